What follows belongs to an exercise in optimizing a design on an open flow for small area, a short achievable clock period and few clock cycles; a production flow would make more cautious choices.
Where RTL was checked, it was by simulation tests only, not by an equivalence proof against the original.
Runs are listed by start time; runs that overlapped did not see each other's results, and the first one shown may already differ from the original design.
Not every run is shown, and edits may drop behaviour that the tests do not exercise.
Function not checked in run 2: the RTL went through the layout flow alone.
Power figures rest on the tool's default switching activity, not on a simulated workload.

<file path="config.mk">
export PLATFORM = sky130hd
export DESIGN_NAME = RISCV
export DESIGN_NICKNAME = RISCV
export VERILOG_FILES = /design/flow/design.v
export SDC_FILE = /design/flow/constraint.sdc
export NUM_CORES = 8
export LEC_CHECK = 0
export CAP_MARGIN = 20
export CORE_MARGIN = 2
export CORE_UTILIZATION = 40
export SLEW_MARGIN = 20
</file>
<file path="constraint.sdc">
create_clock -name core_clock -period 8.5 [get_ports {clk}]
set_input_delay 1.7000 -clock core_clock [delete_from_list [all_inputs] [get_ports {clk}]]
set_output_delay 1.7000 -clock core_clock [all_outputs]
set_load 0.01 [all_outputs]
</file>
<file path="design.v">
module RISCV(clk,
            rst,
            mem_wen_D_o,
            mem_addr_D_o,
            mem_wdata_D_o,
            mem_rdata_D,
            mem_addr_I_o,
            mem_rdata_I);
    input               clk, rst;
    input       [31:0]  mem_rdata_I;
    input       [63:0]  mem_rdata_D;
    output              mem_wen_D_o;
    output reg  [31:2]  mem_addr_I_o;
    output      [31:2]  mem_addr_D_o;
    output      [63:0]  mem_wdata_D_o;
    wire    [31:0]  instruction_1;
    reg     [31:0]  instruction_2;
    wire    [31:0]  immediate_2;
    wire            Jal_2;
    wire            Jalr_2;
    wire            MemWrite_2;
    wire            MemtoReg_2;
    wire            RegWrite_2;
    wire            ALUSrc_2;
    wire            ALUOP_2;
    wire    [63:0]  r_data1_2, r_data2_2;
    wire            pre_WB_data1, pre_WB_data2;
    wire            MEM_forwd_in1_2, MEM_forwd_in2_2;
    wire            WB_forwd_in1_2, WB_forwd_in2_2;
    wire            no_forwd_in1_2;
    wire            no_forwd_in2_2;
    reg     [31:0]  instruction_3;
    reg     [31:0]  immediate_3;
    reg             Jal_3;
    reg             Jalr_3;
    reg             MemWrite_3;
    reg             MemtoReg_3;
    reg             RegWrite_3;
    reg             ALUSrc_3;
    reg             ALUOP_3;
    reg     [63:0]  r_data1_3, r_data2_3;
    reg             MEM_forwd_in1_3, MEM_forwd_in2_3;
    reg             WB_forwd_in1_3, WB_forwd_in2_3;
    reg             no_forwd_in1_3;
    reg             no_forwd_in2_3;
    wire            load_use_hazd_in1, load_use_hazd_in2;
    wire    [63:0]  f_data1_3, f_data2_3;
    wire    [63:0]  PC_4_out_3, PC_imm_out, Jalr_adder_out;
    wire            Branch;
    wire    [63:0]  ALU_in2, ALU_result_3;
    wire    [63:0]  nxt_mem_addr_I;
    wire            flush;
    wire            stall;
    reg     [31:0]  instruction_4;
    reg     [63:0]  PC_4_out_4;
    reg     [63:0]  ALU_result_4;
    reg     [63:0]  f_data2_4;
    reg             Jal_4;
    reg             Jalr_4;
    reg             MemtoReg_4;
    reg             MemWrite_4;
    reg             RegWrite_4;
    wire    [63:0]  mem_data_4;
    wire    [63:0]  forwd_data_4;
    reg     [31:0]  instruction_5;
    reg     [63:0]  mem_data_5;
    reg     [63:0]  PC_4_out_5;
    reg     [63:0]  ALU_result_5;
    reg             Jal_5;
    reg             Jalr_5;
    reg             MemtoReg_5;
    reg             RegWrite_5;
    wire    [63:0]  Reg_write_data;
    wire    [63:0]  forwd_data_5;
    assign instruction_1 = {mem_rdata_I[7:0], mem_rdata_I[15:8],
                            mem_rdata_I[23:16], mem_rdata_I[31:24]};
    always @(posedge clk or posedge rst) begin
        if (rst) instruction_2 <= 0;
        else begin
            if (flush) instruction_2 <= 0; 
            else instruction_2 <= instruction_1;
        end
    end
    CONTROL control(
        .clk(clk), .rst(rst), .opcode(instruction_2[6:2]),
        .Jal(Jal_2), .Jalr(Jalr_2), .MemWrite(MemWrite_2),
        .MemtoReg(MemtoReg_2), .RegWrite(RegWrite_2),
        .ALUSrc(ALUSrc_2), .ALUOP(ALUOP_2)
    );
    Imm_Gen imm_gen(
        .immediate(immediate_2), .instruction(instruction_2)
    );
    REGISTERS registers(
        .clk(clk), .rst(rst), .instruction({instruction_2[31:12],instruction_5[11:7],instruction_2[6:0]}),
        .Regwrite(RegWrite_5), .Writedata(Reg_write_data),
        .reg_data1(r_data1_2), .reg_data2(r_data2_2)
    );
    assign  pre_WB_data1 = RegWrite_5&(instruction_5[11:7]==instruction_2[19:15])&(instruction_5[11:7]!=5'b0);
    assign  pre_WB_data2 = RegWrite_5&(instruction_5[11:7]==instruction_2[24:20])&(instruction_5[11:7]!=5'b0);
    assign  MEM_forwd_in1_2   = (instruction_3[11:7]==instruction_2[19:15])&RegWrite_3&(instruction_3[11:7]!=5'b0);
    assign  MEM_forwd_in2_2   = (instruction_3[11:7]==instruction_2[24:20])&RegWrite_3&(instruction_3[11:7]!=5'b0);
    assign  WB_forwd_in1_2    = (instruction_4[11:7]==instruction_2[19:15])&RegWrite_4&(instruction_4[11:7]!=5'b0);
    assign  WB_forwd_in2_2    = (instruction_4[11:7]==instruction_2[24:20])&RegWrite_4&(instruction_4[11:7]!=5'b0);
    always @(posedge clk or posedge rst) begin
        if (rst) begin
            Jal_3           <= 0;
            Jalr_3          <= 0;
            MemWrite_3      <= 0;
            MemtoReg_3      <= 0;
            RegWrite_3      <= 0;
            ALUSrc_3        <= 0;
            ALUOP_3         <= 0;
            instruction_3   <= 0;
            immediate_3     <= 0;
            r_data1_3       <= 0;
            r_data2_3       <= 0;
            MEM_forwd_in1_3 <= 0;
            MEM_forwd_in2_3 <= 0;
            WB_forwd_in1_3  <= 0;
            WB_forwd_in2_3  <= 0;
        end
        else begin
            if (flush|stall) begin
                Jal_3           <= 0;
                Jalr_3          <= 0;
                MemWrite_3      <= 0;
                MemtoReg_3      <= 0;
                RegWrite_3      <= 0;
                ALUSrc_3        <= 0;
                ALUOP_3         <= 0;
                instruction_3   <= 0;
                immediate_3     <= 0;
                r_data1_3       <= 0;
                r_data2_3       <= 0;
                MEM_forwd_in1_3 <= 0;
                MEM_forwd_in2_3 <= 0;
                WB_forwd_in1_3  <= 0;
                WB_forwd_in2_3  <= 0;
            end
            else begin
            Jal_3           <= Jal_2;
            Jalr_3          <= Jalr_2;
            MemWrite_3      <= MemWrite_2;
            MemtoReg_3      <= MemtoReg_2;
            RegWrite_3      <= RegWrite_2;
            ALUSrc_3        <= ALUSrc_2;
            ALUOP_3         <= ALUOP_2;
            instruction_3   <= instruction_2;
            immediate_3     <= immediate_2;
            MEM_forwd_in1_3 <= MEM_forwd_in1_2;
            MEM_forwd_in2_3 <= MEM_forwd_in2_2;
            WB_forwd_in1_3  <= WB_forwd_in1_2;
            WB_forwd_in2_3  <= WB_forwd_in2_2;
            if (pre_WB_data1)   r_data1_3 <= Reg_write_data;
            else                r_data1_3 <= r_data1_2;
            if (pre_WB_data2)   r_data2_3 <= Reg_write_data;
            else                r_data2_3 <= r_data2_2;
            end
        end
    end
    assign  load_use_hazd_in1   = (instruction_5[6:0]==7'b11)&(instruction_5[14:12]==3'b11)&(instruction_5[11:7]==instruction_3[19:15])&(instruction_5[11:7]!=5'b0);
    assign  load_use_hazd_in2   = (instruction_5[6:0]==7'b11)&(instruction_5[14:12]==3'b11)&(instruction_5[11:7]==instruction_3[24:20])&(instruction_5[11:7]!=5'b0);
    assign  flush               = Branch|Jal_3|Jalr_3;
    assign  stall               = ((instruction_3[6:0]==7'b11)&(instruction_3[14:12]==3'b11)
            &((instruction_3[11:7]==instruction_2[19:15])|(instruction_3[11:7]==instruction_2[24:20])));
    assign  f_data1_3   = (MEM_forwd_in1_3)? forwd_data_4 : (WB_forwd_in1_3)?forwd_data_5 : r_data1_3;
    assign  f_data2_3   = (MEM_forwd_in2_3)? forwd_data_4 : (WB_forwd_in2_3)?forwd_data_5 : r_data2_3;
    assign  ALU_in2 = (ALUSrc_3)? {{32{immediate_3[31]}},immediate_3} : f_data2_3;
    assign  PC_4_out_3 = {32'b0,mem_addr_I_o, 2'b0} + 4;
    assign  PC_imm_out = {32'b0,mem_addr_I_o, 2'b0} + {{32{immediate_3[31]}},immediate_3};
    assign  Jalr_adder_out = f_data1_3 + {{32{immediate_3[31]}},immediate_3};
    assign  nxt_mem_addr_I = (Branch || Jal_3)? (PC_imm_out-8) : (Jalr_3) ? Jalr_adder_out : PC_4_out_3;
    Branch_Unit BRANCH(
        .Branch(Branch), .opcode(instruction_3[6:0]), .funct3(instruction_3[14:12]),
        .r_data_1(f_data1_3), .r_data_2(f_data2_3)
    );
    ALU alu(
        .Z(ALU_result_3), .A(f_data1_3), .B(ALU_in2),
        .inst({instruction_3[5],instruction_3[30],instruction_3[14:12]}), .ALUOP(ALUOP_3)
    );
    always @(posedge clk or posedge rst) begin
        if (rst) begin
            mem_addr_I_o      <= 0;
            instruction_4   <= 0;
            PC_4_out_4      <= 0;
            ALU_result_4    <= 0;
            f_data2_4       <= 0;
            Jal_4           <= 0;
            Jalr_4          <= 0;
            MemtoReg_4      <= 0;
            MemWrite_4      <= 0;
            RegWrite_4      <= 0;
        end
        else begin
            if ((instruction_2[6:0]==7'b11)&(instruction_2[14:12]==3'b11)
                &((instruction_2[11:7]==instruction_1[19:15])|(instruction_2[11:7]==instruction_1[24:20]))
                &!flush&!stall)
                mem_addr_I_o <= nxt_mem_addr_I[31:2]-1;
            else mem_addr_I_o <= nxt_mem_addr_I[31:2];
            instruction_4   <= instruction_3;
            PC_4_out_4      <= PC_4_out_3;
            ALU_result_4    <= ALU_result_3;
            f_data2_4       <= f_data2_3;
            Jal_4           <= Jal_3;
            Jalr_4          <= Jalr_3;
            MemtoReg_4      <= MemtoReg_3;
            MemWrite_4      <= MemWrite_3;
            RegWrite_4      <= RegWrite_3;
        end
    end
    assign mem_addr_D_o = ALU_result_4[31:2];
    assign mem_wen_D_o = MemWrite_4;
    assign mem_data_4 = {mem_rdata_D[7:0],mem_rdata_D[15:8],mem_rdata_D[23:16],mem_rdata_D[31:24],
                            mem_rdata_D[39:32],mem_rdata_D[47:40],mem_rdata_D[55:48],mem_rdata_D[63:56]};
    assign mem_wdata_D_o = {f_data2_4[7:0],f_data2_4[15:8],f_data2_4[23:16],f_data2_4[31:24],
                            f_data2_4[39:32],f_data2_4[47:40],f_data2_4[55:48],f_data2_4[63:56]};
    assign forwd_data_4 = ALU_result_4;
    always @(posedge clk or posedge rst)begin
        if (rst) begin
            instruction_5 <= 0;
            mem_data_5  <= 0;
            Jal_5       <= 0;
            Jalr_5      <= 0;
            MemtoReg_5  <= 0;
            RegWrite_5  <= 0;
            PC_4_out_5  <= 0;
            ALU_result_5 <= 0;
        end
        else begin
            instruction_5 <= instruction_4;
            mem_data_5  <= mem_data_4;
            Jal_5       <= Jal_4;
            Jalr_5      <= Jalr_4;
            MemtoReg_5  <= MemtoReg_4;
            RegWrite_5  <= RegWrite_4;
            PC_4_out_5  <= PC_4_out_4;
            ALU_result_5 <= ALU_result_4;
        end
    end
    assign Reg_write_data = (Jalr_5 || Jal_5)? (PC_4_out_5-8) : (MemtoReg_5)? mem_data_5 : ALU_result_5;
    assign forwd_data_5 = (MemtoReg_5)? mem_data_5 : ALU_result_5;
endmodule
module ALU(Z,A,B,inst,ALUOP);
    input  [63:0]   A,B;
    input  [4:0]    inst;
    input           ALUOP;
    output [63:0]   Z;
    reg    [63:0]   Z;
    wire   [3:0]    ctrl;
    assign ctrl = (ALUOP) ? inst[3:0] : 4'b0000;
    always @(*) begin
        case (ctrl)
            4'b0000 : Z = A + B;         
            4'b0001 : Z = A << B[5:0];   
            4'b1001 : Z = A << B[5:0];   
            4'b0010 : Z = ($signed(A)<$signed(B))?1:0;     
            4'b1010 : Z = ($signed(A)<$signed(B))?1:0;     
            4'b0100 : Z = A^B;           
            4'b1100 : Z = A^B;           
            4'b0101 : Z = A >> B[5:0];   
            4'b0110 : Z = A | B;         
            4'b1110 : Z = A | B;         
            4'b0111 : Z = A & B;         
            4'b1111 : Z = A & B;         
            4'b1000 : Z = (inst[4])? (A - B) : (A+B);         
            4'b1101 : Z = $signed(A) >>> B[5:0];   
            default : Z = A;
        endcase
    end
endmodule
module CONTROL(clk,
            rst,
            opcode,
            Jal,
            Jalr,
            MemWrite,
            MemtoReg,
            RegWrite,
            ALUSrc,
            ALUOP
			);
    input           clk, rst;
    input   [6:2]   opcode;
	output          Jal, Jalr, MemWrite, MemtoReg, RegWrite, ALUSrc, ALUOP;
    localparam JAL      = 5'b11011;
    localparam JALR     = 5'b11001;
    localparam LD       = 5'b00000;
    localparam SD       = 5'b01000;
    localparam R_TYPE   = 5'b01100;
    localparam SB       = 5'b11000;
	assign Jal       = (opcode == JAL)? 1 : 0;
    assign Jalr      = (opcode == JALR)? 1 : 0;
    assign MemWrite  = (opcode == SD)? 1 : 0;
    assign MemtoReg  = (opcode == LD)? 1 : 0;
    assign RegWrite  = (opcode == SD || opcode == SB)? 0 : 1; 
    assign ALUSrc    = (opcode == R_TYPE || opcode == JAL || opcode == SB)? 0 : 1;
    assign ALUOP     = (opcode == SD || opcode == LD)? 0 : 1;
endmodule
module Branch_Unit(
                Branch,
                opcode,
                funct3,
                r_data_1,
                r_data_2
);
    input   [6:0]   opcode;
    input   [14:12] funct3;
    input   [63:0]  r_data_1, r_data_2;
    output          Branch;
    localparam SB = 7'b1100011;
    localparam BEQ = 3'b0;
    localparam BNE = 3'b1;
    wire equal, beq, bne;
    assign equal = ~|(r_data_1 ^ r_data_2);
    assign beq = (opcode == SB && funct3 == BEQ)? 1 : 0;
    assign bne = (opcode == SB && funct3 == BNE)? 1 : 0;
    assign Branch = ((beq && equal) || (bne && !equal))? 1 : 0;
endmodule
module Imm_Gen (
            immediate,
            instruction
);
    input      [31:0] instruction;
    output reg [31:0] immediate;
    wire [6:0] opcode;
    assign opcode = instruction[6:0];
    always @(*) begin
        immediate[11:0]  = instruction[31:20];
        immediate[31:12] = { 20{instruction[31]} };
        case (opcode)
            7'b0100011: begin  
                immediate[11:5]  = instruction[31:25];
                immediate[4:0]   = instruction[11:7];
                immediate[31:12] = { 20{instruction[31]} };
            end
            7'b1100011: begin  
                immediate[12]    = instruction[31];
                immediate[10:5]  = instruction[30:25];
                immediate[4:1]   = instruction[11:8];
                immediate[11]    = instruction[7];
                immediate[31:13] = { 19{instruction[31]} };
                immediate[0]     = 0;
            end
            7'b1101111: begin  
                immediate[20]    = instruction[31];
                immediate[10:1]  = instruction[30:21];
                immediate[11]    = instruction[20];
                immediate[19:12] = instruction[19:12];
                immediate[31:21] = { 11{instruction[31]} };
                immediate[0]     = 0;
            end
        endcase
    end
endmodule
module REGISTERS(clk,
                rst,
                instruction,
                Regwrite,
                Writedata,
                reg_data1,
                reg_data2);
    input   [31:0]  instruction;
    input           Regwrite,rst,clk;
    input   [63:0]  Writedata;
    output  [63:0]  reg_data1, reg_data2;
    reg     [63:0]  x[0:31];
    reg     [63:0]  nxt_x[0:31];
    wire    [4:0]   read_1, read_2, write_1;
    assign read_1 = instruction[19:15];
    assign read_2 = instruction[24:20];
    assign write_1 = instruction[11:7];
    assign reg_data1 = x[read_1];
    assign reg_data2 = x[read_2];
    integer i;
    always @(*) begin
        nxt_x[0] = x[0];
        for (i=1; i<32; i=i+1)
            nxt_x[i] = (Regwrite && (write_1 == i)) ? Writedata : x[i];
    end
    always @(posedge clk or posedge rst) begin
        if (rst) begin
            for (i=0; i<32; i=i+1)
                x[i] <= 0;
        end
        else begin
            for (i=0; i<32; i=i+1)
                x[i] <= nxt_x[i];
        end
    end
endmodule
</file>
<file path="run.sh">
#!/bin/bash
# synth_recipe.tcl (not shown) runs the flow's synth.tcl, then flattens the netlist and writes it again
# the make line also repeats each setting of config.mk as NAME=value (left out here)
make -C /OpenROAD-flow-scripts/flow DESIGN_CONFIG=/design/flow/config.mk WORK_HOME=/design/flow/orfs CLKGATE_MAP_FILE= SYNTH_SCRIPT=/design/flow/synth_recipe.tcl finish
</file>
==> results of run 1 <==
## metrics by stage
stage,power [mW],setup WS (ns)
5_1_grt,62.1,0.821
3_3_place_gp,44.4,1.46
4_1_cts,58.5,1.36
2_1_floorplan,34.1,-28.77
3_5_place_dp,44.6,1.36
6_report,60.0,0.842
## power breakdown
group	internal [mW]	total [mW]	switching (mW)
Sequential	17.4	23.1	5.72
Combinational	7.13	22.8	15.7
Clock	8.22	14.1	5.84
Total	32.8	60.0	27.2
## critical path, stage by stage, from the launching register on
cell and delay [ns]:
dfrtp_4 0.70, nor2_4 0.78, buf_4 0.32, a222oi_1 0.09, buf_4 0.22, xnor2_1 0.93, nand4_1 0.20, nor4_1 0.34
a31oi_1 0.21, nor4_2 0.59, mux2i_1 0.87, nand2_2 0.18, mux2i_1 0.30, ha_1 0.18, and2_1 0.18, nand3_1 0.13
nor4_1 0.71, nand2_1 0.14, nor4_1 0.28, xnor2_1 0.16
## placed cells by master, fill, tap and decap left out, types with 195 or more instances in the layout
cell / count
mux2i_1: 330
a22oi_1: 942
a22o_1: 496
o21ai_0: 2433
clkdlybuf4s50_1: 222
nand4_1: 239
a21oi_1: 517
dfrtp_1: 2550
clkbuf_16: 304
nor3_1: 195
nand2_1: 2435
nand3_1: 340
inv_1: 341
ha_1: 295
buf_4: 435
nor2_1: 693
a221oi_1: 503
## cells by family (layout without fill, tap and decap cells)
| logic type | after synthesis | in the layout | share of synthesized area |
|---|---|---|---|
| compound gates | 6047 | 6047 | 0.284 |
| simple gates | 4439 | 4439 | 0.136 |
| flops | 2558 | 2558 | 0.455 |
| buf+inv | 1842 | 1610 | 0.0515 |
| mux | 407 | 407 | 0.0301 |
| fa+ha+maj | 296 | 296 | 0.0264 |
| xor+xnor | 261 | 261 | 0.0163 |
| other cells | 0 | 59 | 0 |
## metal layers
metal / share of wire / GRT usage / vias to the layer above
li1: - / - / 57300
met1: 0.36 / 0.547 / 70100
met2: 0.41 / 0.625 / 12700
met3: 0.14 / 0.177 / 3816
met4: 0.091 / 0.331 / 30
met5: 0.00025 / 0.00297 / -
## path summary, 6_finish.rpt
kind | cells after the start | end | start | slack [ns]
max | 19 | mem_addr_I_o[22] | MEM_forwd_in1_3 | 0.84
min | 0 | Jal_5 | Jal_4 | 0.34
max reg2reg | 19 | mem_addr_I_o[22] | MEM_forwd_in1_3 | 0.84
min reg2reg | 0 | Jal_5 | Jal_4 | 0.34
max in group asynchronous | 4 | registers.x[16][42] | rst | 5.25
min in group asynchronous | 2 | registers.x[27][61] | rst | 1.27
## layout make-up
cell class | instances | area (µm²) | share of cell area
sequential | 2558 | 64000 | 0.402
inverter | 352 | 1330 | 0.00835
multi-input combinational | 11500 | 70600 | 0.444
antenna | 59 | 148 | 0.000927
tap | 4599 | 5750 | 0.0361
clock inverter | 115 | 1800 | 0.0113
timing repair buffer | 727 | 6890 | 0.0433
clock buffer | 416 | 8610 | 0.0541
==> run_results.csv, run 1 <==
group,metric,value,unit
pwr,max-vdd-ir-drop,0.000203,V
synth,synth_commonest_cells,"dfrtp_1, nand2_1, o21ai_0, clkbuf_1, a22oi_1",
die,pin_count,223,
clock_tree,cts-root-to-sink-buffers,4,
synth,synth-edff-count,0,
hold_path,hp-class,"flip-flop to flip-flop",
synth,synth_most_common_cell,"dfrtp_1",
timing,timing_worst_slew_pin_value,1.28,ns
pwr,power_density,377,nW/µm²
synth,synth_area,141000,µm²
grt,groute.usage.overall,0.445,
timing,fin_setup_tns,0,ns
synth,yosysTopAreaCell,"dfrtp_1",
synth,synth_flop_cell,"dfrtp_1",
routing,dr_total_vias,144000,
final_layout,fin_nets,15800,
die,dieWidth,597,µm
routing,vias_per_cell,7.10,
synth,synthCells,15900,
placement,gpl.final_weighted_congestion,1.04,
status,outcome,"complete, no violations",
critical_path,endpoint_kind,"flip-flop",
die,placeable_core_area,350000,µm²
routing,first_pass_drt_iterations,13,
placement,place_area,149000,µm²
timing,setup_viol,0,
final_layout,layout-area-overhead-vs-synth,13.3,%
timing,maxSlewViolCount,0,
grt,grt.overflow.total,0,
timing,setup_repair_after_global_routing_missed_its_margin,"no",
placement,number_of_cells_in_the_design_after_placement,19700,
clock_tree,clk-insertion-delay-late,0.99,ns
timing,final.min_clock_period,7.66,ns
synth,syn_avg_cell_area,8.87,µm²
synth,share_of_flip_flops_with_an_asynchronous_set_or_reset_after_synthesis,1.00,
run,cap_violations,0,
final_layout,final_area,159000,µm²
synth,synth_top_area_share,0.455,
clock_tree,post_cts_buffers,0,
grt,grt_antenna_before_repair,72,
final_layout,finalCoreUtilization,0.455,
timing,fin_hold_ws,0.342,ns
grt,grt_pass1_vias,134000,
synth,number_of_library_cell_types_mapped_by_synthesis,104,
critical_path,cp_data_required_time,9.38,ns
pwr,power_leakage,68.5,nW
synth,mappedNetlistNets,16200,
clock_tree,path_clk_slew,0.07,ns
timing,final-hold-violation-count,0,
critical_path,crit_path_start_kind,"flip-flop",
final_layout,largest_register_ff_count,1984,
timing,timing.slew.headroom,0.145,
final_layout,nFillCells,34000,
critical_path,cp.arrival,8.54,ns
synth,yosysWarningCount,6,
synth,yosys-top-cells-area,"dfrtp_1, o21ai_0, nand2_1",
routing,routedWlPerCell,40.3,µm
timing,fmaxAchievable,0.131,GHz
grt,grt_start_max_net_pins,167,
clock_tree,number_of_buffers_created_by_cts,297,
clock_tree,cts_root_buf,"clkbuf_16",
placement,numPortBuffers,222,
final_layout,post_route_insts_no_fill,20300,
die,row_count,217,
clock_tree,post_cts_resize_count,0,
die,fp.dieH,597,µm
final_layout,post_route_cells_drive_above_1_share,0.0855,
die,initial_core_utilization,0.402,
routing,drcViolationCount,0,
placement,dp_hpwl,513,mm
clock_tree,clock_tree_from_tritoncts,"built",
critical_path,category_of_the_most_critical_setup_path,"flip-flop to flip-flop",
die,floorplan_die_area,356000,µm²
grt,global_route_wire_length_before_repair,1110,mm
final_layout,top_reg_by_flops,"registers.x",
clock_tree,total_of_hold_buffers_inserted_after_clock_tree_synthesis,0,
synth,seq_area_frac_synth,0.455,
clock_tree,h-tree-depth,5,
routing,drt-total-wl,817,mm
synth,postSynthRegisterBits,2558,
clock_tree,cts.sinks,2558,
routing,dr.first_iter.drc_count,26800,
critical_path,critical_path.max_fanout,38,
timing,largest_clock_skew_in_the_final_design,0.0602,ns
timing,timing.final.crit_share,0.901,
routing,drt.antenna.violating_nets,0,
Testbench counts, summed over its fixed seeds: cycles 143,235.
==> run 2: changes to the inputs <==
==> design.v (replaced) <==
module RISCV(clk,
            rst,
            mem_wen_D_o,
            mem_addr_D_o,
            mem_wdata_D_o,
            mem_rdata_D,
            mem_addr_I_o,
            mem_rdata_I);
    input               clk, rst;
    input       [31:0]  mem_rdata_I;
    input       [63:0]  mem_rdata_D;
    output              mem_wen_D_o;
    output reg  [31:2]  mem_addr_I_o;
    output      [31:2]  mem_addr_D_o;
    output      [63:0]  mem_wdata_D_o;
    integer i;
    wire [31:0] inst = {mem_rdata_I[7:0], mem_rdata_I[15:8],
                        mem_rdata_I[23:16], mem_rdata_I[31:24]};
    wire [29:0] pc = mem_addr_I_o;
    wire [4:0] f_rd  = inst[11:7];
    wire [4:0] f_rs1 = inst[19:15];
    wire [4:0] f_rs2 = inst[24:20];
    wire [2:0] f_f3  = inst[14:12];
    wire f_ctl    =  inst[6];                        
    wire f_br     =  inst[6] & ~inst[2];
    wire f_jalr   =  inst[6] &  inst[2] & ~inst[3];
    wire f_jal    =  inst[6] &  inst[3];
    wire f_load   = ~inst[6] & ~inst[5] & ~inst[4];
    wire f_opimm  = ~inst[6] & ~inst[5] &  inst[4];
    wire f_store  = ~inst[6] &  inst[5] & ~inst[4];
    wire f_op     = ~inst[6] &  inst[5] &  inst[4];
    wire f_alu    = ~inst[6] &  inst[4];             
    wire f_wr     = (f_load | f_alu | f_jal | f_jalr) & (f_rd != 5'd0);
    wire [63:0] f_immi = {{52{inst[31]}}, inst[31:20]};
    wire [11:0] f_imm12 = f_store ? {inst[31:25], inst[11:7]} : inst[31:20];
    wire [29:0] f_offb = {{20{inst[31]}}, inst[7], inst[30:25], inst[11:9]};
    wire [29:0] f_offj = {{12{inst[31]}}, inst[19:12], inst[20], inst[30:22]};
    wire        f_pred   = f_jal | (f_br & inst[31]);
    wire [29:0] f_target = pc + (f_jal ? f_offj : f_offb);
    wire [29:0] f_pc1    = pc + 30'd1;
    reg         x_v;
    reg  [63:0] x_a, x_b;
    reg  [11:0] x_imm;
    reg  [29:0] x_alt;         
    reg  [4:0]  x_rd;
    reg         x_wr, x_load, x_store, x_br, x_bne, x_jalr, x_link, x_pred;
    reg         x_sub, x_cmp;   
    reg         x_s_add, x_s_sh, x_s_slt, x_s_xor, x_s_or, x_s_and;
    reg         x_sh_left, x_sh_arith;
    wire [63:0] x_wb;           
    wire        x_we = x_v & x_wr;
    reg  [31:1] rf_valid;
    reg  [63:0] rf [1:31];
    wire [31:0] dec1 = 32'd1 << f_rs1;
    wire [31:0] dec2 = 32'd1 << f_rs2;
    wire [31:0] sel1 = dec1 & {rf_valid, 1'b0};
    wire [31:0] sel2 = dec2 & {rf_valid, 1'b0};
    reg  [63:0] rd1, rd2;
    always @(*) begin
        rd1 = 64'd0;
        rd2 = 64'd0;
        for (i = 1; i < 32; i = i + 1) begin
            rd1 = rd1 | ({64{sel1[i]}} & rf[i]);
            rd2 = rd2 | ({64{sel2[i]}} & rf[i]);
        end
    end
    wire [31:0] wdec = (32'd1 << x_rd) & {32{x_we}};
    genvar g;
    generate
        for (g = 1; g < 32; g = g + 1) begin : gen_rf
            always @(posedge clk)
                if (wdec[g]) rf[g] <= x_wb;
        end
    endgenerate
    always @(posedge clk or posedge rst) begin
        if (rst) rf_valid <= 31'd0;
        else     rf_valid <= rf_valid | wdec[31:1];
    end
    wire fwd1 = x_we & (x_rd == f_rs1);
    wire fwd2 = x_we & (x_rd == f_rs2);
    wire [63:0] f_a = fwd1 ? x_wb : rd1;
    wire [63:0] f_r2 = fwd2 ? x_wb : rd2;
    wire [63:0] f_b = f_opimm ? f_immi : f_r2;
    wire        x_eq      = (x_a == x_b);
    wire        x_taken   = x_eq ^ x_bne;
    wire [31:0] x_sum     = x_a[31:0] + {{20{x_imm[11]}}, x_imm};
    wire        x_redirect = x_v & (x_jalr | (x_br & (x_taken ^ x_pred)));
    wire [29:0] x_target  = x_jalr ? x_sum[31:2] : x_alt;
    wire [63:0] x_bi   = x_b ^ {64{x_sub}};
    wire [63:0] x_add  = x_a + x_bi + {63'd0, x_sub};
    wire        x_lt   = (x_a[63] ^ x_b[63]) ? x_a[63] : x_add[63];
    reg  [63:0] x_shin, x_shout;
    always @(*) begin
        for (i = 0; i < 64; i = i + 1) x_shin[i] = x_sh_left ? x_a[63-i] : x_a[i];
    end
    wire [63:0] x_shr = $signed({x_sh_arith & x_a[63], x_shin}) >>> x_b[5:0];
    always @(*) begin
        for (i = 0; i < 64; i = i + 1) x_shout[i] = x_sh_left ? x_shr[63-i] : x_shr[i];
    end
    wire [63:0] x_mem  = {mem_rdata_D[7:0],mem_rdata_D[15:8],mem_rdata_D[23:16],mem_rdata_D[31:24],
                          mem_rdata_D[39:32],mem_rdata_D[47:40],mem_rdata_D[55:48],mem_rdata_D[63:56]};
    wire [63:0] x_lnk  = {32'd0, x_alt, 2'b00};
    assign x_wb = ({64{x_s_add}} & x_add)
                | ({64{x_s_sh}}  & x_shout)
                | ({64{x_s_slt}} & {63'd0, x_lt})
                | ({64{x_s_xor}} & (x_a ^ x_b))
                | ({64{x_s_or}}  & (x_a | x_b))
                | ({64{x_s_and}} & (x_a & x_b))
                | ({64{x_load}}  & x_mem)
                | ({64{x_link}}  & x_lnk);
    assign mem_wen_D_o   = x_v & x_store;
    assign mem_addr_D_o  = x_sum[31:2];
    assign mem_wdata_D_o = {x_b[7:0],x_b[15:8],x_b[23:16],x_b[31:24],
                            x_b[39:32],x_b[47:40],x_b[55:48],x_b[63:56]};
    always @(posedge clk or posedge rst) begin
        if (rst) begin
            mem_addr_I_o <= 30'd0;
            x_v          <= 1'b0;
        end else begin
            if (x_redirect)  mem_addr_I_o <= x_target;
            else if (f_pred) mem_addr_I_o <= f_target;
            else             mem_addr_I_o <= f_pc1;
            x_v <= ~x_redirect;
        end
    end
    always @(posedge clk) begin
        x_a      <= f_a;
        x_b      <= f_b;
        x_imm    <= f_imm12;
        x_alt    <= (f_pred | f_jalr) ? f_pc1 : f_target;
        x_rd     <= f_rd;
        x_wr     <= f_wr;
        x_load   <= f_load;
        x_store  <= f_store;
        x_br     <= f_br;
        x_bne    <= f_f3[0];
        x_jalr   <= f_jalr;
        x_link   <= f_jal | f_jalr;
        x_pred   <= inst[31];
        x_sub    <= f_alu & ((f_f3 == 3'd2) | (f_op & inst[30] & (f_f3 == 3'd0)));
        x_s_add  <= f_alu & (f_f3 == 3'd0);
        x_s_sh   <= f_alu & (f_f3[1:0] == 2'd1);
        x_s_slt  <= f_alu & (f_f3 == 3'd2);
        x_s_xor  <= f_alu & (f_f3 == 3'd4);
        x_s_or   <= f_alu & (f_f3 == 3'd6);
        x_s_and  <= f_alu & (f_f3 == 3'd7);
        x_sh_left  <= ~f_f3[2];
        x_sh_arith <= inst[30];
    end
endmodule
==> run 2 against run 1 <==
  * Non-clock buffer count shrank 194
  * Total power down 48%
  * Sequential cell count decreased by 322
  * Global-route usage is 3.5 points lower
  * Synthesized cell count decreased by 49%
  * Hold slack better by 0.16 ns
  * Cell area shrank 23%
  * Via count shrank 33%
  * Synthesized area is 24% lower
  * Fmax up 5.6%
  * Critical path type is now flip-flop to output port
  * Critical endpoint is now mem_addr_D_o[26]
  * Largest cell class is now registers
  * Largest power group unchanged
  * Highest routed layer unchanged
==> run_results.csv, run 2 <==
group,metric,value,unit
synth,synth_most_common_cell,"edfxtp_1",
placement,numPortBuffers,220,
critical_path,cp.arrival,5.55,ns
synth,syn_avg_cell_area,13.2,µm²
final_layout,layout.cells.most_common,"edfxtp_1",
clock_tree,number_of_buffers_created_by_cts,224,
die,pin_count,223,
timing,fin_setup_tns,0,ns
run,cap_violations,0,
clock_tree,cts.sinks,2236,
timing,timing.final.crit_share,0.853,
hold_path,hold_path_startpoint,"rf_valid[18]",
die,initial_core_utilization,0.401,
pwr,share_of_power_burned_in_the_clock_network,0.320,
die,floorplan_die_area,272000,µm²
final_layout,reg.largest.list,"rf x1984, x_a x64, x_b x64",
routing,drt.antenna.violating_nets,0,
routing,first_pass_drt_iterations,17,
final_layout,layout-area-overhead-vs-synth,14.3,%
final_layout,fin_nets,8568,
timing,timing.slew.headroom,0.0970,
routing,dr_total_vias,95800,
synth,yosys-top-cells-area,"edfxtp_1, a221oi_1, a22o_1",
hold_path,whs_endpoint,"rf_valid[18]",
timing,final-hold-violation-count,0,
clock_tree,h-tree-depth,4,
synth,yosysTopAreaCell,"edfxtp_1",
routing,drt-total-wl,582,mm
critical_path,crit-reg2reg-capture,"rf[9][19]",
clock_tree,cts-root-to-sink-buffers,4,
clock_tree,post_cts_buffers,0,
synth,seq_area_frac_synth,0.605,
die,row_count,190,
critical_path,cp_data_required_time,6.80,ns
hold_path,hp-class,"flip-flop to flip-flop",
synth,synth_top_area_share,0.555,
clock_tree,clock_tree_from_tritoncts,"built",
grt,groute.usage.overall,0.410,
routing,dr.first_iter.drc_count,23200,
clock_tree,path_clk_slew,0.07,ns
timing,final.min_clock_period,7.25,ns
routing,routedWlPerCell,48.6,µm
critical_path,worst_r2r_path_depth,10,
grt,grt.overflow.total,0,
synth,mappedNetlistNets,8471,
critical_path,endpoint_kind,"output port",
timing,fmaxAchievable,0.138,GHz
pwr,power.internal,21.0,mW
timing,largest_clock_skew_in_the_final_design,0.0876,ns
clock_tree,post_cts_resize_count,0,
final_layout,leading_cell_types_in_the_layout_fill_and_taps_excluded,"edfxtp_1, a221oi_1, a22o_1, a22oi_1, a21oi_1",
critical_path,worst_r2r_setup_slack,1.87,ns
status,outcome,"complete, no violations",
grt,grt_start_max_net_pins,66,
timing,timing_worst_slew_pin_value,1.34,ns
pwr,portion_of_total_power_attributed_to_combinational_logic,0.241,
critical_path,critical_path.max_fanout,8,
grt,grt_antenna_before_repair,39,
pwr,report.power.total,31.5,mW
die,placeable_core_area,267000,µm²
final_layout,top_reg_by_flops,"rf",
synth,yosysWarningCount,2,
critical_path,crit_path_start_kind,"flip-flop",
placement,dp_hpwl,331,mm
synth,synthCells,8121,
pwr,max-vdd-ir-drop,0.000186,V
hold_path,holdPathStages,1,
critical_path,category_of_the_most_critical_setup_path,"flip-flop to output port",
timing,maxSlewViolCount,0,
synth,number_of_library_cell_types_mapped_by_synthesis,85,
grt,global_route_wire_length_before_repair,764,mm
synth,share_of_flip_flops_with_an_asynchronous_set_or_reset_after_synthesis,0.0277,
clock_tree,total_of_hold_buffers_inserted_after_clock_tree_synthesis,0,
placement,gpl.final_weighted_congestion,1.05,
clock_tree,clk-insertion-delay-late,0.94,ns
final_layout,post_route_cells_drive_above_1_share,0.120,
synth,synth_commonest_cells,"edfxtp_1, a221oi_1, a22o_1, clkbuf_1, a22oi_1",
pwr,seq_power_share,0.439,
pwr,power_density,257,nW/µm²
timing,setup_viol,0,
synth,synth_flop_cell,"edfxtp_1",
synth,postSynthRegisterBits,2236,
final_layout,largest_register_ff_count,1984,
pwr,p_sw_frac,0.332,
routing,drcViolationCount,0,
pwr,p_sw,10.4,mW
synth,synth_area,107000,µm²
timing,setup_repair_after_global_routing_missed_its_margin,"no",
critical_path,r2r-start,"x_b[0]",
die,dieWidth,522,µm
routing,vias_per_cell,8.00,
synth,synth-edff-count,1984,
clock_tree,cts_root_buf,"clkbuf_16",
die,fp.dieH,522,µm
grt,grt_pass1_vias,87600,
pwr,power_leakage,41.9,nW
run 2: changes by cell type in the layout (fill, tap and decap cells not counted), sizes merged, moves of 230 or more:
cell / before / now
dfrtp: 2558 / 62
o21ai: 2457 / 155
nand2: 2460 / 258
edfxtp: 0 / 1984
a22oi: 942 / 382
nor2: 791 / 271
a221oi: 505 / 747
a22o: 496 / 726
run 2: how the worst max path moves through the flow:
| stage | startpoint | to | slack, ns | depth (start not counted) |
|---|---|---|---|---|
| after CTS | x_a[6] | mem_addr_D_o[26] | 1.32 | 11 |
| after global placement | mem_rdata_I[27] | mem_addr_I_o[31] | 1.83 | 15 |
| after floorplan | x_b[3] | rf[10][39] | 3.11 | 14 |
| after global routing | x_a[6] | mem_addr_D_o[26] | 1.15 | 11 |
| after detailed placement | mem_rdata_I[27] | mem_addr_I_o[31] | 2.03 | 15 |
| final | x_a[6] | mem_addr_D_o[26] | 1.25 | 11 |
run 2: layout make-up:
class,instances,area (µm²)
Timing Repair Buffer,533,5210
Clock buffer,276,6020
Antenna cell,33,82.6
Inverter,215,807
Tap cell,3552,4440
Sequential cell,2236,64900
Multi-Input combinational cell,5008,39900
Clock inverter,128,1220
Fill cell,23600,145000
run 2: layer usage:
layer / part of all wire / GRT usage / vias to the layer above
met1: 0.32 / 0.483 / 46400
met3: 0.19 / 0.207 / 3447
met5: 0.0011 / 0.00702 / -
met2: 0.39 / 0.569 / 11600
li1: - / - / 34300
met4: 0.097 / 0.301 / 58
run 2: critical path: stages (launching register included):
cell	delay, ns
dfxtp_1	0.70
ha_1	0.38
and4_1	0.22
a211o_1	0.29
o21ai_0	0.29
o21ai_0	0.33
or4b_2	0.74
a41oi_1	0.34
o21ai_0	0.20
a21o_1	0.22
xor2_1	0.29
clkdlybuf4s50_1	0.61
run 2: cell families after synthesis:
family | synth area share
AOI/OAI and AO/OA | 0.217
xor gates and xnor gates | 0.0170
adders and majority gates | 0.0295
buffers and inverters | 0.0311
DFF | 0.605
muxes | 0.0376
and+or+nand+nor | 0.0624
run 2: metrics by stage:
| step | setup WS, ns | std cells | utilization | hold slack, ns | area [µm²] |
|---|---|---|---|---|---|
| 2_1_floorplan | 3.11 | 8121 | - | 0.446 | 107000 |
| 3_3_place_gp | 1.83 | 11500 | 0.431 | 0.483 | 115000 |
| 3_5_place_dp | 2.03 | 11500 | 0.431 | 0.486 | 115000 |
| 4_1_cts | 1.32 | 11900 | 0.458 | 0.501 | 122000 |
| 5_1_grt | 1.15 | 12000 | 0.458 | 0.518 | 123000 |
| 6_report | 1.25 | 12000 | 0.458 | 0.500 | 123000 |
run 2: power by group through the flow:
stage                     Combinational [mW]  Clock (mW)  Sequential, mW
after floorplan                         4.09           0            13.5
after global placement                  7.16           0            14.0
after detailed placement                7.20           0            14.0
after CTS                               7.23        9.98            13.7
after global routing                    7.85        10.4            13.8
final                                   7.60        10.1            13.8
==> run 3: changes to the inputs <==
==> design.v (replaced) <==
module RISCV(clk,
            rst,
            mem_wen_D_o,
            mem_addr_D_o,
            mem_wdata_D_o,
            mem_rdata_D,
            mem_addr_I_o,
            mem_rdata_I);
    input               clk, rst;
    input       [31:0]  mem_rdata_I;
    input       [63:0]  mem_rdata_D;
    output              mem_wen_D_o;
    output reg  [31:2]  mem_addr_I_o;
    output reg  [31:2]  mem_addr_D_o;
    output      [63:0]  mem_wdata_D_o;
    integer i;
    wire [31:0] inst = {mem_rdata_I[7:0], mem_rdata_I[15:8],
                        mem_rdata_I[23:16], mem_rdata_I[31:24]};
    wire [29:0] pc = mem_addr_I_o;
    wire [4:0] f_rd  = inst[11:7];
    wire [4:0] f_rs1 = inst[19:15];
    wire [4:0] f_rs2 = inst[24:20];
    wire [2:0] f_f3  = inst[14:12];
    wire f_br     =  inst[6] & ~inst[2];
    wire f_jalr   =  inst[6] &  inst[2] & ~inst[3];
    wire f_jal    =  inst[6] &  inst[3];
    wire f_load   = ~inst[6] & ~inst[5] & ~inst[4];
    wire f_opimm  = ~inst[6] & ~inst[5] &  inst[4];
    wire f_store  = ~inst[6] &  inst[5] & ~inst[4];
    wire f_op     = ~inst[6] &  inst[5] &  inst[4];
    wire f_alu    = ~inst[6] &  inst[4];             
    wire f_wr     = (f_load | f_alu | f_jal | f_jalr) & (f_rd != 5'd0);
    wire [63:0] f_immi  = {{52{inst[31]}}, inst[31:20]};
    wire [11:0] f_imm12 = f_store ? {inst[31:25], inst[11:7]} :
                          f_br    ? {inst[31], inst[31], inst[7], inst[30:25], inst[11:9]} :
                                    inst[31:20];
    wire [29:0] f_offb  = {{20{inst[31]}}, inst[7], inst[30:25], inst[11:9]};
    wire [29:0] f_offj  = {{12{inst[31]}}, inst[19:12], inst[20], inst[30:22]};
    wire        f_same   = (f_rs1 == f_rs2);
    wire        f_bpred  = f_same ? ~f_f3[0] : inst[31];
    wire        f_pred   = f_jal | (f_br & f_bpred);
    wire [10:0] f_fb     = {1'b0, pc[9:0]} + {1'b0, f_offb[9:0]};
    wire [10:0] f_fj     = {1'b0, pc[9:0]} + {1'b0, f_offj[9:0]};
    wire        f_fb_ok  = (f_fb[10] == inst[31]);
    wire        f_fj_ok  = (f_fj[10] == inst[31]) & (f_offj[17:10] == {8{inst[31]}});
    wire [29:0] f_ftb    = {pc[29:10], f_fb[9:0]};
    wire [29:0] f_ftj    = {pc[29:10], f_fj[9:0]};
    reg         fx_pend;       
    reg  [18:0] fx_off;
    wire [29:0] fx_tgt   = pc + {{11{fx_off[18]}}, fx_off};
    wire        f_slow   = ~fx_pend & ((f_jal & ~f_fj_ok) | (f_br & f_bpred & ~f_fb_ok));
    wire [29:0] f_pc1    = pc + 30'd1;
    reg  [4:0]  lk_reg, kc_reg;
    reg  [9:0]  lk_val, kc_val;
    wire        f_lk_hit = f_jalr & (f_rs1 == lk_reg);
    wire        f_kc_hit = f_jalr & (f_rs1 == kc_reg);
    wire [9:0]  f_jbase  = f_lk_hit ? lk_val : kc_val;
    wire [10:0] f_jl     = {1'b0, lk_val} + {1'b0, inst[31:22]};
    wire [10:0] f_jk     = {1'b0, kc_val} + {1'b0, inst[31:22]};
    wire [29:0] f_jtgt   = {20'd0, ({10{f_lk_hit}} & f_jl[9:0]) | ({10{~f_lk_hit}} & f_jk[9:0])};
    wire        f_jpred  = f_lk_hit | f_kc_hit;
    wire        f_jok    = f_lk_hit ? (f_jl[10] == inst[31]) : (f_kc_hit & (f_jk[10] == inst[31]));
    wire        f_li     = f_opimm & (f_f3 == 3'd0) & (f_rs1 == 5'd0);
    always @(posedge clk or posedge rst) begin
        if (rst) begin
            lk_reg <= 5'd0; lk_val <= 10'd0;
            kc_reg <= 5'd0; kc_val <= 10'd0;
        end else begin
            if ((f_jal | f_jalr) & (f_rd != 5'd0)) begin
                lk_reg <= f_rd; lk_val <= f_pc1[9:0];
            end
            if (f_li & (f_rd != 5'd0)) begin
                kc_reg <= f_rd; kc_val <= inst[31:22];
            end
        end
    end
    reg         x_v;
    reg  [63:0] x_a, x_b;
    reg  [11:0] x_imm;
    reg  [29:0] x_alt;         
    reg  [4:0]  x_rd;
    reg         x_wr, x_load, x_store, x_br, x_bne, x_jalr, x_link, x_pred;
    reg         x_sub;
    reg         x_s_add, x_s_sll, x_s_sr, x_s_slt, x_s_xor, x_s_or, x_s_and;
    reg         x_sh_arith;
    reg  [63:0] x_bn;          
    reg  [9:0]  x_jb;          
    reg         x_jp;          
    reg         m_v;
    reg  [63:0] m_res;         
    reg  [4:0]  m_rd;
    reg         m_wr, m_load, m_store;
    wire        x_we = x_v & x_wr;
    wire        m_we = m_v & m_wr;
    wire [63:0] m_mem = {mem_rdata_D[7:0],mem_rdata_D[15:8],mem_rdata_D[23:16],mem_rdata_D[31:24],
                         mem_rdata_D[39:32],mem_rdata_D[47:40],mem_rdata_D[55:48],mem_rdata_D[63:56]};
    wire [63:0] m_wb  = m_load ? m_mem : m_res;
    wire [63:0] x_res;
    reg  [31:1] rf_valid;
    reg  [63:0] rf [1:31];
    wire [31:0] dec1 = 32'd1 << f_rs1;
    wire [31:0] dec2 = 32'd1 << f_rs2;
    wire [31:0] sel1 = dec1 & {rf_valid, 1'b0};
    wire [31:0] sel2 = dec2 & {rf_valid, 1'b0};
    reg  [63:0] rd1, rd2;
    always @(*) begin
        rd1 = 64'd0;
        rd2 = 64'd0;
        for (i = 1; i < 32; i = i + 1) begin
            rd1 = rd1 | ({64{sel1[i]}} & rf[i]);
            rd2 = rd2 | ({64{sel2[i]}} & rf[i]);
        end
    end
    wire [31:0] wdec = (32'd1 << m_rd) & {32{m_we}};
    genvar g;
    generate
        for (g = 1; g < 32; g = g + 1) begin : gen_rf
            always @(posedge clk)
                if (wdec[g]) rf[g] <= m_wb;
        end
    endgenerate
    always @(posedge clk or posedge rst) begin
        if (rst) rf_valid <= 31'd0;
        else     rf_valid <= rf_valid | wdec[31:1];
    end
    wire fx1 = x_we & ~x_load & (x_rd == f_rs1);
    wire fx2 = x_we & ~x_load & (x_rd == f_rs2);
    wire fm1 = m_we & (m_rd == f_rs1);
    wire fm2 = m_we & (m_rd == f_rs2);
    wire [63:0] f_a  = fx1 ? x_res : fm1 ? m_wb : rd1;
    wire [63:0] f_r2 = fx2 ? x_res : fm2 ? m_wb : rd2;
    wire [63:0] f_b  = f_opimm ? f_immi : f_r2;
    wire f_sub = f_alu & ((f_f3 == 3'd2) | (f_op & inst[30] & (f_f3 == 3'd0)));
    wire f_use2 = (~inst[6] & inst[5]) | f_br;      
    wire f_ldwait = x_we & x_load & (((x_rd == f_rs1) & ~f_jal) | ((x_rd == f_rs2) & f_use2));
    wire f_stall = f_ldwait | f_slow;
    wire [63:0] a = x_a;
    wire [63:0] b = x_b;
    wire        x_eq      = (a == b);
    wire        x_jok     = x_jp & (a[31:0] == {20'd0, x_jb, 2'b00});
    wire [31:0] x_sum     = a[31:0] + {{20{x_imm[11]}}, x_imm};
    wire        x_redirect = x_v & ((x_jalr & ~x_jok) | (x_br & (x_eq ^ x_bne ^ x_pred)));
    wire [29:0] x_pc1     = x_alt + 30'd1;
    wire [29:0] x_btgt    = x_alt + {{19{x_imm[10]}}, x_imm[10:0]};
    wire [29:0] x_target  = x_jalr ? x_sum[31:2] : (x_eq ^ x_bne) ? x_btgt : x_pc1;
    wire [64:0] x_add1 = {a, 1'b1} + {x_bn, x_sub};
    wire [63:0] x_add  = x_add1[64:1];
    wire        x_lt   = (a[63] ^ b[63]) ? a[63] : x_add[63];
    wire [63:0] x_sll  = a << b[5:0];
    wire [63:0] x_sr   = $signed({x_sh_arith & a[63], a}) >>> b[5:0];
    wire [63:0] x_lnk  = {32'd0, x_pc1, 2'b00};
    assign x_res = ({64{x_s_add}} & x_add)
                 | ({64{x_s_sll}} & x_sll)
                 | ({64{x_s_sr}}  & x_sr)
                 | ({64{x_s_slt}} & {63'd0, x_lt})
                 | ({64{x_s_xor}} & (a ^ b))
                 | ({64{x_s_or}}  & (a | b))
                 | ({64{x_s_and}} & (a & b))
                 | ({64{x_link}}  & x_lnk)
                 | ({64{x_store}} & b);
    assign mem_wen_D_o   = m_v & m_store;
    assign mem_wdata_D_o = {m_res[7:0],m_res[15:8],m_res[23:16],m_res[31:24],
                            m_res[39:32],m_res[47:40],m_res[55:48],m_res[63:56]};
    wire s_hold = f_stall;
    wire s_fx   = ~f_stall & fx_pend;
    wire s_j    = ~f_stall & ~fx_pend & f_jal;
    wire s_b    = ~f_stall & ~fx_pend & f_br & f_bpred;
    wire s_jr   = ~f_stall & f_jpred;
    wire s_n    = ~f_stall & ~f_jal & ~(f_br & f_bpred) & ~f_jpred;
    wire [29:0] f_next = ({30{s_hold}} & pc)
                       | ({30{s_fx}}   & fx_tgt)
                       | ({30{s_j}}    & f_ftj)
                       | ({30{s_b}}    & f_ftb)
                       | ({30{s_jr}}   & f_jtgt)
                       | ({30{s_n}}    & f_pc1);
    always @(posedge clk or posedge rst) begin
        if (rst) begin
            mem_addr_I_o <= 30'd0;
            fx_pend      <= 1'b0;
            x_v          <= 1'b0;
            m_v          <= 1'b0;
        end else begin
            mem_addr_I_o <= x_redirect ? x_target : f_next;
            fx_pend      <= ~x_redirect & (fx_pend ? f_ldwait : f_slow);
            x_v <= ~x_redirect & ~f_stall;
            m_v <= x_v;
        end
    end
    always @(posedge clk) begin
        x_a      <= f_a;
        x_b      <= f_b;
        x_bn     <= f_b ^ {64{f_sub}};
        x_jb     <= f_jbase;
        x_jp     <= f_jok;
        x_imm    <= f_imm12;
        x_alt    <= pc;
        fx_off   <= f_jal ? f_offj[18:0] : f_offb[18:0];
        x_rd     <= f_rd;
        x_wr     <= f_wr;
        x_load   <= f_load;
        x_store  <= f_store;
        x_br     <= f_br;
        x_bne    <= f_f3[0];
        x_jalr   <= f_jalr;
        x_link   <= f_jal | f_jalr;
        x_pred   <= f_bpred;
        x_sub    <= f_sub;
        x_s_add  <= f_alu & (f_f3 == 3'd0);
        x_s_sll  <= f_alu & (f_f3 == 3'd1);
        x_s_sr   <= f_alu & (f_f3 == 3'd5);
        x_s_slt  <= f_alu & (f_f3 == 3'd2);
        x_s_xor  <= f_alu & (f_f3 == 3'd4);
        x_s_or   <= f_alu & (f_f3 == 3'd6);
        x_s_and  <= f_alu & (f_f3 == 3'd7);
        x_sh_arith <= inst[30];
        m_res        <= x_res;
        mem_addr_D_o <= x_sum[31:2];
        m_rd         <= x_rd;
        m_wr         <= x_wr;
        m_load       <= x_load;
        m_store      <= x_store;
    end
endmodule
==> flow/run.sh (new file) <==
#!/bin/bash
set -euo pipefail
bash standard.sh \
  'BUFFER_PORTS_ARGS=-buffer_cell sky130_fd_sc_hd__buf_4' \
  'CTS_ARGS=-sink_clustering_enable -repair_clock_nets -dont_use_dummy_load -buf_list sky130_fd_sc_hd__clkbuf_8' \
  finish > make.log 2>&1
==> standard.sh (new file) <==
#!/bin/bash
# synth_recipe.tcl (not shown) runs the flow's synth.tcl, then flattens the netlist and writes it again
# the make line also repeats each setting of config.mk as NAME=value (left out here)
make -C /OpenROAD-flow-scripts/flow DESIGN_CONFIG=/design/flow/config.mk WORK_HOME=/design/flow/orfs CLKGATE_MAP_FILE= SYNTH_SCRIPT=/design/flow/synth_recipe.tcl "${@:-finish}"
--- a/config.mk
+++ b/config.mk
@@ -7,5 +7,8 @@
 export LEC_CHECK = 0
 export CAP_MARGIN = 20
+export CELL_PAD_IN_SITES_DETAIL_PLACEMENT = 1
 export CORE_MARGIN = 2
-export CORE_UTILIZATION = 40
+export CORE_UTILIZATION = 42
+export PLACE_DENSITY = 0.5
+export SETUP_SLACK_MARGIN = 5
 export SLEW_MARGIN = 20
removed: run.sh
==> run 3 against run 2 <==
  * Global-route usage rose by 11 points
  * Synthesized cell count rose by 23%
  * Worst setup slack improved by 3.0 ns
  * Sequential power rose by 12%
  * Clock power fell by 9.5%
  * Non-clock buffer count rose by 1061
  * Total power rose by 30%
  * Largest power group is now combinational cells
  * Still clean
  * Critical path type is now flip-flop to flip-flop
  * Sequential cell count rose by 228
  * Fmax rose by 71%
==> run_results.csv, run 3 <==
group,metric,value,unit
status,outcome,"complete, no violations",
critical_path,critical_path.max_fanout,6,
critical_path,worst_path_max_delay_cell,"nand4_1",
placement,pre_cts_slack,2.34,ns
synth,yosysWarningCount,2,
die,row_count,197,
final_layout,largest_register_ff_count,1984,
routing,first_pass_drt_iterations,15,
routing,drt.antenna.violating_nets,0,
clock_tree,cts.sinks,2464,
timing,final-hold-violation-count,0,
routing,drcViolationCount,0,
synth,synth-edff-count,1984,
timing,maxSlewViolCount,0,
clock_tree,path_clk_slew,0.06,ns
grt,grt_pass1_vias,112000,
timing,fmaxAchievable,0.236,GHz
die,floorplan_die_area,294000,µm²
timing,final.min_clock_period,4.23,ns
pwr,power_leakage,56.5,nW
routing,drt-total-wl,815,mm
final_layout,post_route_insts_no_fill,15100,
synth,synth_area,122000,µm²
timing,setup_repair_after_global_routing_missed_its_margin,"yes",
hold_path,hp-class,"flip-flop to flip-flop",
synth,synth_flop_cell,"edfxtp_1",
routing,vias_per_cell,8.14,
clock_tree,clk-insertion-delay-late,1.18,ns
final_layout,layout.cells.most_common,"edfxtp_1",
final_layout,top_reg_by_flops,"rf",
clock_tree,total_of_hold_buffers_inserted_after_clock_tree_synthesis,0,
clock_tree,cts-root-to-sink-buffers,4,
timing,timing.final.crit_share,0.498,
critical_path,critPathMaxStageDelay,0.62,ns
clock_tree,cts_root_buf,"clkbuf_8",
timing,timing.slew.headroom,0.106,
final_layout,finalCoreUtilization,0.545,
pwr,max-vdd-ir-drop,0.000171,V
grt,global_route_wire_length_before_repair,1030,mm
pwr,power_density,261,nW/µm²
critical_path,critical_path.top_delay_family,"simple AND/OR/NAND/NOR gates",
synth,number_of_library_cell_types_mapped_by_synthesis,89,
synth,mappedNetlistNets,10400,
routing,dr_total_vias,123000,
timing,fin_setup_tns,0,ns
synth,yosys-top-cells-area,"edfxtp_1, dfxtp_1, a22oi_1",
placement,numPortBuffers,220,
grt,grt.overflow.total,0,
final_layout,fin_nets,11700,
clock_tree,clock_tree_from_tritoncts,"built",
critical_path,worstPathBufferInverterCount,3,
die,initial_core_utilization,0.422,
run,cap_violations,0,
synth,synth_most_common_cell,"edfxtp_1",
timing,largest_clock_skew_in_the_final_design,0.161,ns
grt,groute.usage.overall,0.517,
synth,share_of_flip_flops_with_an_asynchronous_set_or_reset_after_synthesis,0.0381,
final_layout,leading_cell_types_in_the_layout_fill_and_taps_excluded,"edfxtp_1, buf_4, a22oi_1, a22o_1, nand2_1",
die,fp.dieH,542,µm
pwr,report.power.total,41.1,mW
placement,dp_hpwl,431,mm
synth,synth_top_area_share,0.490,
synth,seq_area_frac_synth,0.572,
grt,grt_antenna_before_repair,98,
critical_path,cp.arrival,5.22,ns
routing,routedWlPerCell,53.9,µm
routing,dr.first_iter.drc_count,27400,
final_layout,layout-area-overhead-vs-synth,29.1,%
timing,setup_ws,4.27,ns
critical_path,crit_path_start_kind,"flip-flop",
synth,yosysTopAreaCell,"edfxtp_1",
placement,gpl.final_weighted_congestion,1.05,
placement,number_of_cells_in_the_design_after_placement,13600,
final_layout,post_route_cells_drive_above_1_share,0.333,
die,placeable_core_area,288000,µm²
synth,synth_commonest_cells,"edfxtp_1, a22oi_1, a221oi_1, a22o_1, nor2_1",
critical_path,endpoint_kind,"flip-flop",
critical_path,category_of_the_most_critical_setup_path,"flip-flop to flip-flop",
die,pin_count,223,
clock_tree,h-tree-depth,5,
critical_path,critical_path.cell_chain,"inv_1 > ha_4 > nor4_4 > nand4_1 > nor4_2 > buf_4 > xor2_4 > xor2_1 > a22o_1 > and2_4 > buf_12 > a221oi_4 > o21ai_1 > o32a_1",
clock_tree,number_of_buffers_created_by_cts,420,
synth,postSynthRegisterBits,2464,
die,dieWidth,542,µm
synth,synthCells,9977,
critical_path,cp_data_required_time,9.49,ns
synth,syn_avg_cell_area,12.2,µm²
grt,grt_start_max_net_pins,67,
timing,timing_worst_slew_pin_value,1.34,ns
timing,setup_viol,0,
==> run 3: cell count changes after synthesis, moves of 59 or more <==
cell      delta
nand4_1     -59
o21ai_0    +251
clkbuf_1    +62
a22o_1     -191
nand2_1    +252
nand3_1    +162
a22oi_1    +407
nor2_1     +243
ha_1        +66
a221oi_1   -144
nor3_1      +85
dfxtp_1    +196
==> run 3: final cells by class <==
| cell class | count | area (µm²) |
|---|---|---|
| inverter | 240 | 936 |
| timing repair buffer | 1594 | 18400 |
| multi-input combinational | 6527 | 57200 |
| tap | 3781 | 4730 |
| clock buffer | 420 | 5780 |
| fill | 28300 | 131000 |
| antenna | 97 | 243 |
| sequential | 2464 | 69800 |
==> run 3: layer usage <==
layer | track usage | wire [µm]
met5 | 0.0390 | 2320
met4 | 0.417 | 89100
met3 | 0.232 | 136000
met2 | 0.716 | 320000
met1 | 0.613 | 267000
==> run 3: repair_timing <==
| action | 4_1_cts | 5_1_grt |
|---|---|---|
| pin swaps | 296 | 378 |
| gates resized for setup | 1226 | 751 |
| endpoints found under the setup margin | 643 | 410 |
| cloned | 74 | 49 |
| setup buffers | 591 | 309 |
==> run 3: worst paths after layout <==
kind	from	to	slack, ns	depth (start not counted)
min in group asynchronous	rst	mem_addr_I_o[26]	0.79	3
setup / recovery	x_a[41]	mem_addr_I_o[11]	4.27	14
hold reg to reg	x_wr	m_wr	0.40	0
setup reg to reg	x_a[41]	mem_addr_I_o[11]	4.27	14
max in group asynchronous	rst	mem_addr_I_o[2]	6.25	4
hold / removal	x_wr	m_wr	0.40	0
==> run 3: logic make-up after synthesis <==
kind of cell             share of synthesized area
AO/OA/AOI/OAI                                0.213
AND/OR/NAND/NOR                             0.0813
adder cells (fa/ha/maj)                     0.0336
flip-flops                                   0.572
multiplexers                                0.0474
buffers and inverters                       0.0320
XOR/XNOR                                    0.0207
==> run 3: stage by stage <==
step | cell area (µm²) | hold WS [ns]
6_report | 157000 | 0.399
3_5_place_dp | 132000 | 0.383
3_3_place_gp | 132000 | 0.379
2_1_floorplan | 127000 | 0.329
4_1_cts | 150000 | 0.398
5_1_grt | 157000 | 0.402
==> run 3: report_power, final <==
| group | internal (mW) | switching, mW |
|---|---|---|
| Combinational | 5.87 | 10.5 |
| Clock | 4.32 | 4.82 |
| Sequential | 14.4 | 1.12 |
| Total | 24.6 | 16.5 |
==> run 3: worst register-to-register path, stage by stage (launching register included) <==
cell and delay, ns:
dfxtp_4 0.38, inv_1 0.08, ha_4 0.25, nor4_4 0.61, nand4_1 0.62, nor4_2 0.44
buf_4 0.24, xor2_4 0.20, xor2_1 0.09, a22o_1 0.21, and2_4 0.21, buf_12 0.15
a221oi_4 0.18, o21ai_1 0.11, o32a_1 0.35
Testbench counts for the RTL of run 3, summed over its fixed seeds: cycles 120,139.
==> run 4: changes to the inputs <==
--- a/design.v
+++ b/design.v
@@ -32,7 +32,5 @@
     wire f_wr     = (f_load | f_alu | f_jal | f_jalr) & (f_rd != 5'd0);
     wire [63:0] f_immi  = {{52{inst[31]}}, inst[31:20]};
-    wire [11:0] f_imm12 = f_store ? {inst[31:25], inst[11:7]} :
-                          f_br    ? {inst[31], inst[31], inst[7], inst[30:25], inst[11:9]} :
-                                    inst[31:20];
+    wire [11:0] f_imm12 = f_store ? {inst[31:25], inst[11:7]} : inst[31:20];
     wire [29:0] f_offb  = {{20{inst[31]}}, inst[7], inst[30:25], inst[11:9]};
     wire [29:0] f_offj  = {{12{inst[31]}}, inst[19:12], inst[20], inst[30:22]};
@@ -46,8 +44,5 @@
     wire [29:0] f_ftb    = {pc[29:10], f_fb[9:0]};
     wire [29:0] f_ftj    = {pc[29:10], f_fj[9:0]};
-    reg         fx_pend;       
-    reg  [18:0] fx_off;
-    wire [29:0] fx_tgt   = pc + {{11{fx_off[18]}}, fx_off};
-    wire        f_slow   = ~fx_pend & ((f_jal & ~f_fj_ok) | (f_br & f_bpred & ~f_fb_ok));
+    wire        f_fix    = (f_jal & ~f_fj_ok) | (f_br & f_bpred & ~f_fb_ok);
     wire [29:0] f_pc1    = pc + 30'd1;
     reg  [4:0]  lk_reg, kc_reg;
@@ -76,9 +71,11 @@
     end
     reg         x_v;
-    reg  [63:0] x_a, x_b;
+    reg  [63:0] x_a;
     reg  [11:0] x_imm;
     reg  [29:0] x_alt;         
     reg  [4:0]  x_rd;
-    reg         x_wr, x_load, x_store, x_br, x_bne, x_jalr, x_link, x_pred;
+    reg         x_wr, x_load, x_store, x_br, x_bne, x_jal, x_jalr, x_link, x_pred;
+    reg  [18:0] x_off;         
+    reg         x_fix;         
     reg         x_sub;
     reg         x_s_add, x_s_sll, x_s_sr, x_s_slt, x_s_xor, x_s_or, x_s_and;
@@ -133,18 +130,19 @@
     wire f_sub = f_alu & ((f_f3 == 3'd2) | (f_op & inst[30] & (f_f3 == 3'd0)));
     wire f_use2 = (~inst[6] & inst[5]) | f_br;      
-    wire f_ldwait = x_we & x_load & (((x_rd == f_rs1) & ~f_jal) | ((x_rd == f_rs2) & f_use2));
-    wire f_stall = f_ldwait | f_slow;
+    wire f_stall = x_we & x_load & (((x_rd == f_rs1) & ~f_jal) | ((x_rd == f_rs2) & f_use2));
     wire [63:0] a = x_a;
-    wire [63:0] b = x_b;
+    wire [63:0] b = x_bn;
     wire        x_eq      = (a == b);
     wire        x_jok     = x_jp & (a[31:0] == {20'd0, x_jb, 2'b00});
     wire [31:0] x_sum     = a[31:0] + {{20{x_imm[11]}}, x_imm};
-    wire        x_redirect = x_v & ((x_jalr & ~x_jok) | (x_br & (x_eq ^ x_bne ^ x_pred)));
+    wire        x_taken   = x_eq ^ x_bne;
+    wire        x_redirect = x_v & ((x_jalr & ~x_jok) | (x_jal & x_fix) |
+                                    (x_br & ((x_taken ^ x_pred) | (x_taken & x_fix))));
     wire [29:0] x_pc1     = x_alt + 30'd1;
-    wire [29:0] x_btgt    = x_alt + {{19{x_imm[10]}}, x_imm[10:0]};
-    wire [29:0] x_target  = x_jalr ? x_sum[31:2] : (x_eq ^ x_bne) ? x_btgt : x_pc1;
+    wire [29:0] x_btgt    = x_alt + {{11{x_off[18]}}, x_off};
+    wire [29:0] x_target  = x_jalr ? x_sum[31:2] : (x_jal | x_taken) ? x_btgt : x_pc1;
     wire [64:0] x_add1 = {a, 1'b1} + {x_bn, x_sub};
     wire [63:0] x_add  = x_add1[64:1];
-    wire        x_lt   = (a[63] ^ b[63]) ? a[63] : x_add[63];
+    wire        x_lt   = (a[63] ^ ~x_bn[63]) ? a[63] : x_add[63];
     wire [63:0] x_sll  = a << b[5:0];
     wire [63:0] x_sr   = $signed({x_sh_arith & a[63], a}) >>> b[5:0];
@@ -162,13 +160,9 @@
     assign mem_wdata_D_o = {m_res[7:0],m_res[15:8],m_res[23:16],m_res[31:24],
                             m_res[39:32],m_res[47:40],m_res[55:48],m_res[63:56]};
-    wire s_hold = f_stall;
-    wire s_fx   = ~f_stall & fx_pend;
-    wire s_j    = ~f_stall & ~fx_pend & f_jal;
-    wire s_b    = ~f_stall & ~fx_pend & f_br & f_bpred;
-    wire s_jr   = ~f_stall & f_jpred;
-    wire s_n    = ~f_stall & ~f_jal & ~(f_br & f_bpred) & ~f_jpred;
-    wire [29:0] f_next = ({30{s_hold}} & pc)
-                       | ({30{s_fx}}   & fx_tgt)
-                       | ({30{s_j}}    & f_ftj)
+    wire s_j    = f_jal;
+    wire s_b    = f_br & f_bpred;
+    wire s_jr   = f_jpred;
+    wire s_n    = ~f_jal & ~(f_br & f_bpred) & ~f_jpred;
+    wire [29:0] f_next = ({30{s_j}}    & f_ftj)
                        | ({30{s_b}}    & f_ftb)
                        | ({30{s_jr}}   & f_jtgt)
@@ -177,10 +171,8 @@
         if (rst) begin
             mem_addr_I_o <= 30'd0;
-            fx_pend      <= 1'b0;
             x_v          <= 1'b0;
             m_v          <= 1'b0;
         end else begin
-            mem_addr_I_o <= x_redirect ? x_target : f_next;
-            fx_pend      <= ~x_redirect & (fx_pend ? f_ldwait : f_slow);
+            if (!f_stall) mem_addr_I_o <= x_redirect ? x_target : f_next;
             x_v <= ~x_redirect & ~f_stall;
             m_v <= x_v;
@@ -189,5 +181,4 @@
     always @(posedge clk) begin
         x_a      <= f_a;
-        x_b      <= f_b;
         x_bn     <= f_b ^ {64{f_sub}};
         x_jb     <= f_jbase;
@@ -195,5 +186,7 @@
         x_imm    <= f_imm12;
         x_alt    <= pc;
-        fx_off   <= f_jal ? f_offj[18:0] : f_offb[18:0];
+        x_off    <= f_jal ? f_offj[18:0] : f_offb[18:0];
+        x_fix    <= f_fix;
+        x_jal    <= f_jal;
         x_rd     <= f_rd;
         x_wr     <= f_wr;
==> flow/run.sh (replaced) <==
#!/bin/bash
set -euo pipefail
here=$(pwd)
bash standard.sh \
  'ADDER_MAP_FILE=' \
  'BUFFER_PORTS_ARGS=-buffer_cell sky130_fd_sc_hd__buf_4' \
  'CTS_ARGS=-sink_clustering_enable -repair_clock_nets -dont_use_dummy_load -buf_list sky130_fd_sc_hd__clkbuf_8' \
  "POST_GLOBAL_ROUTE_TCL=$here/flow/post_grt.tcl" \
  finish > make.log 2>&1
==> flow/post_grt.tcl (new file) <==
# After global routing: repair antennas again with a 30% ratio margin, so
# that detailed routing rarely leaves antenna violations to repair (each
# repair after detailed routing reroutes the design).
repair_antennas -ratio_margin 30 -iterations 3
check_placement -verbose
==> run 4 against run 3 <==
  * Now fails the layout checks on max-slew violations
  * Critical path depth fell by 1
  * Register-to-register slack got worse by 0.24 ns
  * Largest cell class unchanged
  * Global-route usage fell by 0.37 points
  * Synthesized cell count shrank 1.0%
  * Total power is 7.0% lower
  * Clock skew rose by 0.0052 ns
  * Critical endpoint is now mem_addr_I_o[18]
==> run_results.csv, run 4 <==
group,metric,value,unit
status,outcome,"complete, but fails checks",
status,failed_checks,"max-slew violations",
grt,grt_start_max_net_pins,77,
hold_path,hp-class,"flip-flop to flip-flop",
critical_path,critPathMostFrequentCell,"nand4_1",
clock_tree,cts-root-to-sink-buffers,4,
placement,number_of_cells_in_the_design_after_placement,13200,
timing,final.min_clock_period,4.47,ns
synth,seq_area_frac_synth,0.584,
grt,use_met1,0.615,
pwr,power.internal,23.1,mW
clock_tree,total_of_hold_buffers_inserted_after_clock_tree_synthesis,0,
grt,gr-max-usage-layer,"met2",
synth,yosysWarningCount,2,
synth,yosys-top-cells-area,"edfxtp_1, dfxtp_1, a22oi_1",
synth,synthCells,9874,
grt,grt_pass1_vias,108000,
critical_path,endpoint_kind,"flip-flop",
synth,synth_area,117000,µm²
clock_tree,post_cts_buffers,471,
synth,synth-edff-count,1984,
placement,gpl.final_weighted_congestion,1.04,
routing,drt-total-wl,774,mm
pwr,p_sw_frac,0.395,
synth,synth_top_area_share,0.510,
die,pin_count,223,
routing,drcViolationCount,0,
critical_path,cp_num_cells,13,
critical_path,critical_path.cell_chain,"buf_4 > xnor2_4 > nand4_1 > nor4_4 > nand4_1 > xor2_2 > xnor2_1 > a222oi_1 > nor2b_4 > or3_4 > or4_4 > o21ai_2 > a221o_1",
routing,drt.antenna.violating_nets,0,
pwr,report.power.total,38.2,mW
timing,setup_viol,0,
grt,grt_antenna_before_repair,91,
pwr,power_density,256,nW/µm²
synth,mappedNetlistNets,9972,
final_layout,largest_register_ff_count,1984,
synth,yosysTopAreaCell,"edfxtp_1",
timing,fmaxAchievable,0.224,GHz
timing,fin_setup_tns,0,ns
pwr,p_sw,15.1,mW
clock_tree,post_cts_resize_count,1316,
run,cap_violations,0,
timing,timing_worst_slew_pin_value,1.61,ns
final_layout,nFillCells,27400,
critical_path,worstPathBufferInverterCount,1,
synth,synth_most_common_cell,"edfxtp_1",
final_layout,top_reg_by_flops,"rf",
die,row_count,193,
final_layout,layout-area-overhead-vs-synth,27.7,%
critical_path,critical_path.max_fanout,15,
synth,syn_avg_cell_area,11.8,µm²
synth,postSynthRegisterBits,2395,
placement,dp_hpwl,409,mm
timing,fin_hold_ws,0.384,ns
critical_path,critPathMaxStageDelay,0.53,ns
clock_tree,number_of_buffers_created_by_cts,407,
die,dieWidth,532,µm
critical_path,worst_r2r_path_depth,13,
synth,number_of_library_cell_types_mapped_by_synthesis,88,
timing,maxSlewViolCount,25,
pwr,portion_of_total_power_attributed_to_combinational_logic,0.365,
grt,groute.usage.overall,0.513,
grt,global_route_wire_length_before_repair,988,mm
clock_tree,clock_tree_from_tritoncts,"built",
final_layout,leading_cell_types_in_the_layout_fill_and_taps_excluded,"edfxtp_1, buf_4, a22oi_1, a22o_1, nand2_1",
critical_path,category_of_the_most_critical_setup_path,"flip-flop to flip-flop",
final_layout,fin_nets,10900,
die,floorplan_die_area,283000,µm²
clock_tree,path_clk_slew,0.06,ns
clock_tree,cts_root_buf,"clkbuf_8",
die,placeable_core_area,277000,µm²
grt,grtUsageMet3,0.224,
final_layout,finalCoreUtilization,0.539,
final_layout,layout.cells.most_common,"edfxtp_1",
critical_path,cp_data_required_time,9.48,ns
critical_path,crit_path_start_kind,"flip-flop",
grt,gr-usage-met2,0.715,
routing,dr.first_iter.drc_count,27500,
grt,grt.overflow.total,0,
timing,timing.slew.headroom,-0.0754,
placement,numPortBuffers,220,
clock_tree,h-tree-depth,5,
pwr,max-vdd-ir-drop,0.000141,V
synth,synth_commonest_cells,"edfxtp_1, a22oi_1, clkbuf_1, a221oi_1, a22o_1",
synth,share_of_flip_flops_with_an_asynchronous_set_or_reset_after_synthesis,0.0388,
timing,largest_clock_skew_in_the_final_design,0.166,ns
die,fp.dieH,532,µm
clock_tree,clk-insertion-delay-late,1.20,ns
timing,timing.final.crit_share,0.526,
clock_tree,cts.sinks,2395,
final_layout,post_route_cells_drive_above_1_share,0.313,
pwr,seq_power_share,0.404,
routing,routedWlPerCell,52.8,µm
pwr,share_of_power_burned_in_the_clock_network,0.231,
critical_path,critical_path.top_delay_family,"simple AND/OR/NAND/NOR gates",
routing,vias_per_cell,8.04,
routing,first_pass_drt_iterations,21,
die,initial_core_utilization,0.422,
final_layout,post_route_insts_no_fill,14700,
critical_path,cp.arrival,5.46,ns
hold_path,holdPathStages,0,
synth,synth_flop_cell,"edfxtp_1",
routing,dr_total_vias,118000,
critical_path,worst_path_max_delay_cell,"nand4_1",
timing,final-hold-violation-count,0,
pwr,power_leakage,51.6,nW
[run 4: through the flow]
step           area (µm²)  setup slack, ns
6_report           149000             4.03
3_5_place_dp       125000             2.56
3_3_place_gp       125000             2.51
2_1_floorplan      120000             3.62
4_1_cts            142000             4.16
[run 4: worst paths after layout]
kind / from / end / slack [ns]
worst max-delay path: x_a[49] / mem_addr_I_o[18] / 4.03
worst min-delay path: x_wr / m_wr / 0.38
worst max register to register: x_a[49] / mem_addr_I_o[18] / 4.03
worst min register to register: x_wr / m_wr / 0.38
max in group asynchronous: rst / mem_addr_I_o[10] / 6.66
min in group asynchronous: rst / lk_reg[4] / 0.60
[run 4: worst register-to-register path: cells and delay by family (launching register included)]
kind | cells | cell delay [ns]
xor gates and xnor gates | 3 | 0.82
and+or+nand+nor | 6 | 2.36
AOI/OAI and AO/OA | 3 | 0.72
buffers and inverters | 1 | 0.21
DFF | 1 | 0.29
[run 4: cells by family after synthesis]
family                   count (synthesis)  share of synthesized area
AND/OR/NAND/NOR                       2095                     0.0867
AO/OA/AOI/OAI                         3418                      0.215
adder cells (fa/ha/maj)                 82                    0.00717
XOR/XNOR                               437                     0.0327
multiplexers                           446                     0.0414
flip-flops                            2395                      0.584
buffers and inverters                 1001                     0.0327
[run 4: area by class of cell]
type | count | area, µm² | area share
inverter | 79 | 314 | 0.00210
sequential | 2395 | 68500 | 0.459
clock buffer | 407 | 5600 | 0.0375
antenna | 107 | 268 | 0.00179
multi-input combinational | 6518 | 53400 | 0.358
timing repair buffer | 1442 | 16500 | 0.111
tap | 3705 | 4640 | 0.0311
[run 4: layer usage]
| metal | vias to the layer above | part of all wire |
|---|---|---|
| met4 | 125 | 0.11 |
| met3 | 4115 | 0.17 |
| met1 | 58500 | 0.33 |
| met2 | 13400 | 0.39 |
| li1 | 41700 | - |
| met5 | - | 0.0044 |
[run 4: power groups by stage]
stage | clock [mW] | combinational [mW] | sequential [mW]
after detailed placement | 0 | 9.97 | 15.4
final | 8.82 | 13.9 | 15.4
after CTS | 8.70 | 12.0 | 15.3
after floorplan | 0 | 5.68 | 14.7
after global placement | 0 | 9.87 | 15.3
Testbench counts for the RTL of run 4, summed over its fixed seeds: cycles 120,139.
==> run 5: changes to the inputs <==
==> flow/run.sh (replaced) <==
#!/bin/bash
set -euo pipefail
here=$(pwd)
bash standard.sh \
  'ADDER_MAP_FILE=' \
  'BUFFER_PORTS_ARGS=-buffer_cell sky130_fd_sc_hd__buf_4' \
  'CTS_ARGS=-sink_clustering_enable -repair_clock_nets -dont_use_dummy_load -buf_list sky130_fd_sc_hd__clkbuf_16 -sink_clustering_size 20 -sink_clustering_max_diameter 80' \
  "POST_GLOBAL_ROUTE_TCL=$here/flow/post_grt.tcl" \
  finish > make.log 2>&1
==> run 5 against run 4 <==
  * Still fails the layout checks on max-slew violations
  * Sequential power barely moved
  * First-iteration DRC count decreased by 0.60%
  * Cell area increased by 2.0%
  * Worst setup slack better by 0.078 ns
  * Utilization is 1.1 points higher
  * Sequential cell count stayed put
  * Synthesized cell count unchanged
  * Sequential share of layout area fell by 0.90 points
  * Critical path type unchanged
  * Critical endpoint unchanged
  * Largest power group unchanged
  * Highest routed layer unchanged
==> run_results.csv, run 5 <==
group,metric,value,unit
critical_path,r2r-start,"x_a[15]",
routing,first_pass_drt_iterations,28,
clock_tree,clk-insertion-delay-late,0.98,ns
die,dieWidth,532,µm
timing,timing.slew.headroom,-0.0373,
clock_tree,clock_tree_from_tritoncts,"built",
synth,synthCells,9874,
grt,grt_pass1_vias,107000,
synth,number_of_library_cell_types_mapped_by_synthesis,88,
final_layout,top_reg_by_flops,"rf",
synth,mappedNetlistNets,9972,
grt,grt_antenna_before_repair,91,
timing,setup_viol,0,
pwr,power_leakage,52.7,nW
critical_path,crit-reg2reg-capture,"mem_addr_I_o[18]",
pwr,report.power.total,37.1,mW
die,placeable_core_area,277000,µm²
run,cap_violations,0,
routing,dr_total_vias,118000,
grt,groute.usage.overall,0.518,
synth,yosysWarningCount,2,
hold_path,holdPathStages,0,
pwr,max-vdd-ir-drop,0.000192,V
grt,use_met1,0.616,
clock_tree,h-tree-depth,4,
status,outcome,"complete, but fails checks",
critical_path,worst_setup_path_startpoint,"x_a[15]",
synth,synth_top_area_share,0.510,
placement,pre_cts_slack,2.56,ns
timing,timing_worst_slew_pin_value,1.56,ns
critical_path,category_of_the_most_critical_setup_path,"flip-flop to flip-flop",
clock_tree,number_of_buffers_created_by_cts,156,
synth,postSynthRegisterBits,2395,
timing,fmaxAchievable,0.228,GHz
placement,place_area,125000,µm²
critical_path,cp_data_required_time,9.31,ns
final_layout,post_route_cells_drive_above_1_share,0.328,
hold_path,hold_path_startpoint,"x_wr",
timing,maxSlewViolCount,19,
timing,timing.final.crit_share,0.517,
synth,yosys-top-cells-area,"edfxtp_1, dfxtp_1, a22oi_1",
routing,vias_per_cell,8.06,
final_layout,post_route_insts_no_fill,14600,
final_layout,layout.cells.most_common,"edfxtp_1",
hold_path,whs_endpoint,"m_wr",
critical_path,critical_path.max_fanout,17,
grt,gr-max-usage-layer,"met2",
clock_tree,post_cts_buffers,585,
critical_path,worst_r2r_path_depth,13,
timing,final.min_clock_period,4.39,ns
synth,seq_area_frac_synth,0.584,
die,pin_count,223,
die,row_count,193,
final_layout,largest_register_ff_count,1984,
clock_tree,total_of_hold_buffers_inserted_after_clock_tree_synthesis,0,
routing,drt.antenna.violating_nets,0,
synth,synth_most_common_cell,"edfxtp_1",
placement,gpl.final_weighted_congestion,1.04,
synth,synth_commonest_cells,"edfxtp_1, a22oi_1, clkbuf_1, a221oi_1, a22o_1",
die,initial_core_utilization,0.422,
critical_path,worst_r2r_setup_slack,4.11,ns
timing,final-hold-violation-count,0,
grt,grt.overflow.total,0,
timing,fin_setup_tns,0,ns
routing,dr.first_iter.drc_count,27400,
critical_path,crit_path_start_kind,"flip-flop",
placement,numPortBuffers,220,
final_layout,layout-area-overhead-vs-synth,30.2,%
final_layout,final_area,152000,µm²
synth,synth_flop_cell,"edfxtp_1",
die,floorplan_die_area,283000,µm²
grt,gr-usage-met2,0.719,
placement,dp_hpwl,409,mm
pwr,power_density,244,nW/µm²
final_layout,leading_cell_types_in_the_layout_fill_and_taps_excluded,"edfxtp_1, buf_4, a22oi_1, a22o_1, nand2_1",
hold_path,hp-class,"flip-flop to flip-flop",
die,fp.dieH,532,µm
synth,synth-edff-count,1984,
routing,drcViolationCount,0,
synth,syn_avg_cell_area,11.8,µm²
clock_tree,post_cts_resize_count,1652,
synth,synth_area,117000,µm²
critical_path,cp.arrival,5.20,ns
timing,largest_clock_skew_in_the_final_design,0.127,ns
synth,share_of_flip_flops_with_an_asynchronous_set_or_reset_after_synthesis,0.0388,
clock_tree,path_clk_slew,0.08,ns
critical_path,endpoint_kind,"flip-flop",
status,failed_checks,"max-slew violations",
synth,yosysTopAreaCell,"edfxtp_1",
grt,grt_start_max_net_pins,104,
clock_tree,cts_root_buf,"clkbuf_16",
grt,grtUsageMet3,0.235,
clock_tree,cts.sinks,2395,
placement,number_of_cells_in_the_design_after_placement,13200,
final_layout,fin_nets,10900,
routing,routedWlPerCell,53.6,µm
routing,drt-total-wl,785,mm
grt,global_route_wire_length_before_repair,995,mm
clock_tree,cts-root-to-sink-buffers,4,
timing,setup_ws,4.11,ns
==> run 5: layer usage <==
layer,share of wire,up-vias
li1,-,41800
met5,0.0040,-
met4,0.11,92
met1,0.33,58700
met3,0.17,4343
met2,0.39,13100
==> run 5: kinds of logic (layout without fill, tap and decap cells) <==
family                     Yosys count  after routing  share of synthesized area
other                                0            104                          0
DFF                               2395           2395                      0.584
xor gates and xnor gates           437            437                     0.0327
and+or+nand+nor                   2095           2133                     0.0867
muxes                              446            446                     0.0414
adders and majority gates           82             82                    0.00717
buffers and inverters             1001           1926                     0.0327
AOI/OAI and AO/OA                 3418           3418                      0.215
==> run 5: worst max path at each step <==
stage | end | slack [ns] | cells past startpoint
6_report | mem_addr_I_o[18] | 4.11 | 13
4_1_cts | mem_addr_I_o[18] | 4.14 | 13
3_5_place_dp | x_bn[46] | 2.56 | 14
3_3_place_gp | x_bn[57] | 2.51 | 14
2_1_floorplan | mem_addr_I_o[11] | 3.62 | 14
==> run 5: power by group <==
group          internal [mW]  total [mW]  leakage [nW]  switching, mW
clock network           3.26        7.49          1.92           4.23
logic                   4.98        14.1          28.8           9.15
registers               14.1        15.4          22.0           1.39
total                   22.3        37.1          52.7           14.8
==> run 5: worst max-delay path: stages, from the launching register on <==
cell and delay [ns]:
dfxtp_1 0.31, buf_6 0.17, xnor2_1 0.53, nand3_1 0.30, nor4_4 0.31, nand4_1 0.49
xor2_2 0.32, xnor2_1 0.15, a222oi_1 0.40, nor2b_4 0.13, or3_4 0.37, or4_4 0.48
o21ai_2 0.15, a221o_1 0.14
==> run 5: layout make-up <==
| class | instances | area (µm²) |
|---|---|---|
| diodes | 104 | 260 |
| clock buffers | 156 | 3900 |
| fillers | 27100 | 125000 |
| inverters | 79 | 314 |
| multi-input cells | 6516 | 54700 |
| flip-flops and latches | 2395 | 68500 |
| well taps | 3705 | 4640 |
| repair buffers | 1691 | 19900 |
==> run 5: metrics by stage <==
| stage | utilization | hold WS [ns] |
|---|---|---|
| finish | 0.550 | 0.389 |
| CTS | 0.517 | 0.381 |
| global placement | 0.451 | 0.375 |
| detailed placement | 0.451 | 0.366 |
| floorplan | - | 0.343 |
==> run 6: changes to the inputs <==
--- a/config.mk
+++ b/config.mk
@@ -6,5 +6,5 @@
 export NUM_CORES = 8
 export LEC_CHECK = 0
-export CAP_MARGIN = 20
+export CAP_MARGIN = 30
 export CELL_PAD_IN_SITES_DETAIL_PLACEMENT = 1
 export CORE_MARGIN = 2
@@ -12,3 +12,4 @@
 export PLACE_DENSITY = 0.5
 export SETUP_SLACK_MARGIN = 5
-export SLEW_MARGIN = 20
+export SLEW_MARGIN = 40
+export TNS_END_PERCENT = 10
==> run 6 against run 5 <==
  * Now clean on timing, DRC and antenna
  * Hold slack worse by 0.0082 ns
  * Sequential power about the same
  * Total power decreased by 3.8%
  * Clock skew is 0.014 ns lower
  * First-iteration DRC count grew 0.44%
  * Cell area decreased by 7.2%
  * Synthesized cell count did not move
  * Fmax shrank 1.7%
  * Global-route usage shrank 1.2 points
  * Largest cell class unchanged
  * Highest routed layer unchanged
==> run_results.csv, run 6 <==
group,metric,value,unit
status,outcome,"complete, no violations",
grt,global_route_wire_length_before_repair,973,mm
critical_path,endpoint_kind,"flip-flop",
synth,syn_avg_cell_area,11.8,µm²
timing,setup_ws,4.03,ns
final_layout,post_route_insts_no_fill,14200,
critical_path,cp.arrival,5.19,ns
run,cap_violations,0,
routing,first_pass_drt_iterations,14,
placement,number_of_cells_in_the_design_after_placement,13300,
clock_tree,clock_tree_from_tritoncts,"built",
clock_tree,cts-root-to-sink-buffers,4,
timing,maxSlewViolCount,0,
critical_path,critical_path.max_fanout,11,
final_layout,leading_cell_types_in_the_layout_fill_and_taps_excluded,"edfxtp_1, buf_4, a22oi_1, a22o_1, a221oi_1",
final_layout,layout.cells.most_common,"edfxtp_1",
routing,vias_per_cell,8.09,
clock_tree,h-tree-depth,4,
critical_path,critPathMaxStageDelay,0.42,ns
placement,numPortBuffers,220,
synth,synth_flop_cell,"edfxtp_1",
synth,synth-edff-count,1984,
synth,seq_area_frac_synth,0.584,
clock_tree,path_clk_slew,0.08,ns
synth,share_of_flip_flops_with_an_asynchronous_set_or_reset_after_synthesis,0.0388,
timing,setup_viol,0,
placement,gpl.final_weighted_congestion,1.05,
grt,grt_pass1_vias,104000,
clock_tree,number_of_buffers_created_by_cts,158,
die,pin_count,223,
timing,fin_hold_ws,0.381,ns
routing,routedWlPerCell,53.4,µm
timing,largest_clock_skew_in_the_final_design,0.112,ns
grt,grt_start_max_net_pins,76,
critical_path,worstPathBufferInverterCount,3,
critical_path,worst_path_max_delay_cell,"nand2_1",
synth,synth_top_area_share,0.510,
critical_path,r2r-start,"x_bn[51]",
critical_path,crit_path_start_kind,"input pin",
routing,dr_total_vias,115000,
die,fp.dieH,532,µm
routing,drcViolationCount,0,
critical_path,worst_setup_path_startpoint,"mem_rdata_I[0]",
routing,dr.first_iter.drc_count,27500,
critical_path,category_of_the_most_critical_setup_path,"input pin to flip-flop",
die,floorplan_die_area,283000,µm²
pwr,p_sw_frac,0.396,
critical_path,cp_data_required_time,9.22,ns
clock_tree,total_of_hold_buffers_inserted_after_clock_tree_synthesis,0,
pwr,power_leakage,48.2,nW
critical_path,worst_r2r_path_depth,12,
final_layout,final_area,141000,µm²
final_layout,finalCoreUtilization,0.510,
final_layout,nFillCells,27800,
timing,timing.final.crit_share,0.526,
placement,place_area,125000,µm²
grt,grt_antenna_before_repair,117,
final_layout,layout-area-overhead-vs-synth,20.9,%
clock_tree,clk-insertion-delay-late,0.95,ns
timing,final-hold-violation-count,0,
routing,drt.antenna.violating_nets,0,
synth,synth_area,117000,µm²
die,initial_core_utilization,0.422,
die,dieWidth,532,µm
pwr,p_sw,14.1,mW
final_layout,largest_register_ff_count,1984,
final_layout,post_route_cells_drive_above_1_share,0.233,
synth,synth_most_common_cell,"edfxtp_1",
clock_tree,cts_root_buf,"clkbuf_16",
timing,fmaxAchievable,0.224,GHz
grt,grt.overflow.total,0,
timing,final.min_clock_period,4.47,ns
synth,mappedNetlistNets,9972,
synth,number_of_library_cell_types_mapped_by_synthesis,88,
pwr,report.power.total,35.7,mW
die,placeable_core_area,277000,µm²
synth,yosys-top-cells-area,"edfxtp_1, dfxtp_1, a22oi_1",
critical_path,critPathMostFrequentCell,"buf_4",
pwr,power_density,252,nW/µm²
synth,synth_commonest_cells,"edfxtp_1, a22oi_1, clkbuf_1, a221oi_1, a22o_1",
pwr,seq_power_share,0.430,
timing,timing_worst_slew_pin_value,1.29,ns
die,row_count,193,
critical_path,critical_path.top_delay_family,"simple AND/OR/NAND/NOR gates",
critical_path,worst_r2r_setup_slack,4.12,ns
timing,timing.slew.headroom,0.143,
pwr,max-vdd-ir-drop,0.000201,V
final_layout,area_of_combinational_cells_with_multiple_inputs,49900,µm²
placement,pre_cts_slack,2.40,ns
final_layout,layout.area.seq,68400,µm²
clock_tree,post_cts_buffers,334,
pwr,portion_of_total_power_attributed_to_combinational_logic,0.360,
placement,dp_hpwl,425,mm
timing,fin_setup_tns,0,ns
synth,synthCells,9874,
pwr,power.internal,21.5,mW
final_layout,top_reg_by_flops,"rf",
synth,yosysWarningCount,2,
clock_tree,cts.sinks,2395,
critical_path,critical_path.cell_chain,"bufbuf_16 > nor3_4 > buf_4 > and3_4 > buf_4 > a22oi_1 > nand4_1 > nor3_1 > nand2_1 > o21ai_2 > nand2_2 > o21ai_0 > a21oi_1 > xor2_1",
synth,yosysTopAreaCell,"edfxtp_1",
grt,groute.usage.overall,0.507,
synth,postSynthRegisterBits,2395,
critical_path,timing.critical_path.to,"x_bn[61]",
clock_tree,post_cts_resize_count,828,
final_layout,fin_nets,10500,
pwr,share_of_power_burned_in_the_clock_network,0.210,
routing,drt-total-wl,758,mm
critical_path,crit-reg2reg-capture,"mem_addr_I_o[14]",
hold_path,hp-class,"flip-flop to flip-flop",
critical_path,cp_num_cells,14,
run 6: cell counts after synthesis:
No cell type changed its count.
run 6: worst min-delay path by stage:
stage | start | end | slack, ns | cells after the start
floorplan | x_wr | m_wr | 0.34 | 0
global placement | x_wr | m_wr | 0.37 | 0
detailed placement | x_wr | m_wr | 0.36 | 0
CTS | x_wr | m_wr | 0.38 | 0
finish | x_wr | m_wr | 0.38 | 0
run 6: cell families after synthesis:
group | Yosys count | synth area share
muxes | 446 | 0.0414
AOI/OAI and AO/OA | 3418 | 0.215
and+or+nand+nor | 2095 | 0.0867
buffers and inverters | 1001 | 0.0327
adders and majority gates | 82 | 0.00717
xor gates and xnor gates | 437 | 0.0327
DFF | 2395 | 0.584
run 6: area by class of cell:
class                      count  share of cell area
clock buffer                 158              0.0280
antenna                      133             0.00236
sequential                  2395               0.484
tap                         3705              0.0328
inverter                      79             0.00218
timing repair buffer        1223              0.0967
multi-input combinational   6510               0.354
run 6: metal layers:
layer  vias up  global-route usage  wire length, µm
met1     57300               0.617           253000
met3      3774               0.203           124000
met2     13000               0.709           304000
met5         -              0.0108             1010
li1      40800                   -                -
met4        62               0.399            75800
run 6: power groups by stage:
| stage | clock [mW] | sequential, mW | combinational (mW) |
|---|---|---|---|
| floorplan | 0 | 14.7 | 5.58 |
| CTS | 7.40 | 15.2 | 11.5 |
| global placement | 0 | 15.4 | 10.0 |
| detailed placement | 0 | 15.4 | 10.2 |
| finish | 7.48 | 15.3 | 12.8 |
==> run 7: changes to the inputs <==
--- a/design.v
+++ b/design.v
@@ -78,4 +78,6 @@
     reg  [18:0] x_off;         
     reg         x_fix;         
+    reg         x_r_eq, x_r_ne;    
+    reg         x_t_eq, x_t_ne;    
     reg         x_sub;
     reg         x_s_add, x_s_sll, x_s_sr, x_s_slt, x_s_xor, x_s_or, x_s_and;
@@ -136,10 +138,8 @@
     wire        x_jok     = x_jp & (a[31:0] == {20'd0, x_jb, 2'b00});
     wire [31:0] x_sum     = a[31:0] + {{20{x_imm[11]}}, x_imm};
-    wire        x_taken   = x_eq ^ x_bne;
-    wire        x_redirect = x_v & ((x_jalr & ~x_jok) | (x_jal & x_fix) |
-                                    (x_br & ((x_taken ^ x_pred) | (x_taken & x_fix))));
+    wire        x_redirect = (x_eq ? x_r_eq : x_r_ne) | (x_v & x_jalr & ~x_jok);
     wire [29:0] x_pc1     = x_alt + 30'd1;
     wire [29:0] x_btgt    = x_alt + {{11{x_off[18]}}, x_off};
-    wire [29:0] x_target  = x_jalr ? x_sum[31:2] : (x_jal | x_taken) ? x_btgt : x_pc1;
+    wire [29:0] x_target  = x_jalr ? x_sum[31:2] : (x_eq ? x_t_eq : x_t_ne) ? x_btgt : x_pc1;
     wire [64:0] x_add1 = {a, 1'b1} + {x_bn, x_sub};
     wire [63:0] x_add  = x_add1[64:1];
@@ -172,8 +172,14 @@
             mem_addr_I_o <= 30'd0;
             x_v          <= 1'b0;
+            x_r_eq       <= 1'b0;
+            x_r_ne       <= 1'b0;
             m_v          <= 1'b0;
         end else begin
             if (!f_stall) mem_addr_I_o <= x_redirect ? x_target : f_next;
             x_v <= ~x_redirect & ~f_stall;
+            x_r_eq <= ~x_redirect & ~f_stall &
+                      ((f_br & (f_f3[0] ? f_bpred : (~f_bpred | f_fix))) | (f_jal & f_fix));
+            x_r_ne <= ~x_redirect & ~f_stall &
+                      ((f_br & (f_f3[0] ? (~f_bpred | f_fix) : f_bpred)) | (f_jal & f_fix));
             m_v <= x_v;
         end
@@ -188,4 +194,6 @@
         x_off    <= f_jal ? f_offj[18:0] : f_offb[18:0];
         x_fix    <= f_fix;
+        x_t_eq   <= f_jal | (f_br & ~f_f3[0]);
+        x_t_ne   <= f_jal | (f_br &  f_f3[0]);
         x_jal    <= f_jal;
         x_rd     <= f_rd;
--- a/config.mk
+++ b/config.mk
@@ -13,3 +13,3 @@
 export SETUP_SLACK_MARGIN = 5
 export SLEW_MARGIN = 40
-export TNS_END_PERCENT = 10
+export TNS_END_PERCENT = 3
==> run 7 against run 6 <==
  * Sequential cell count is 1 lower
  * Die area is 0.70% higher
  * Sequential share of layout area is 1.6 points higher
  * Cell area is 3.2% lower
  * First-iteration DRC count is 1.7% lower
  * Cell count is 1.9% lower
  * Critical path depth is 1 lower
  * Worst setup slack worse by 0.080 ns
  * Sequential power hardly changed
  * Still clean on timing, DRC and antenna
  * Utilization is 2.1 points lower
  * Register-to-register slack worse by 0.02 ns
==> run_results.csv, run 7 <==
group,metric,value,unit
status,outcome,"complete, no violations",
pwr,power_density,254,nW/µm²
clock_tree,total_of_hold_buffers_inserted_after_clock_tree_synthesis,0,
synth,synth-edff-count,1984,
critical_path,crit_path_start_kind,"input pin",
critical_path,worst_r2r_setup_slack,4.10,ns
timing,fmaxAchievable,0.220,GHz
routing,drt-total-wl,739,mm
clock_tree,path_clk_slew,0.07,ns
die,floorplan_die_area,284000,µm²
timing,setup_viol,0,
grt,global_route_wire_length_before_repair,956,mm
placement,pre_cts_slack,2.66,ns
critical_path,cp.arrival,5.24,ns
die,fp.dieH,533,µm
final_layout,post_route_insts_no_fill,13900,
final_layout,fin_nets,10100,
synth,synth_most_common_cell,"edfxtp_1",
final_layout,largest_register_ff_count,1984,
critical_path,worst_path_max_delay_cell,"and3_4",
critical_path,crit-reg2reg-capture,"x_bn[58]",
die,placeable_core_area,279000,µm²
critical_path,critical_path.max_fanout,13,
critical_path,category_of_the_most_critical_setup_path,"input pin to flip-flop",
timing,timing_worst_slew_pin_value,1.39,ns
clock_tree,post_cts_buffers,180,
final_layout,top_reg_by_flops,"rf",
synth,yosysTopAreaCell,"edfxtp_1",
die,pin_count,223,
die,row_count,194,
timing,maxSlewViolCount,0,
final_layout,layout-area-overhead-vs-synth,16.1,%
routing,dr_total_vias,112000,
clock_tree,number_of_buffers_created_by_cts,160,
clock_tree,cts-root-to-sink-buffers,4,
synth,synthCells,9869,
clock_tree,h-tree-depth,4,
synth,number_of_library_cell_types_mapped_by_synthesis,100,
pwr,power_leakage,46.2,nW
pwr,max-vdd-ir-drop,0.000191,V
critical_path,critPathMostFrequentCell,"buf_4",
clock_tree,clock_tree_from_tritoncts,"built",
routing,routedWlPerCell,53.0,µm
synth,share_of_flip_flops_with_an_asynchronous_set_or_reset_after_synthesis,0.0397,
critical_path,cp_data_required_time,9.19,ns
timing,timing.final.crit_share,0.535,
final_layout,leading_cell_types_in_the_layout_fill_and_taps_excluded,"edfxtp_1, buf_4, a22oi_1, nor2_1, a22o_1",
placement,place_area,126000,µm²
critical_path,critPathMaxStageDelay,0.61,ns
grt,groute.usage.overall,0.494,
critical_path,worst_r2r_path_depth,13,
critical_path,r2r-start,"x_bn[3]",
clock_tree,post_cts_resize_count,304,
timing,fin_setup_tns,0,ns
critical_path,critical_path.cell_chain,"buf_4 > nor3b_4 > buf_4 > and3_4 > buf_4 > a22oi_2 > nand4_1 > nor3_4 > a21oi_4 > nor2_1 > a21oi_1 > o21ai_1 > xnor2_1",
synth,yosysWarningCount,2,
pwr,report.power.total,34.7,mW
routing,vias_per_cell,8.06,
synth,synth_top_area_share,0.506,
final_layout,final_area,137000,µm²
timing,final-hold-violation-count,0,
routing,drt.antenna.violating_nets,0,
grt,grt.overflow.total,0,
synth,mappedNetlistNets,9967,
placement,number_of_cells_in_the_design_after_placement,13300,
hold_path,hp-class,"flip-flop to flip-flop",
routing,first_pass_drt_iterations,12,
final_layout,finalCoreUtilization,0.490,
final_layout,post_route_cells_drive_above_1_share,0.205,
timing,timing.slew.headroom,0.0729,
clock_tree,cts.sinks,2394,
grt,grt_pass1_vias,103000,
die,dieWidth,533,µm
synth,synth_flop_cell,"edfxtp_1",
timing,final.min_clock_period,4.55,ns
timing,largest_clock_skew_in_the_final_design,0.137,ns
synth,synth_commonest_cells,"edfxtp_1, a22oi_1, clkbuf_1, nor2_1, a221oi_1",
grt,grt_antenna_before_repair,106,
synth,yosys-top-cells-area,"edfxtp_1, dfxtp_1, a22oi_1",
synth,syn_avg_cell_area,11.9,µm²
placement,numPortBuffers,220,
final_layout,layout.cells.most_common,"edfxtp_1",
routing,drcViolationCount,0,
synth,seq_area_frac_synth,0.580,
hold_path,holdPathStages,0,
die,initial_core_utilization,0.422,
timing,setup_ws,3.95,ns
hold_path,hold_path_startpoint,"x_wr",
critical_path,endpoint_kind,"flip-flop",
timing,fin_hold_ws,0.382,ns
synth,postSynthRegisterBits,2394,
hold_path,whs_endpoint,"m_wr",
clock_tree,clk-insertion-delay-late,0.94,ns
run,cap_violations,0,
synth,synth_area,118000,µm²
clock_tree,cts_root_buf,"clkbuf_16",
grt,grt_start_max_net_pins,121,
placement,dp_hpwl,423,mm
placement,gpl.final_weighted_congestion,1.02,
routing,dr.first_iter.drc_count,27000,
## run 7: how the worst max path moves through the flow
stage                                from       end  depth (start not counted)  slack (ns)
final                     mem_rdata_I[13]  x_bn[52]                         13        3.95
after global placement    mem_rdata_I[23]   x_a[12]                         11        2.63
after detailed placement   mem_rdata_I[0]  x_bn[45]                         11        2.66
after CTS                          x_a[5]  x_bn[57]                         16        4.25
after floorplan           mem_rdata_I[18]    x_r_eq                         14        3.70
## run 7: where the power goes
group          switching, mW  internal, mW  total (mW)
clock network           4.17          3.34        7.51
logic                   8.15          3.69        11.8
registers               1.31          14.0        15.3
total                   13.6          21.0        34.7
## run 7: area by class of cell
cell class	count	area, µm²
clock buffers	160	4000
diodes	160	400
inverters	88	342
flip-flops and latches	2394	68400
well taps	3724	4660
fillers	28200	142000
repair buffers	934	9470
multi-input cells	6472	49400
## run 7: worst max-delay path, delay by kind of cell
kind,cells,cell delay [ns]
xor gates and xnor gates,1,0.16
AOI/OAI and AO/OA,4,0.95
buffers and inverters,3,1.00
and+or+nand+nor,5,1.38
## run 7: kinds of logic (layout without fill, tap and decap cells)
family / after synthesis / count (layout) / synth area share
xor+xnor: 430 / 430 / 0.0322
fa+ha+maj: 82 / 82 / 0.00720
other cells: 0 / 160 / 0
flops: 2394 / 2394 / 0.580
simple gates: 2184 / 2207 / 0.0882
mux: 368 / 369 / 0.0453
buf+inv: 1027 / 1182 / 0.0333
compound gates: 3384 / 3384 / 0.214
## run 7: layer usage
layer | share of wire | routed length [µm] | GRT usage
met1 | 0.34 | 253000 | 0.622
met2 | 0.40 | 299000 | 0.694
met3 | 0.16 | 119000 | 0.192
met4 | 0.089 | 65500 | 0.342
met5 | 0.0027 | 2000 | 0.0187
Testbench counts for the RTL of run 7, summed over its fixed seeds: cycles 120,139.
==> run 8: changes to the inputs <==
--- a/config.mk
+++ b/config.mk
@@ -13,3 +13,3 @@
 export SETUP_SLACK_MARGIN = 5
 export SLEW_MARGIN = 40
-export TNS_END_PERCENT = 3
+export TNS_END_PERCENT = 20
==> run 8 against run 7 <==
  * Largest cell class unchanged
  * Total power up 4.6%
  * Non-clock buffer count up 477
  * Critical endpoint is now x_bn[51]
  * Critical path type unchanged
  * Cell area up 6.4%
  * Clock skew up 0.019 ns
  * Cell count up 3.2%
  * Via count up 3.3%
  * Synthesized area unchanged
  * Hold slack better by 0.0043 ns
  * Worst setup slack better by 0.26 ns
  * Fmax up 6.1%
==> run_results.csv, run 8 <==
group,metric,value,unit
status,outcome,"complete, no violations",
critical_path,worstPathBufferInverterCount,3,
critical_path,critPathMaxStageDelay,0.52,ns
final_layout,layout-area-overhead-vs-synth,23.6,%
grt,groute.usage.overall,0.513,
final_layout,fin_nets,10600,
clock_tree,cts-root-to-sink-buffers,4,
synth,yosysWarningCount,2,
critical_path,category_of_the_most_critical_setup_path,"input pin to flip-flop",
critical_path,worst_setup_path_startpoint,"mem_rdata_I[14]",
die,row_count,194,
critical_path,r2r-start,"x_bn[0]",
critical_path,cp.arrival,4.97,ns
critical_path,worst_path_max_delay_cell,"nor3_4",
routing,dr.first_iter.drc_count,26700,
hold_path,hold_path_startpoint,"x_wr",
final_layout,leading_cell_types_in_the_layout_fill_and_taps_excluded,"edfxtp_1, buf_4, a22oi_1, a22o_1, nor2_1",
synth,number_of_library_cell_types_mapped_by_synthesis,100,
final_layout,nFillCells,27800,
clock_tree,post_cts_buffers,402,
synth,synth_top_area_share,0.506,
die,dieWidth,533,µm
synth,synth_commonest_cells,"edfxtp_1, a22oi_1, clkbuf_1, nor2_1, a221oi_1",
synth,syn_avg_cell_area,11.9,µm²
synth,yosys-top-cells-area,"edfxtp_1, dfxtp_1, a22oi_1",
synth,mappedNetlistNets,9967,
placement,gpl.final_weighted_congestion,1.03,
timing,timing_worst_slew_pin_value,1.28,ns
routing,drcViolationCount,0,
die,floorplan_die_area,284000,µm²
synth,synth-edff-count,1984,
critical_path,critical_path.top_delay_family,"simple AND/OR/NAND/NOR gates",
synth,synthCells,9869,
run,cap_violations,0,
clock_tree,h-tree-depth,4,
routing,first_pass_drt_iterations,12,
routing,vias_per_cell,8.07,
timing,final-hold-violation-count,0,
final_layout,layout.cells.most_common,"edfxtp_1",
clock_tree,clk-insertion-delay-late,0.97,ns
grt,grt_start_max_net_pins,103,
grt,grt.overflow.total,0,
placement,dp_hpwl,436,mm
pwr,max-vdd-ir-drop,0.000198,V
die,fp.dieH,533,µm
grt,global_route_wire_length_before_repair,986,mm
placement,place_area,127000,µm²
timing,timing.final.crit_share,0.505,
clock_tree,post_cts_resize_count,821,
clock_tree,clock_tree_from_tritoncts,"built",
die,initial_core_utilization,0.422,
routing,drt.antenna.violating_nets,0,
clock_tree,cts.sinks,2394,
clock_tree,total_of_hold_buffers_inserted_after_clock_tree_synthesis,0,
synth,postSynthRegisterBits,2394,
timing,timing.slew.headroom,0.146,
clock_tree,path_clk_slew,0.08,ns
synth,synth_flop_cell,"edfxtp_1",
routing,drt-total-wl,771,mm
synth,synth_most_common_cell,"edfxtp_1",
timing,setup_viol,0,
timing,maxSlewViolCount,0,
pwr,power_leakage,50.2,nW
pwr,power_density,249,nW/µm²
timing,fmaxAchievable,0.233,GHz
placement,numPortBuffers,220,
timing,fin_hold_ws,0.386,ns
critical_path,critical_path.max_fanout,9,
critical_path,critical_path.cell_chain,"buf_16 > buf_12 > and2_4 > and3_4 > buf_4 > a22o_1 > a221oi_1 > nand4_1 > nor3_4 > nand2_1 > o21ai_1 > nand2_1 > o21ai_1 > o21ai_4 > xor2_1",
routing,routedWlPerCell,53.6,µm
final_layout,final_area,146000,µm²
die,placeable_core_area,279000,µm²
timing,final.min_clock_period,4.29,ns
placement,number_of_cells_in_the_design_after_placement,13300,
clock_tree,cts_root_buf,"clkbuf_16",
final_layout,largest_register_ff_count,1984,
final_layout,top_reg_by_flops,"rf",
clock_tree,number_of_buffers_created_by_cts,157,
synth,seq_area_frac_synth,0.580,
timing,largest_clock_skew_in_the_final_design,0.156,ns
timing,fin_setup_tns,0,ns
final_layout,post_route_cells_drive_above_1_share,0.281,
die,pin_count,223,
final_layout,post_route_insts_no_fill,14400,
synth,synth_area,118000,µm²
critical_path,crit_path_start_kind,"input pin",
routing,dr_total_vias,116000,
hold_path,hp-class,"flip-flop to flip-flop",
synth,share_of_flip_flops_with_an_asynchronous_set_or_reset_after_synthesis,0.0397,
critical_path,cp_data_required_time,9.18,ns
synth,yosysTopAreaCell,"edfxtp_1",
critical_path,endpoint_kind,"flip-flop",
grt,grt_antenna_before_repair,97,
grt,grt_pass1_vias,106000,
## run 8: worst paths after layout
kind | to | slack [ns] | cells after the start
max | x_bn[51] | 4.21 | 15
min | m_wr | 0.39 | 0
max reg2reg | x_bn[10] | 4.31 | 16
min reg2reg | m_wr | 0.39 | 0
max in group asynchronous | rf_valid[31] | 6.72 | 3
min in group asynchronous | kc_val[5] | 0.79 | 2
## run 8: layout make-up
type | instances | area [µm²] | area share
multi-input cells | 6476 | 52300 | 0.359
clock buffers | 157 | 3930 | 0.0270
inverters | 88 | 355 | 0.00244
diodes | 126 | 315 | 0.00217
flip-flops and latches | 2394 | 68400 | 0.470
repair buffers | 1411 | 15600 | 0.107
well taps | 3724 | 4660 | 0.0320
## run 8: power by group
| part | switching (mW) | internal [mW] | total, mW |
|---|---|---|---|
| clock network | 4.20 | 3.28 | 7.48 |
| registers | 1.24 | 14.0 | 15.3 |
| logic | 8.94 | 4.60 | 13.5 |
| total | 14.4 | 21.9 | 36.3 |
## run 8: per-stage QoR
step	power, mW	utilization	worst slack, ns
2_1_floorplan	20.5	-	3.70
3_3_place_gp	25.6	0.452	2.67
3_5_place_dp	25.8	0.455	2.86
4_1_cts	34.5	0.499	4.31
6_report	36.3	0.521	4.21
## run 8: per-layer routing
metal | track usage | vias up | routed length [µm]
met5 | 0.0360 | - | 1800
met4 | 0.403 | 90 | 77600
met3 | 0.220 | 3709 | 126000
met2 | 0.715 | 12900 | 309000
met1 | 0.616 | 58200 | 256000
li1 | - | 41200 | -
## run 8: logic make-up after synthesis
kind of cell,share of synthesized area
adder cells (fa/ha/maj),0.00720
AND/OR/NAND/NOR,0.0882
flip-flops,0.580
buffers and inverters,0.0333
XOR/XNOR,0.0322
multiplexers,0.0453
AO/OA/AOI/OAI,0.214
## run 8: worst register-to-register path: cells and delay by family, from the launching register on
family	cells	cell delay (ns)
AOI/OAI and AO/OA	6	1.86
xor gates and xnor gates	1	0.15
buffers and inverters	5	0.73
DFF	1	0.41
muxes	1	0.38
and+or+nand+nor	3	0.52
==> run 9: changes to the inputs <==
--- a/config.mk
+++ b/config.mk
@@ -13,3 +13,3 @@
 export SETUP_SLACK_MARGIN = 5
 export SLEW_MARGIN = 40
-export TNS_END_PERCENT = 20
+export TNS_END_PERCENT = 0
==> run 9 against run 8 <==
  * Cell count is 3.6% lower
  * Utilization is 4.1 points lower
  * Critical endpoint is now x_bn[57]
  * Global-route usage is 1.6 points lower
  * Total power is 5.5% lower
  * Non-clock buffer count is 525 lower
  * Worst setup slack worse by 0.18 ns
  * Via count is 2.8% lower
  * Register-to-register slack worse by 0.23 ns
  * Clock-buffer cell count stayed put
  * Critical path type unchanged
  * Synthesized cell count stayed put
  * Still clean
  * Combinational power is 14% lower
  * Hold slack worse by 0.0095 ns
==> run_results.csv, run 9 <==
group,metric,value,unit
status,outcome,"complete, no violations",
hold_path,hp-class,"flip-flop to flip-flop",
clock_tree,number_of_buffers_created_by_cts,157,
critical_path,cp.arrival,5.26,ns
clock_tree,post_cts_resize_count,252,
routing,drt-total-wl,736,mm
synth,number_of_library_cell_types_mapped_by_synthesis,100,
timing,final.min_clock_period,4.47,ns
grt,grt.overflow.total,0,
synth,synth_most_common_cell,"edfxtp_1",
final_layout,leading_cell_types_in_the_layout_fill_and_taps_excluded,"edfxtp_1, a22oi_1, buf_4, a221oi_1, nor2_1",
final_layout,layout.cells.most_common,"edfxtp_1",
timing,timing_worst_slew_pin_value,1.09,ns
clock_tree,path_clk_slew,0.08,ns
timing,setup_viol,0,
final_layout,layout-area-overhead-vs-synth,13.9,%
pwr,report.power.total,34.3,mW
placement,gpl.final_weighted_congestion,1.03,
grt,global_route_wire_length_before_repair,958,mm
clock_tree,clk-insertion-delay-late,0.93,ns
placement,numPortBuffers,220,
routing,first_pass_drt_iterations,17,
grt,groute.usage.overall,0.496,
routing,dr_total_vias,113000,
final_layout,top_reg_by_flops,"rf",
final_layout,post_route_cells_drive_above_1_share,0.180,
timing,maxSlewViolCount,0,
critical_path,r2r-start,"x_bn[1]",
routing,dr.first_iter.drc_count,26500,
synth,synth_commonest_cells,"edfxtp_1, a22oi_1, clkbuf_1, nor2_1, a221oi_1",
die,floorplan_die_area,284000,µm²
synth,synthCells,9869,
clock_tree,clock_tree_from_tritoncts,"built",
pwr,power_leakage,45.3,nW
final_layout,fin_nets,10100,
die,placeable_core_area,279000,µm²
synth,synth_top_area_share,0.506,
critical_path,critical_path.max_fanout,17,
die,initial_core_utilization,0.422,
die,row_count,194,
clock_tree,post_cts_buffers,163,
synth,postSynthRegisterBits,2394,
clock_tree,total_of_hold_buffers_inserted_after_clock_tree_synthesis,0,
clock_tree,cts_root_buf,"clkbuf_16",
synth,yosysTopAreaCell,"edfxtp_1",
die,dieWidth,533,µm
placement,dp_hpwl,432,mm
synth,share_of_flip_flops_with_an_asynchronous_set_or_reset_after_synthesis,0.0397,
timing,final-hold-violation-count,0,
synth,synth_area,118000,µm²
pwr,max-vdd-ir-drop,0.000182,V
critical_path,crit_path_start_kind,"input pin",
routing,vias_per_cell,8.14,
clock_tree,cts.sinks,2394,
synth,syn_avg_cell_area,11.9,µm²
timing,fmaxAchievable,0.224,GHz
critical_path,worst_r2r_setup_slack,4.08,ns
grt,grt_start_max_net_pins,124,
timing,fin_setup_tns,0,ns
synth,seq_area_frac_synth,0.580,
timing,timing.slew.headroom,0.274,
clock_tree,h-tree-depth,4,
run,cap_violations,0,
timing,largest_clock_skew_in_the_final_design,0.109,ns
final_layout,largest_register_ff_count,1984,
critical_path,cp_data_required_time,9.29,ns
synth,synth_flop_cell,"edfxtp_1",
final_layout,finalCoreUtilization,0.480,
critical_path,crit-reg2reg-capture,"x_bn[4]",
routing,routedWlPerCell,53.1,µm
critical_path,worst_setup_path_startpoint,"mem_rdata_I[14]",
clock_tree,cts-root-to-sink-buffers,4,
die,fp.dieH,533,µm
routing,drt.antenna.violating_nets,0,
critical_path,endpoint_kind,"flip-flop",
synth,mappedNetlistNets,9967,
synth,synth-edff-count,1984,
timing,timing.final.crit_share,0.526,
critical_path,worst_r2r_path_depth,15,
grt,grt_pass1_vias,104000,
critical_path,category_of_the_most_critical_setup_path,"input pin to flip-flop",
routing,drcViolationCount,0,
die,pin_count,223,
synth,yosysWarningCount,2,
pwr,power_density,256,nW/µm²
synth,yosys-top-cells-area,"edfxtp_1, dfxtp_1, a22oi_1",
critical_path,timing.critical_path.to,"x_bn[57]",
grt,grt_antenna_before_repair,102,
## run 9: cell counts after synthesis
Identical to the previous run, type by type.
## run 9: worst min path at each step
stage,from,slack (ns),cells after the start,to
final,x_wr,0.38,0,m_wr
after global placement,x_wr,0.37,0,m_wr
after floorplan,x_wr,0.34,0,m_wr
after CTS,x_wr,0.38,0,m_wr
after detailed placement,x_wr,0.37,0,m_wr
## run 9: report_power, final
group | internal, mW | switching, mW | leakage, nW | total [mW]
Combinational | 3.56 | 8.08 | 21.4 | 11.6
Sequential | 14.0 | 1.20 | 22.0 | 15.2
Clock | 3.28 | 4.14 | 1.94 | 7.42
Total | 20.9 | 13.4 | 45.3 | 34.3
## run 9: per-stage QoR
stage	cells	cell area (µm²)	hold slack, ns	setup slack [ns]
floorplan	9869	118000	0.343	3.70
global placement	13300	125000	0.369	2.51
detailed placement	13300	126000	0.365	2.60
CTS	13700	133000	0.377	4.27
finish	13900	134000	0.377	4.03
## run 9: final cells by class
cell class / instances / area [µm²]
Sequential cell: 2394 / 68300
Tap cell: 3724 / 4660
Fill cell: 28400 / 145000
Clock buffer: 157 / 3930
Timing Repair Buffer: 886 / 8470
Multi-Input combinational cell: 6473 / 48000
Inverter: 88 / 343
Antenna cell: 131 / 328
## run 9: layer usage
layer	wire length, µm	part of all wire	up-vias	global-route usage
met3	118000	0.16	3440	0.204
met2	295000	0.40	12400	0.694
met5	1250	0.0017	-	0.00483
met4	70200	0.095	92	0.364
met1	251000	0.34	56800	0.613
li1	-	-	40100	-
## run 9: worst max-delay path, cell delays in order
cell and delay [ns]:
buf_16 0.13, buf_4 0.16, nor2b_4 0.42, and3_4 0.49
buf_4 0.53, a22o_1 0.21, a221oi_1 0.06, nand4_1 0.15
nor3_1 0.08, a21oi_1 0.54, a21oi_1 0.22, nand2_1 0.11
nand2_1 0.07, a21oi_2 0.18, xor2_1 0.17
## run 9: kinds of logic (layout without fill, tap and decap cells)
kind of cell    count (synthesis)  in the layout  synth area share
simple gates                 2184           2209            0.0882
compound gates               3384           3384             0.214
buf+inv                      1027           1131            0.0333
other cells                     0            131                 0
fa+ha+maj                      82             82           0.00720
flops                        2394           2394             0.580
xor+xnor                      430            430            0.0322
mux                           368            368            0.0453

what the ideal ports hide:
The results above use ideal ports. As a check the final layouts listed here were re-extracted and re-timed, cells and wires unchanged.
Step 1 assumes that a clkbuf_16 drives the clock port and a buf_2 every other input.
Step 2 also shifts input and output timing later by t, the mid clock arrival at the registers, as if the neighbouring blocks saw the same clock.
a / b / c = ideal ports / drivers / drivers and shift; a / b = the first two.
run | t, ns | setup slack, ns | worst hold slack (ns) | worst setup path after step 2 | worst register clock-pin slew, ns
run 1 | 1.063 | 0.842 / 0.842 / 0.842 | 0.342 / 0.342 / 0.342 | register to register | 0.07 / 0.07
run 2 | 1.014 | 1.248 / 1.126 / 1.857 | 0.500 / 0.500 / 0.500 | input to register | 0.07 / 0.07
run 3 | 1.221 | 4.265 / 4.208 / 2.987 | 0.399 / 0.399 / 0.399 | input to register | 0.08 / 0.08
run 4 | 1.206 | 4.028 / 4.028 / 3.126 | 0.384 / 0.384 / 0.384 | input to register | 0.09 / 0.09
run 5 | 1.010 | 4.106 / 4.106 / 3.271 | 0.389 / 0.389 / 0.389 | input to register | 0.10 / 0.10
run 6 | 1.008 | 4.029 / 4.001 / 2.994 | 0.381 / 0.381 / 0.381 | input to register | 0.10 / 0.10
run 7 | 0.993 | 3.949 / 4.038 / 3.045 | 0.382 / 0.382 / 0.382 | input to register | 0.10 / 0.10
run 8 | 1.010 | 4.209 / 4.141 / 3.131 | 0.386 / 0.386 / 0.386 | input to register | 0.10 / 0.10
run 9 | 0.978 | 4.029 / 4.025 / 3.047 | 0.377 / 0.377 / 0.377 | input to register | 0.10 / 0.10
The setup slack of run 3, which loses most, moves by -0.057 ns with the drivers and by -1.278 ns with both steps.
